Source: an optimization exercise on an open RTL-to-GDS flow (aim: small area, a short achievable clock period and few clock cycles). Production flows keep margins and buffers that such runs may drop. RTL that was checked went through simulation tests only; none was proved equivalent to the original. Runs are listed by start time; runs that overlapped did not see each other's results, and the first one shown may already differ from the original design. Not every run is shown, and edits may drop behaviour that the tests do not exercise. For run 1, only the layout was checked, not whether the RTL still works. Power figures rest on the tool's default switching activity, not on a simulated workload.

## run.sh

```bash
#!/bin/bash
# synth_recipe.tcl (not shown) runs the flow's synth.tcl, then flattens the netlist and writes it again
# the make line also repeats each setting of config.mk as NAME=value (left out here)
make -C /OpenROAD-flow-scripts/flow DESIGN_CONFIG=/design/flow/config.mk WORK_HOME=/design/flow/orfs CLKGATE_MAP_FILE= SYNTH_SCRIPT=/design/flow/synth_recipe.tcl finish
```

## config.mk

```make
export PLATFORM = sky130hd
export DESIGN_NAME = JAM
export DESIGN_NICKNAME = JAM
export VERILOG_FILES = /design/flow/design.v
export SDC_FILE = /design/flow/constraint.sdc
export NUM_CORES = 4
export LEC_CHECK = 0
export ABC_CLOCK_PERIOD_IN_PS = 3500
export CAP_MARGIN = 20
export CORE_MARGIN = 2
export CORE_UTILIZATION = 40
export SLEW_MARGIN = 20
```

## constraint.sdc

```tcl
create_clock -name core_clock -period 12.0 [get_ports {clk}]
set_input_delay 2.4000 -clock core_clock [delete_from_list [all_inputs] [get_ports {clk}]]
set_output_delay 2.4000 -clock core_clock [all_outputs]
set_load 0.01 [all_outputs]
```

## design.v

```verilog
module JAM(
    input  clk,
    input  rst_n,
    input  in_valid,
    input  [6:0] in_cost,
    output logic out_valid,
    output logic [3:0] out_job,
    output logic [9:0] out_cost
);
localparam [3:0] S_IDLE   = 4'd0,    
                 S_WAIT   = 4'd1,    
                 S_RELAX  = 4'd2,    
                 S_SETTLE = 4'd3,    
                 S_END    = 4'd4,    
                 S_WALK   = 4'd5,    
                 S_EDGE   = 4'd6,    
                 S_CHECK  = 4'd7,    
                 S_BFS    = 4'd8,    
                 S_ROT    = 4'd9,    
                 S_OUT    = 4'd10;   
logic [3:0] state;
logic [5:0] cnt;         
logic [3:0] nrows;       
logic [2:0] ph;          
logic       root;        
logic [2:0] ok;          
logic [7:0][7:0][6:0] A;     
logic [7:0][6:0] pr;         
logic [7:0][6:0] U;          
logic [7:0][7:0] dst;       
logic [7:0][2:0] way;        
logic [7:0]      wroot;      
logic [7:0]      vis;        
logic [7:0]      vrow;       
logic [7:0][7:0] P;          
logic [7:0][7:0] T;          
logic [9:0]      cost;
logic [7:0] j1;              
logic [2:0] j1i;             
logic [7:0] xs;              
logic [8:0] K;               
logic [6:0] Dfin;
logic [7:0] j0;              
logic [7:0][7:0] E;          
logic [7:0]      bF, bV;     
logic [7:0][2:0] par;        
logic [2:0]      rw, ry;     
logic [2:0]      rcur;       
logic [7:0]      carry;
logic [7:0] cm;              
always_comb
    for (integer j = 0; j < 8; j = j + 1) begin
        cm[j] = 1'b0;
        for (integer x = 0; x < 8; x = x + 1) cm[j] = cm[j] | P[x][j];
    end
logic [7:0] xsel;
logic [7:0][6:0] arow;
always_comb begin
    xsel = root ? (8'd1 << ph) : xs;
    arow = '0;
    for (integer x = 0; x < 8; x = x + 1)
        if (xsel[x]) arow = arow | A[x];
end
logic [7:0][7:0] cand;
logic [7:0][9:0] csum;
logic [7:0] lt, eq;
always_comb
    for (integer j = 0; j < 8; j = j + 1) begin
        csum[j] = (root ? 10'd0 : {K[8], K}) + {3'd0, arow[j]} + {3'd0, pr[j]};
        cand[j] = (csum[j][9:8] != 2'b00) ? 8'hff : csum[j][7:0];
        lt[j] = root | (cand[j] < dst[j]);
        eq[j] = !root & (cand[j] == dst[j]);
    end
logic [2:0] smi;
logic [7:0] smd;
logic [3:0][7:0] sd0;
logic [3:0][2:0] si0;
logic [1:0][7:0] sd1;
logic [1:0][2:0] si1;
logic [7:0][7:0] dmask;
always_comb begin
    for (integer j = 0; j < 8; j = j + 1)
        dmask[j] = vis[j] ? 8'hff : dst[j];
    for (integer k = 0; k < 4; k = k + 1) begin
        if (dmask[2*k+1] < dmask[2*k]) begin sd0[k] = dmask[2*k+1]; si0[k] = 2*k+1; end
        else                           begin sd0[k] = dmask[2*k];   si0[k] = 2*k;   end
    end
    for (integer k = 0; k < 2; k = k + 1) begin
        if (sd0[2*k+1] < sd0[2*k]) begin sd1[k] = sd0[2*k+1]; si1[k] = si0[2*k+1]; end
        else                       begin sd1[k] = sd0[2*k];   si1[k] = si0[2*k];   end
    end
    if (sd1[1] < sd1[0]) begin smd = sd1[1]; smi = si1[1]; end
    else                 begin smd = sd1[0]; smi = si1[0]; end
end
logic [7:0] smh;
assign smh = 8'd1 << smi;
logic [7:0] xcol;            
always_comb
    for (integer x = 0; x < 8; x = x + 1) xcol[x] = P[x][smi];
logic [7:0] eqf;
logic [7:0][6:0] dlt;
always_comb
    for (integer j = 0; j < 8; j = j + 1) begin
        eqf[j] = (dst[j] == {1'b0, Dfin});
        dlt[j] = vis[j] ? (Dfin - dst[j][6:0]) : 7'd0;
    end
logic [2:0] j0i;
always_comb begin
    j0i = 3'd0;
    for (integer j = 0; j < 8; j = j + 1) if (j0[j]) j0i = j;
end
logic [2:0] wj;      
logic       wr;
assign wj = way[j0i];
assign wr = wroot[j0i];
logic [7:0] wrow;    
always_comb
    for (integer x = 0; x < 8; x = x + 1) wrow[x] = wr ? (x == ph) : P[x][wj];
logic [7:0][2:0] mj;
always_comb
    for (integer x = 0; x < 8; x = x + 1) begin
        mj[x] = 3'd0;
        for (integer j = 0; j < 8; j = j + 1) if (P[x][j]) mj[x] = j;
    end
logic [7:0][7:0] Ec;
always_comb
    for (integer x = 0; x < 8; x = x + 1)
        for (integer y = 0; y < 8; y = y + 1)
            Ec[x][y] = (x != y) && ((T[x] & P[y]) != 8'd0);
logic [7:0][7:0] X;
logic [8:0][7:0][7:0] R;
always_comb begin
    R[8] = E;
    for (integer k = 7; k >= 1; k = k - 1) begin
        for (integer a = 0; a < 8; a = a + 1)
            for (integer b = 0; b < 8; b = b + 1)
                if (a != k && b != k && a != b)
                    R[k][a][b] = R[k+1][a][b] | (R[k+1][a][k] & R[k+1][k][b]);
                else
                    R[k][a][b] = R[k+1][a][b];
    end
    R[0] = R[1];
    for (integer w = 0; w < 8; w = w + 1)
        for (integer y = 0; y < 8; y = y + 1)
            X[w][y] = (y > w && w < 7) ? R[w+1][y][w] : 1'b0;
end
logic [7:0][7:0] imp;    
logic [7:0] impw;
always_comb
    for (integer w = 0; w < 8; w = w + 1) begin
        for (integer y = 0; y < 8; y = y + 1)
            imp[w][y] = X[w][y] & E[w][y] & (mj[y] < mj[w]);
        impw[w] = imp[w] != 8'd0;
    end
logic [2:0] iw;
logic [2:0] iy;
logic [7:0] icols;
logic [2:0] ijc;
always_comb begin
    iw = 3'd0;
    for (integer w = 7; w >= 0; w = w - 1) if (impw[w]) iw = w;
    icols = 8'd0;
    for (integer y = 0; y < 8; y = y + 1) if (imp[iw][y]) icols = icols | P[y];
    ijc = 3'd0;
    for (integer j = 7; j >= 0; j = j - 1) if (icols[j]) ijc = j;
    iy = 3'd0;
    for (integer y = 0; y < 8; y = y + 1) if (P[y][ijc]) iy = y;
end
logic [7:0] bN;
logic [7:0][2:0] bpar;
always_comb
    for (integer z = 0; z < 8; z = z + 1) begin
        bN[z] = 1'b0;
        bpar[z] = par[z];
        if ((z > rw || z == rw) && !bV[z]) begin
            for (integer f = 7; f >= 0; f--)
                if (bF[f] && E[f][z]) begin bN[z] = 1'b1; bpar[z] = f; end
        end
    end
always_ff @(posedge clk or negedge rst_n) begin
    if (!rst_n) begin
        state <= S_IDLE;
        cnt   <= 6'd0;
        nrows <= 4'd0;
        ph    <= 3'd0;
        root  <= 1'b0;
        ok    <= 3'd0;
    end else begin
        if (in_valid) begin
            cnt <= cnt + 6'd1;
            if (cnt[2:0] == 3'd7) nrows <= nrows + 4'd1;
        end
        case (state)
            S_IDLE: begin
                nrows <= 4'd0;
                cnt   <= in_valid ? 6'd1 : 6'd0;
                ph    <= 3'd0;
                if (in_valid) state <= S_WAIT;
            end
            S_WAIT:
                if (nrows > {1'b0, ph}) begin
                    state <= S_RELAX;
                    root  <= 1'b1;
                end
            S_RELAX: begin
                root  <= 1'b0;
                state <= S_SETTLE;
            end
            S_SETTLE:
                state <= cm[smi] ? S_RELAX : S_END;
            S_END:
                state <= S_WALK;
            S_WALK:
                if (wr) begin
                    ph <= ph + 3'd1;
                    if (ph == 3'd7) state <= S_EDGE;
                    else if (nrows > {1'b0, ph} + 4'd1) begin
                        state <= S_RELAX;
                        root  <= 1'b1;
                    end else
                        state <= S_WAIT;
                end
            S_EDGE:
                state <= S_CHECK;
            S_CHECK:
                if (impw != 8'd0) state <= S_BFS;
                else begin
                    state <= S_OUT;
                    ok    <= 3'd0;
                end
            S_BFS:
                if (bN[rw]) state <= S_ROT;
            S_ROT:
                if (par[rcur] == ry) state <= S_EDGE;
            S_OUT: begin
                ok <= ok + 3'd1;
                if (ok == 3'd7) state <= S_IDLE;
            end
            default: state <= S_IDLE;
        endcase
    end
end
always_ff @(posedge clk)
    for (integer w = 0; w < 8; w = w + 1)
        for (integer j = 0; j < 8; j = j + 1)
            if (in_valid && cnt == 8*w + j)
                A[w][j] <= in_cost;
always_ff @(posedge clk) begin
    case (state)
        S_IDLE: begin
            pr   <= '0;
            P    <= '0;
            cost <= 10'd0;
        end
        S_RELAX: begin
            for (integer j = 0; j < 8; j = j + 1) begin
                if ((root || !vis[j]) && lt[j]) begin
                    dst[j]  <= cand[j];
                    way[j]   <= j1i;
                    wroot[j] <= root;
                end
                for (integer x = 0; x < 8; x = x + 1) begin
                    if (xsel[x])
                        T[x][j] <= (!root && vis[j]) ? eq[j] : (lt[j] | eq[j]);
                    else if (!root && vrow[x] && !vis[j] && lt[j])
                        T[x][j] <= 1'b0;
                end
            end
            if (root) begin
                vis  <= 8'd0;
                vrow <= xsel;
            end else
                vrow <= vrow | xsel;
        end
        S_SETTLE: begin
            vis <= vis | smh;
            j1  <= smh;
            j1i <= smi;
            xs  <= xcol;
            K   <= {2'b00, smd[6:0]} - {2'b00, U[smi]};
            Dfin <= smd[6:0];
            j0  <= smh;
        end
        S_END: begin
            cost <= cost + {3'd0, Dfin};
            for (integer j = 0; j < 8; j = j + 1) begin
                pr[j] <= pr[j] + dlt[j];
                U[j]  <= U[j] + dlt[j];
                for (integer x = 0; x < 8; x = x + 1)
                    T[x][j] <= T[x][j] & (eqf[j] | (vrow[x] == vis[j]));
            end
        end
        S_WALK: begin
            for (integer x = 0; x < 8; x = x + 1) P[x][j0i] <= wrow[x];
            U[j0i] <= wr ? Dfin : U[wj];
            j0 <= 8'd1 << wj;
        end
        S_EDGE:
            E <= Ec;
        S_CHECK: begin
            rw <= iw;
            ry <= iy;
            bF <= 8'd1 << iy;
            bV <= 8'd1 << iy;
        end
        S_BFS: begin
            bF  <= bN;
            bV  <= bV | bN;
            par <= bpar;
            rcur  <= rw;
            carry <= P[rw];
        end
        S_ROT: begin
            P[par[rcur]] <= carry;
            carry <= P[par[rcur]];
            rcur  <= par[rcur];
            if (par[rcur] == ry) P[rw] <= P[ry];
        end
        default: ;
    endcase
end
always_ff @(posedge clk or negedge rst_n) begin
    if (!rst_n) begin
        out_valid <= 1'b0;
        out_job   <= 4'd0;
        out_cost  <= 10'd0;
    end else if (state == S_OUT) begin
        out_valid <= 1'b1;
        out_job   <= {1'b0, mj[ok]} + 4'd1;
        out_cost  <= cost;
    end else begin
        out_valid <= 1'b0;
        out_job   <= 4'd0;
        out_cost  <= 10'd0;
    end
end
endmodule
```

==> run notes, run 1 <==
* Root Buffer: clkbuf_16
* Clk Latency, worst-skew pair at 0.80 ns
* Primary FF master, synth: edfxtp_1
* Skew final at 0.0698 ns
* Avg WL per Cell at 30.4 µm
* Detailed-route DRC error count at 0
* Post-route ant nets at 0
* Worst path max stage delay at 0.80 ns
* RSZ-0062 raised after global routing: no
* Drt via density at 6.54
* Starting DRC count in detailed routing at just over 9,000
* Layout cells sized above 1 at 8.05%
* First-pass GRT wire length at 380,000 µm
* Setup violators final at 0
* Post CTS Setup Buffer Count at 0
* Gpl congestion at roughly 1.1
* TritonCTS clock tree: built
* PortBufs at 24
* DR vias at 57,180
* Post-cts sizing count at 0
* Mapped cell area at 66,700 µm²
* Synth warnings at 1
* Die X at 412 µm
* Post-synth EDFFs at 956
* Synth-to-layout area growth at 9.85%
* Final period util at 82.9%
* WL final at 266,000 µm
* CTS H-tree depth at 3
* Worst rel slew slack at 19.9%
* Antenna violations before repair at 12
* Setup crit end kind: flop
* DP HPWL at 185,000 µm
* CP most frequent cell: o21a_1
* Crit Path Class: reg2reg
* Critical path required time at 12.51 ns
* Fin Setup TNS at 0 ns
* CP max-delay cell: edfxtp_1
* Synthesized flop and latch total at a little under 1,000
* Clock buffer count from CTS at 108
* Max-cap violations at 0
* Post-synthesis cell type count at 96
* CP startpoint kind: flop
* Nets at 6,987
* Slew Viols, Final at 0
* Tmin final at 9.95 ns
* Io pins at 25
* Grt ovf at 0
* Clock Path Buffers at 3
* Fill count at roughly 16,000
* Vias in the first global route at 54,383
* Syn Nets at ~7,000
* CORE AREA at roughly 170,000 µm²
* Asr flop ratio synth at under 10%
* Largest net degree at the start of global routing at 90
* DR pass1 iterations at 14
* Mean post-synth cell area at 10.1 µm²
* Global-route usage over all layers at 30.5%
* Part of the Yosys area used for sequential elements at 44.4%
* HP Class: reg2reg
* Worst-Margin Slew at 1.19 ns
* Clock transition at path regs at about 0.060 ns
* Status: finished clean
* Fmax at 101 MHz
* Final core utilization at 44.3%
* Row cnt at 149
* Die area at around 170,000 µm²
* Vert. Die Dim at 412 µm
* Final hold vios at 0
* Initial Util at about 40%
* CP Data Arrival Time at ~10 ns
* Clk sink count at 992
* Cts hold-fix bufs at 0
* Critical path peak fanout at 22
* Post-Synthesis Cells at 6,619
-- cell type report --
cell class / count / area (µm²) / area share (%)
multi-input cells: 4716 / 33900 / 46.3
flip-flops and latches: 992 / 29600 / 40.4
clock buffers: 130 / 2830 / 3.86
well taps: 2189 / 2740 / 3.74
repair buffers: 207 / 1630 / 2.22
inverters: 428 / 1610 / 2.19
clock inverters: 73 / 920 / 1.26
diodes: 5 / 12.5 / 0.0171
-- final timing paths --
path,end,slack (ns),from,cells after the start
max reg2reg,K[6],2.05,vis[6],40
max,K[6],2.05,vis[6],40
max in group asynchronous,root,9.70,rst_n,2
min in group asynchronous,cnt[4],1.71,rst_n,2
min,out_cost[9],0.54,cost[9],1
min reg2reg,out_cost[9],0.54,cost[9],1
-- critical path, delay by kind of cell (launching register included) --
| family | cells | cell delay (ns) |
|---|---|---|
| AO/OA/AOI/OAI | 18 | 2.93 |
| XOR/XNOR | 1 | 0.08 |
| adder cells (fa/ha/maj) | 5 | 1.33 |
| flip-flops | 1 | 0.80 |
| buffers and inverters | 4 | 1.42 |
| AND/OR/NAND/NOR | 12 | 3.11 |
-- stage by stage --
stage / hold WS (ns) / setup slack, ns / instances / instance area [µm²]
6_report: 0.535 / 2.05 / 8740 / 73200
3_3_place_gp: 0.513 / 2.37 / 8528 / 69400
2_1_floorplan: 0.485 / 3.14 / 6619 / 66700
3_5_place_dp: 0.526 / 2.31 / 8529 / 69400
5_1_grt: 0.551 / 1.17 / 8735 / 73200
4_1_cts: 0.540 / 2.28 / 8732 / 73100
-- Yosys cell counts, drive strengths merged (64+ instances only) --
| cell | instances | area (µm²) |
|---|---|---|
| edfxtp | 956 | 28700 |
| nor2 | 514 | 1930 |
| o21ai | 476 | 2390 |
| nand2 | 464 | 1740 |
| ha | 434 | 5430 |
| inv | 423 | 1590 |
| a22oi | 381 | 2860 |
| clkbuf | 361 | 1360 |
| a21oi | 359 | 1840 |
| xnor2 | 201 | 1760 |
| o22ai | 150 | 938 |
| a21o | 135 | 1010 |
| nand3 | 129 | 646 |
| a222oi | 127 | 1270 |
| nor2b | 127 | 795 |
| buf | 122 | 488 |
| fa | 90 | 1800 |
| nand4 | 90 | 563 |
| and3 | 86 | 538 |
| nand2b | 79 | 494 |
| and2 | 74 | 463 |
| mux2i | 70 | 701 |
| o21a | 64 | 480 |
-- cells by family (layout without fill, tap and decap cells) --
family | Yosys count | in the layout | synth area share, %
muxes | 137 | 137 | 2.94
other | 0 | 5 | 0
buffers and inverters | 911 | 838 | 5.18
AOI/OAI and AO/OA | 2069 | 2069 | 20.8
xor gates and xnor gates | 240 | 240 | 3.15
adders and majority gates | 524 | 524 | 10.8
and+or+nand+nor | 1746 | 1746 | 12.6
DFF | 992 | 992 | 44.4
-- state kept, by name, indices dropped and copies added, names as in the netlist, 10 cells and up --
name,cells
A,448
E,56
P,64
T,64
U,56
cost,10
dst,64
out_cost,10
par,24
pr,56
way,24
-- layout by cell type, fill, tap and decap left out, types with 179 or more instances in the layout --
cell type  synthesis  final
edfxtp_1         956    956
nand2_1          464    460
o21ai_0          448    440
xnor2_1          201    201
buf_4              4    179
a22oi_1          381    381
inv_1            422    421
ha_1             434    434
nor2_1           513    503
a21oi_1          351    351
-- layer usage --
layer | track usage [%] | up-vias | share of wire, %
li1 | - | 24537 | -
met1 | 39.1 | 27770 | 38
met2 | 46.9 | 3831 | 44
met3 | 7.24 | 1028 | 11
met4 | 17.9 | 14 | 7.2
met5 | 0.283 | - | 0.047
Power of run 1 is not shown: default switching activity piles up to over one toggle a cycle in this logic, so the estimate is an artifact.
==> inputs of run 2 (changes only) <==
==> design.v (replaced) <==
module JAM(
    input  clk,
    input  rst_n,
    input  in_valid,
    input  [6:0] in_cost,
    output logic out_valid,
    output logic [3:0] out_job,
    output logic [9:0] out_cost
);
function automatic le8;
    input [7:0] a, b;
    reg [7:0] l, e;
    reg [3:0] l1, e1;
    reg [1:0] l2, e2;
    integer k;
    begin
        l = ~a & b;
        e = ~(a ^ b);
        for (k = 0; k < 4; k = k + 1) begin
            l1[k] = l[2*k+1] | (e[2*k+1] & l[2*k]);
            e1[k] = e[2*k+1] & e[2*k];
        end
        for (k = 0; k < 2; k = k + 1) begin
            l2[k] = l1[2*k+1] | (e1[2*k+1] & l1[2*k]);
            e2[k] = e1[2*k+1] & e1[2*k];
        end
        le8 = l2[1] | (e2[1] & l2[0]) | (e2[1] & e2[0]);
    end
endfunction
function automatic [9:0] add10;
    input [9:0] a, b;
    input ci;
    reg [9:0] g, p, gg, pp, gn, pn;
    integer i, d;
    begin
        g = a & b;
        p = a ^ b;
        gg = g;
        pp = p;
        gg[0] = g[0] | (p[0] & ci);
        for (d = 1; d < 10; d = d * 2) begin
            gn = gg;
            pn = pp;
            for (i = d; i < 10; i = i + 1) begin
                gn[i] = gg[i] | (pp[i] & gg[i-d]);
                pn[i] = pp[i] & pp[i-d];
            end
            gg = gn;
            pp = pn;
        end
        add10 = p ^ {gg[8:0], ci};
    end
endfunction
function automatic [6:0] add7;
    input [6:0] a, b;
    input ci;
    reg [6:0] g, p, gg, pp, gn, pn;
    integer i, d;
    begin
        g = a & b;
        p = a ^ b;
        gg = g;
        pp = p;
        gg[0] = g[0] | (p[0] & ci);
        for (d = 1; d < 7; d = d * 2) begin
            gn = gg;
            pn = pp;
            for (i = d; i < 7; i = i + 1) begin
                gn[i] = gg[i] | (pp[i] & gg[i-d]);
                pn[i] = pp[i] & pp[i-d];
            end
            gg = gn;
            pp = pn;
        end
        add7 = p ^ {gg[5:0], ci};
    end
endfunction
function automatic lt3;
    input [2:0] a, b;
    begin
        lt3 = (~a[2] & b[2]) | (~(a[2] ^ b[2]) & ((~a[1] & b[1]) | (~(a[1] ^ b[1]) & ~a[0] & b[0])));
    end
endfunction
localparam [3:0] S_IDLE   = 4'd0,    
                 S_WAIT   = 4'd1,    
                 S_RELAX  = 4'd2,    
                 S_SETTLE = 4'd3,    
                 S_LAST   = 4'd4,    
                 S_EDGE   = 4'd5,    
                 S_CHECK  = 4'd6,    
                 S_PICK   = 4'd7,    
                 S_PICK2  = 4'd8,
                 S_BFS    = 4'd9,    
                 S_ROT    = 4'd10,   
                 S_OUT    = 4'd11;   
logic [3:0] state;
logic [5:0] cnt;         
logic [3:0] nrows;       
logic [2:0] ph;          
logic       root;        
logic [2:0] ok;          
logic [7:0][7:0][6:0] A;     
logic [7:0][6:0] pr;         
logic [7:0][6:0] U;          
logic [7:0][7:0] dst;        
logic [7:0][2:0] way;        
logic [1:0][7:0] nrt;        
logic [7:0]      vis;        
logic [7:0]      vrow;       
logic [7:0][7:0] P;          
logic [7:0][7:0] T;          
logic [9:0]      cost;
logic [2:0] j1i;             
logic [7:0] xs;              
logic [9:0] K;               
logic       walking;
logic [7:0] j0;              
logic [6:0] Dw;              
logic [2:0] wph;             
logic       wbank;
logic       endc;            
logic [7:0][7:0] R5;         
logic [5:0]      xhi;        
logic [2:0]      rw, ry;     
logic [7:0]      pcols;
logic [7:0]      bF, bV;     
logic [7:0][2:0] par;        
logic [2:0]      rcur;       
logic [7:0]      carry;
logic [7:0] cm;
always_comb
    for (integer j = 0; j < 8; j = j + 1) begin
        cm[j] = 1'b0;
        for (integer x = 0; x < 8; x = x + 1) cm[j] = cm[j] | P[x][j];
    end
logic [7:0] xsel;
logic [7:0][6:0] arow;
always_comb begin
    xsel = xs;
    arow = '0;
    for (integer x = 0; x < 8; x = x + 1)
        if (xsel[x]) arow = arow | A[x];
end
logic [7:0][9:0] cp;
logic [7:0] rv;              
logic [7:0][9:0] Kx, Bx;
logic [7:0] cx;
always_comb
    for (integer j = 0; j < 8; j = j + 1) begin
        cp[j] = add10({3'd0, pr[j]}, {2'b11, ~dst[j]}, 1'b0);
        rv[j] = root & endc & vis[j];
        Kx[j] = rv[j] ? {3'd0, Dw} : (root ? 10'd0 : K);
        Bx[j] = rv[j] ? cp[j] : {3'd0, pr[j]};
        cx[j] = rv[j];
    end
logic [7:0][7:0] cand;
logic [7:0] lt, eq;
logic [7:0][9:0] s1, c1, s2, c2, sdif;
always_comb
    for (integer j = 0; j < 8; j = j + 1) begin
        s1[j] = Kx[j] ^ {3'd0, arow[j]} ^ Bx[j];
        c1[j] = ((Kx[j] & {3'd0, arow[j]}) | (Kx[j] & Bx[j]) | ({3'd0, arow[j]} & Bx[j])) << 1;
        cand[j] = add10(s1[j], c1[j], cx[j]);
        s2[j] = K ^ {3'd0, arow[j]} ^ cp[j];
        c2[j] = ((K & {3'd0, arow[j]}) | (K & cp[j]) | ({3'd0, arow[j]} & cp[j])) << 1;
        sdif[j] = add10(s2[j], c2[j], 1'b1);
        lt[j] = root | sdif[j][9];
        eq[j] = !root & ((s2[j] ^ c2[j]) == 10'h3ff);
    end
logic [7:0][7:0] le;         
logic [7:0] win;
always_comb begin
    le = '0;
    for (integer j = 0; j < 8; j = j + 1)
        for (integer k = j + 1; k < 8; k = k + 1)
            le[j][k] = le8(dst[j], dst[k]);
    for (integer j = 0; j < 8; j = j + 1) begin
        win[j] = !vis[j];
        for (integer k = 0; k < 8; k = k + 1)
            if (k > j) win[j] = win[j] & (vis[k] | le[j][k]);
            else if (k < j) win[j] = win[j] & (vis[k] | !le[k][j]);
    end
end
logic [2:0] wini;
logic [7:0] smd;
logic [9:0] smk;
logic [7:0] xcol;
logic       wfree;
logic [7:0][9:0] dmu;
always_comb begin
    wini = 3'd0;
    smd = 8'd0;
    smk = 10'd0;
    xcol = 8'd0;
    wfree = 1'b1;
    for (integer j = 0; j < 8; j = j + 1) begin
        dmu[j] = add10({2'b00, dst[j]}, {3'b111, ~U[j]}, 1'b1);
        if (win[j]) begin
            wini = wini | j;
            smd = smd | dst[j];
            smk = smk | dmu[j];
            wfree = wfree & !cm[j];
            for (integer x = 0; x < 8; x = x + 1) xcol[x] = xcol[x] | P[x][j];
        end
    end
end
logic [7:0] visn;
assign visn = vis | win;
logic [7:0] eqf;
logic [7:0][6:0] dlt, prn, un;
always_comb
    for (integer j = 0; j < 8; j = j + 1) begin
        eqf[j] = (dst[j] == {1'b0, Dw});
        dlt[j] = (endc && vis[j]) ? add7(Dw, ~dst[j][6:0], 1'b1) : 7'd0;
        prn[j] = add7(pr[j], dlt[j], 1'b0);
        un[j]  = add7(U[j], dlt[j], 1'b0);
    end
logic [2:0] j0i;
logic [2:0] wj;
logic       wr;
logic [7:0] wrow;
logic [6:0] wu;
always_comb begin
    j0i = 3'd0;
    for (integer j = 0; j < 8; j = j + 1) if (j0[j]) j0i = j0i | j;
    wj = way[j0i];
    wr = !nrt[wbank][j0i];
    for (integer x = 0; x < 8; x = x + 1) wrow[x] = wr ? (x == wph) : P[x][wj];
    wu = wr ? Dw : un[wj];
end
logic [7:0][2:0] mj;         
always_comb
    for (integer x = 0; x < 8; x = x + 1) begin
        mj[x] = 3'd0;
        for (integer j = 0; j < 8; j = j + 1) if (P[x][j]) mj[x] = mj[x] | j;
    end
logic [7:0][7:0] Ec;         
always_comb
    for (integer x = 0; x < 8; x = x + 1)
        for (integer y = 0; y < 8; y = y + 1)
            Ec[x][y] = (x != y) && ((T[x] & P[y]) != 8'd0);
logic [3:0][7:0][7:0] Ra;    
logic [5:0] xhin;
always_comb begin
    Ra[3] = Ec;
    for (integer k = 7; k >= 5; k = k - 1)
        for (integer a = 0; a < 8; a = a + 1)
            for (integer b = 0; b < 8; b = b + 1)
                if (a != k && b != k && a != b)
                    Ra[k-5][a][b] = Ra[k-4][a][b] | (Ra[k-4][a][k] & Ra[k-4][k][b]);
                else
                    Ra[k-5][a][b] = Ra[k-4][a][b];
    xhin[0] = Ra[2][7][6];
    xhin[1] = Ra[1][6][5];
    xhin[2] = Ra[1][7][5];
    xhin[3] = Ra[0][5][4];
    xhin[4] = Ra[0][6][4];
    xhin[5] = Ra[0][7][4];
end
logic [7:0][7:0] X;          
logic [4:0][7:0][7:0] Rb;    
always_comb begin
    Rb[4] = '0;
    X = '0;
    X[6][7] = xhi[0];
    X[5][6] = xhi[1];
    X[5][7] = xhi[2];
    X[4][5] = xhi[3];
    X[4][6] = xhi[4];
    X[4][7] = xhi[5];
    for (integer k = 4; k >= 1; k = k - 1) begin
        for (integer a = 0; a < 8; a = a + 1)
            for (integer b = 0; b < 8; b = b + 1)
                if (a != k && b != k && a != b)
                    Rb[k-1][a][b] = (k == 4 ? R5[a][b] : Rb[k][a][b])
                                  | ((k == 4 ? R5[a][k] : Rb[k][a][k]) & (k == 4 ? R5[k][b] : Rb[k][k][b]));
                else
                    Rb[k-1][a][b] = (k == 4 ? R5[a][b] : Rb[k][a][b]);
        for (integer y = 0; y < 8; y = y + 1)
            if (y > k - 1) X[k-1][y] = Rb[k-1][y][k-1];
    end
end
logic [7:0][7:0] imp;        
logic [7:0] impw;
always_comb
    for (integer w = 0; w < 8; w = w + 1) begin
        for (integer y = 0; y < 8; y = y + 1)
            imp[w][y] = X[w][y] & Ec[w][y] & lt3(mj[y], mj[w]);
        impw[w] = imp[w] != 8'd0;
    end
logic [2:0] iw;
always_comb begin
    iw = 3'd0;
    for (integer w = 7; w >= 0; w = w - 1) if (impw[w]) iw = w;
end
logic [7:0] icols;
always_comb begin
    icols = 8'd0;
    for (integer y = 0; y < 8; y = y + 1) if (imp[rw][y]) icols = icols | P[y];
end
logic [2:0] iy;
logic [7:0] pc1;
always_comb begin
    pc1 = pcols & (~pcols + 8'd1);
    iy = 3'd0;
    for (integer y = 0; y < 8; y = y + 1) if ((P[y] & pc1) != 8'd0) iy = iy | y;
end
logic [7:0] bN;
logic [7:0][2:0] bpar;
always_comb
    for (integer z = 0; z < 8; z = z + 1) begin
        bN[z] = 1'b0;
        bpar[z] = par[z];
        if (z >= rw && !bV[z])
            for (integer f = 7; f >= 0; f = f - 1)
                if (bF[f] && Ec[f][z]) begin bN[z] = 1'b1; bpar[z] = f; end
    end
logic [2:0] rnext;
assign rnext = par[rcur];
logic rowrdy;                
assign rowrdy = nrows > {1'b0, ph} + 4'd1;
logic gor;                   
logic [2:0] gorow;           
always_comb begin
    gor = 1'b0;
    gorow = ph;
    if (state == S_WAIT && nrows > {1'b0, ph}) gor = 1'b1;
    if (state == S_SETTLE && !walking && wfree && ph != 3'd7 && rowrdy) begin
        gor = 1'b1;
        gorow = ph + 3'd1;
    end
end
always_ff @(posedge clk or negedge rst_n) begin
    if (!rst_n) begin
        state   <= S_IDLE;
        cnt     <= 6'd0;
        nrows   <= 4'd0;
        ph      <= 3'd0;
        root    <= 1'b0;
        ok      <= 3'd0;
        walking <= 1'b0;
        endc    <= 1'b0;
    end else begin
        if (in_valid) begin
            cnt <= cnt + 6'd1;
            if (cnt[2:0] == 3'd7) nrows <= nrows + 4'd1;
        end
        if (walking && wr) walking <= 1'b0;
        root <= 1'b0;
        endc <= 1'b0;
        case (state)
            S_IDLE: begin
                ph <= 3'd0;
                if (in_valid) state <= S_WAIT;
            end
            S_WAIT:
                if (nrows > {1'b0, ph}) begin
                    state <= S_RELAX;
                    root  <= 1'b1;
                end
            S_RELAX:
                state <= S_SETTLE;
            S_SETTLE:
                if (!walking) begin
                    if (!wfree) state <= S_RELAX;
                    else begin
                        walking <= 1'b1;
                        endc    <= 1'b1;
                        ph <= ph + 3'd1;
                        if (ph == 3'd7) state <= S_LAST;
                        else if (rowrdy) begin
                            state <= S_RELAX;
                            root  <= 1'b1;
                        end else
                            state <= S_WAIT;
                    end
                end
            S_LAST:
                if (!walking) state <= S_EDGE;
            S_EDGE:
                state <= S_CHECK;
            S_CHECK:
                if (impw != 8'd0) state <= S_PICK;
                else begin
                    state <= S_OUT;
                    ok    <= 3'd0;
                end
            S_PICK:
                state <= S_PICK2;
            S_PICK2:
                state <= S_BFS;
            S_BFS:
                if (bN[rw]) state <= S_ROT;
            S_ROT:
                if (rnext == ry) state <= S_EDGE;
            S_OUT: begin
                ok <= ok + 3'd1;
                if (ok == 3'd7) begin
                    state <= S_IDLE;
                    cnt   <= 6'd0;
                    nrows <= 4'd0;
                end
            end
            default: state <= S_IDLE;
        endcase
    end
end
always_ff @(posedge clk)
    for (integer w = 0; w < 8; w = w + 1)
        for (integer j = 0; j < 8; j = j + 1)
            if (in_valid && cnt == 8*w + j)
                A[w][j] <= in_cost;
always_ff @(posedge clk) begin
    j1i <= wini;
    xs  <= gor ? (8'd1 << gorow) : xcol;
    K   <= smk;
    R5  <= Ra[0];
    xhi <= xhin;
    pcols <= icols;
end
always_ff @(posedge clk) begin
    if (state == S_IDLE) begin
        pr   <= '0;
        P    <= '0;
        cost <= 10'd0;
    end
    if (state == S_RELAX) begin
        for (integer j = 0; j < 8; j = j + 1) begin
            if ((root || !vis[j]) && lt[j]) begin
                dst[j] <= cand[j];
                if (!root) way[j] <= j1i;
                nrt[ph[0]][j] <= !root;
            end
            for (integer x = 0; x < 8; x = x + 1) begin
                if (xsel[x])
                    T[x][j] <= (!root && vis[j]) ? eq[j] : (lt[j] | eq[j]);
                else if (!root && vrow[x] && !vis[j] && lt[j])
                    T[x][j] <= 1'b0;
            end
        end
        if (root) begin
            vis  <= 8'd0;
            vrow <= xsel;
        end else
            vrow <= vrow | xsel;
    end
    if (state == S_SETTLE && !walking) begin
        vis <= visn;
        if (wfree) begin
            j0    <= win;
            Dw    <= smd[6:0];
            wph   <= ph;
            wbank <= ph[0];
        end
    end
    if (endc) begin
        cost <= add10(cost, {3'd0, Dw}, 1'b0);
        pr   <= prn;
        U    <= un;
        for (integer j = 0; j < 8; j = j + 1)
            for (integer x = 0; x < 8; x = x + 1)
                if (!(state == S_RELAX && xsel[x]))
                    T[x][j] <= T[x][j] & (eqf[j] | (vrow[x] == vis[j]));
    end
    if (walking) begin
        for (integer x = 0; x < 8; x = x + 1) P[x][j0i] <= wrow[x];
        U[j0i] <= wu;
        j0 <= 8'd1 << wj;
    end
    if (state == S_CHECK) rw <= iw;
    if (state == S_PICK2) begin
        ry <= iy;
        bF <= 8'd1 << iy;
        bV <= 8'd1 << iy;
    end
    if (state == S_BFS) begin
        bF  <= bN;
        bV  <= bV | bN;
        par <= bpar;
        rcur  <= rw;
        carry <= P[rw];
    end
    if (state == S_ROT) begin
        P[rnext] <= carry;
        carry <= P[rnext];
        rcur  <= rnext;
        if (rnext == ry) P[rw] <= P[ry];
    end
end
always_ff @(posedge clk or negedge rst_n) begin
    if (!rst_n) begin
        out_valid <= 1'b0;
        out_job   <= 4'd0;
        out_cost  <= 10'd0;
    end else if (state == S_OUT) begin
        out_valid <= 1'b1;
        out_job   <= {1'b0, mj[ok]} + 4'd1;
        out_cost  <= cost;
    end else begin
        out_valid <= 1'b0;
        out_job   <= 4'd0;
        out_cost  <= 10'd0;
    end
end
endmodule
--- a/config.mk
+++ b/config.mk
@@ -6,5 +6,5 @@
 export NUM_CORES = 4
 export LEC_CHECK = 0
-export ABC_CLOCK_PERIOD_IN_PS = 3500
+export ABC_CLOCK_PERIOD_IN_PS = 2500
 export CAP_MARGIN = 20
 export CORE_MARGIN = 2
==> run notes, run 2 <==
* Tmin final at 6.18 ns
* Status: finished clean
* Post-synth EDFFs at 708
* RSZ-0062 raised after global routing: no
* Synth area leader: edfxtp_1
* Max-cap violations at 0
* CP most frequent cell: a21oi_1
* P_int at 5860 µW
* Crit Path Class: reg2reg
* Worst setup startpoint: dst[17]
* Net Sw Frac at between 20 and 25%
* DR vias at 67,358
* DP Worst Slack at 6.03 ns
* Synth area leaders: edfxtp_1 29%, ha_1 12%, dfxtp_1 6.6%
* Clk Latency, worst-skew pair at 0.83 ns
* First-pass GRT wire length at ~470,000 µm
* Most common cell after layout, fill and taps aside: ha_1
* CP startpoint kind: flop
* DP HPWL at 242,000 µm
* Vias in the first global route at roughly 64,000
* Avg WL per Cell at 32.7 µm
* Skew final at 0.119 ns
* Gpl congestion at 1.02
* DR pass1 iterations at 14
* Fin Setup TNS at 0 ns
* Worst rel slew slack at a little under a fifth
* CTS H-tree depth at 3
* Fin Hold WS at ~0.50 ns
* HP Class: reg2reg
* Reg2reg start: dst[17]
* Drt via density at around 6.6
* Io pins at 25
* Worst path max stage delay at 0.85 ns
* Commonest cells after routing, fill and taps aside: 716 x ha_1, 708 x edfxtp_1, 546 x inv_1
* Layout cells sized above 1 at roughly 7.7%
* Critical path required time at 12.35 ns
* Logic pwr share at 3.4%
* Worst-Margin Slew at 1.20 ns
* PortBufs at 24
* Synthesized flop and latch total at between 900 and 1,000
* Leak at 0.0323 µW
* Sequential share of power at 48.6%
* PD cells at around 95 nW/µm²
* Vert. Die Dim at 435 µm
* Primary FF master, synth: edfxtp_1
* Final cell count without fillers at between 10,000 and 15,000
* Synth top area share at 28.5%
* Root Buffer: clkbuf_16
* Mapped cell area at 74,500 µm²
* Clock share of power at 48.0%
* CORE AREA at 185,000 µm²
* Post-Synthesis Cells at 7,739
* Cts hold-fix bufs at 0
* Detailed-route DRC error count at 0
* Worst VDD drop at between 0.00015 and 0.0002 V
* Post-cts sizing count at 0
* Synth warnings at 1
* Die X at 435 µm
* Post-synthesis cell type count at 99
* Clock transition at path regs at 0.06 ns
* Nets at about 8,500
* Final period util at between 50% and 60%
* Post CTS Setup Buffer Count at 0
* Setup crit end kind: flop
* Setup violators final at 0
* Mean post-synth cell area at between 9 and 10 µm²
* Clock Path Buffers at 3
* Buf/Inv on CP at 1
* WL final at 333,000 µm
* TritonCTS clock tree: built
* Synth-to-layout area growth at 9.52%
* Grt ovf at 0
* Final worst slack at 5.82 ns
* Post-route ant nets at 0
* Dpl cells at ~10,000
* Final hold vios at 0
* Hold wc startpoint: cost[5]
* Final core utilization at 44.0%
* Largest net degree at the start of global routing at between 60 and 70
* Fmax at 162 MHz
* Global-route usage over all layers at 33.8%
* Net switching power at 1880 µW
* Worst path top cell family by delay: compound AO/OA/AOI/OAI gates
* Critical path peak fanout at 11
* Initial Util at 40.2%
* Starting DRC count in detailed routing at 9,947
* Largest register by flop count: A
* Asr flop ratio synth at 3.83%
* Max FFs per register at 448
* Clk sink count at 993
* CP Data Arrival Time at 6.53 ns
* Commonest cells post-synth: 716 x ha_1, 708 x edfxtp_1, 550 x inv_1, 533 x nand2_1, 525 x a22oi_1
* Row cnt at 158
* CP max-delay cell: xor2_2
* Part of the Yosys area used for sequential elements at 36.5%
* Clock buffer count from CTS at 116
* Worst-path cell chain: inv_1 -> ha_1 -> a21o_1 -> a21oi_1 -> o21ai_0 -> a21oi_1 -> o21bai_1 -> a21oi_1 -> xnor2_1 -> ha_1 -> ha_1 -> a21o_1 -> a21oi_1 -> o21ai_0 -> xor2_2 -> a21oi_1 -> nor2_1
* Die area at approximately 190,000 µm²
* Antenna violations before repair at 7
* Syn Nets at about 8,600
* Slew Viols, Final at 0
* Count leader, synth: ha_1
[run 2: metal layers]
| metal | share of wire, % | track usage, % |
|---|---|---|
| met1 | 39 | 44.3 |
| met2 | 42 | 50.8 |
| met3 | 11 | 8.58 |
| met4 | 6.8 | 19.1 |
| met5 | 0.012 | 0 |
[run 2: final cells by class]
cell class / count / area (µm²)
Antenna cell: 3 / 7.51
Clock buffer: 146 / 3130
Clock inverter: 74 / 838
Fill cell: 17792 / 104000
Inverter: 563 / 2120
Multi-Input combinational cell: 5686 / 43400
Sequential cell: 993 / 27200
Tap cell: 2480 / 3100
Timing Repair Buffer: 232 / 1790
[run 2: kinds of logic (layout without fill, tap and decap cells)]
kind of cell | count (synthesis) | in the layout | synth area share, %
buf+inv | 1060 | 1015 | 5.49
fa+ha+maj | 877 | 877 | 16.4
mux | 159 | 159 | 2.95
xor+xnor | 315 | 315 | 3.70
compound gates | 2455 | 2455 | 22.7
other cells | 0 | 3 | 0
flops | 993 | 993 | 36.5
simple gates | 1880 | 1880 | 12.4
[run 2: worst reg2reg max path: cells and delay by family, from the launching register on]
family	cells	cell delay, ns
buffers and inverters	1	0.59
flip-flops	1	0.59
AND/OR/NAND/NOR	1	0.69
adder cells (fa/ha/maj)	3	0.96
AO/OA/AOI/OAI	10	1.94
XOR/XNOR	2	1.04
[run 2: power groups by stage]
stage / clock (µW) / sequential, µW / combinational, µW
6_report: 3710 / 3760 / 261
3_3_place_gp: 0 / 3840 / 245
2_1_floorplan: 0 / 3820 / 139
4_1_cts: 3740 / 3760 / 257
3_5_place_dp: 0 / 3840 / 256
5_1_grt: 3880 / 3770 / 279
[run 2: path summary, 6_finish.rpt]
check | to | slack [ns] | depth (start not counted)
worst min-delay path | out_cost[5] | 0.50 | 1
max in group asynchronous | endc | 9.62 | 2
worst max register to register | dst[17] | 5.82 | 17
min in group asynchronous | nrows[2] | 1.76 | 2
worst max-delay path | dst[17] | 5.82 | 17
worst min register to register | out_cost[5] | 0.50 | 1
[run 2: per-stage QoR]
step                      instance area, µm²  total power [µW]
after floorplan                        74500              3960
after global placement                 77500              4080
after detailed placement               77600              4090
after CTS                              81500              7760
after global routing                   81600              7920
final                                  81600              7740
Testbench counts for the RTL of run 2, summed over its fixed seeds: cycles 29,491.
==> inputs of run 3 (changes only) <==
==> design.v (replaced) <==
module JAM(
    input  clk,
    input  rst_n,
    input  in_valid,
    input  [6:0] in_cost,
    output logic out_valid,
    output logic [3:0] out_job,
    output logic [9:0] out_cost
);
function automatic le8;
    input [7:0] a, b;
    reg [7:0] l, e;
    reg [3:0] l1, e1;
    reg [1:0] l2, e2;
    integer k;
    begin
        l = ~a & b;
        e = ~(a ^ b);
        for (k = 0; k < 4; k = k + 1) begin
            l1[k] = l[2*k+1] | (e[2*k+1] & l[2*k]);
            e1[k] = e[2*k+1] & e[2*k];
        end
        for (k = 0; k < 2; k = k + 1) begin
            l2[k] = l1[2*k+1] | (e1[2*k+1] & l1[2*k]);
            e2[k] = e1[2*k+1] & e1[2*k];
        end
        le8 = l2[1] | (e2[1] & l2[0]) | (e2[1] & e2[0]);
    end
endfunction
function automatic [9:0] add10;
    input [9:0] a, b;
    input ci;
    reg [9:0] g, p, gg, pp, gn, pn;
    integer i, d;
    begin
        g = a & b;
        p = a ^ b;
        gg = g;
        pp = p;
        gg[0] = g[0] | (p[0] & ci);
        for (d = 1; d < 10; d = d * 2) begin
            gn = gg;
            pn = pp;
            for (i = d; i < 10; i = i + 1) begin
                gn[i] = gg[i] | (pp[i] & gg[i-d]);
                pn[i] = pp[i] & pp[i-d];
            end
            gg = gn;
            pp = pn;
        end
        add10 = p ^ {gg[8:0], ci};
    end
endfunction
function automatic [6:0] add7;
    input [6:0] a, b;
    input ci;
    reg [6:0] g, p, gg, pp, gn, pn;
    integer i, d;
    begin
        g = a & b;
        p = a ^ b;
        gg = g;
        pp = p;
        gg[0] = g[0] | (p[0] & ci);
        for (d = 1; d < 7; d = d * 2) begin
            gn = gg;
            pn = pp;
            for (i = d; i < 7; i = i + 1) begin
                gn[i] = gg[i] | (pp[i] & gg[i-d]);
                pn[i] = pp[i] & pp[i-d];
            end
            gg = gn;
            pp = pn;
        end
        add7 = p ^ {gg[5:0], ci};
    end
endfunction
function automatic [6:0] add7x3;
    input [6:0] a, b, c;
    input ci;
    reg [6:0] s, cy;
    begin
        s = a ^ b ^ c;
        cy = (a & b) | (a & c) | (b & c);
        add7x3 = add7(s, {cy[5:0], 1'b0}, ci);
    end
endfunction
function automatic lt3;
    input [2:0] a, b;
    begin
        lt3 = (~a[2] & b[2]) | (~(a[2] ^ b[2]) & ((~a[1] & b[1]) | (~(a[1] ^ b[1]) & ~a[0] & b[0])));
    end
endfunction
function automatic [7:0] rot8;
    input [7:0] v;
    begin
        rot8 = {v[0], v[7:1]};
    end
endfunction
localparam [3:0] S_IDLE   = 4'd0,    
                 S_WAIT   = 4'd1,    
                 S_RELAX  = 4'd2,    
                 S_SETTLE = 4'd3,    
                 S_LAST   = 4'd4,    
                 S_EDGE   = 4'd5,    
                 S_CHECK  = 4'd6,    
                 S_PICK   = 4'd7,    
                 S_PICK2  = 4'd11,
                 S_BFS    = 4'd8,    
                 S_ROT    = 4'd9,    
                 S_OUT    = 4'd10;   
logic [3:0] state;
logic [5:0] cnt;         
logic [3:0] nrows;       
logic [2:0] ph;          
logic [7:0] phh;         
logic       root;        
logic [2:0] ok;          
logic [2:0] rho;         
logic [7:0][7:0][6:0] A;     
logic [7:0][7:0][6:0] nA;    
logic [7:0][6:0] pr;         
logic [7:0][6:0] U;          
logic [7:0][7:0] dst;        
logic [7:0][2:0] way;        
logic [1:0][7:0] nrt;        
logic [7:0]      vis;        
logic [7:0]      vrow;       
logic [7:0][7:0] P;          
logic [7:0][7:0] T;          
logic [9:0]      cost;
logic [7:0][6:0] arow;       
logic [7:0] xs;              
logic [2:0] j1p;             
logic [9:0] K;               
logic [7:0] ltr, eqr;        
logic [7:0][7:0] candr;
logic       rootr;
logic [7:0] xsr;
logic       rlx;             
logic [7:0] updr;            
logic [7:0] kmask;           
logic       walking;
logic [7:0] j0;              
logic [6:0] Dw;              
logic [2:0] wph;             
logic       wbank;
logic       endc;            
logic [7:0][7:0] R5;         
logic [5:0]      xhi;        
logic [2:0]      rw, ry;     
logic [7:0]      bF, bV;     
logic [7:0][2:0] par;        
logic [2:0]      rcur;       
logic [7:0]      carry;
logic [7:0] cm;
always_comb
    for (integer j = 0; j < 8; j = j + 1) begin
        cm[j] = 1'b0;
        for (integer x = 0; x < 8; x = x + 1) cm[j] = cm[j] | P[x][j];
    end
logic [7:0] rv;
logic [7:0][9:0] Kx;
logic [7:0][7:0] cand;
logic [7:0] lt, eq;
logic [7:0][9:0] s1, c1, s2, c2, sdif, sum1;
always_comb
    for (integer j = 0; j < 8; j = j + 1) begin
        rv[j] = root & kmask[j];
        Kx[j] = K & {10{!root | kmask[j]}};
        s1[j] = Kx[j] ^ {3'd0, arow[j]} ^ {3'd0, pr[j]};
        c1[j] = ((Kx[j] & {3'd0, arow[j]}) | (Kx[j] & {3'd0, pr[j]}) | ({3'd0, arow[j]} & {3'd0, pr[j]})) << 1;
        s2[j] = s1[j] ^ c1[j] ^ {2'b11, ~dst[j]};
        c2[j] = ((s1[j] & c1[j]) | (s1[j] & {2'b11, ~dst[j]}) | (c1[j] & {2'b11, ~dst[j]})) << 1;
        sdif[j] = add10(s2[j], c2[j], 1'b1);
        sum1[j] = add10(s1[j], c1[j], 1'b0);
        cand[j] = rv[j] ? sdif[j][7:0] : sum1[j][7:0];
        lt[j] = root | sdif[j][9];
        eq[j] = !root & ((s2[j] ^ c2[j]) == 10'h3ff);
    end
logic [7:0][7:0] le;         
logic [7:0] win;
logic [7:0] upd;             
logic [7:0][7:0] deff;       
always_comb begin
    for (integer j = 0; j < 8; j = j + 1) begin
        upd[j] = updr[j];
        deff[j] = upd[j] ? candr[j] : dst[j];
    end
    le = '0;
    for (integer j = 0; j < 8; j = j + 1)
        for (integer k = j + 1; k < 8; k = k + 1)
            le[j][k] = le8(deff[j], deff[k]);
    for (integer j = 0; j < 8; j = j + 1) begin
        win[j] = !vis[j];
        for (integer k = 0; k < 8; k = k + 1)
            if (k > j) win[j] = win[j] & (vis[k] | le[j][k]);
            else if (k < j) win[j] = win[j] & (vis[k] | !le[k][j]);
    end
end
logic [2:0] wini;
logic [7:0] smd;
logic [9:0] smk;
logic [7:0] xcol;
logic       wfree;
logic [7:0][9:0] dmu;
always_comb begin
    wini = 3'd0;
    smd = 8'd0;
    smk = 10'd0;
    xcol = 8'd0;
    wfree = 1'b1;
    for (integer j = 0; j < 8; j = j + 1) begin
        dmu[j] = add10({2'b00, deff[j]}, {3'b111, ~U[j]}, 1'b1);
        if (win[j]) begin
            wini = wini | j;
            smd = smd | deff[j];
            smk = smk | dmu[j];
            wfree = wfree & !cm[j];
            for (integer x = 0; x < 8; x = x + 1) xcol[x] = xcol[x] | P[x][j];
        end
    end
end
logic rowrdy;                
assign rowrdy = nrows > {1'b0, ph} + 4'd1 || (in_valid && cnt == {ph + 3'd1, 3'b111});
logic settle;                
assign settle = state == S_SETTLE && !walking;
logic gor;                   
logic [2:0] gorow;           
always_comb begin
    gor = 1'b0;
    gorow = ph;
    if (state == S_WAIT && (nrows > {1'b0, ph} || (in_valid && cnt == {ph, 3'b111}))) gor = 1'b1;
    if (settle && wfree && ph != 3'd7 && rowrdy) begin
        gor = 1'b1;
        gorow = ph + 3'd1;
    end
end
logic [7:0] xsel;             
always_comb begin
    xsel = xs;
    arow = '0;
    for (integer x = 0; x < 8; x = x + 1)
        if (xsel[x]) arow = arow | A[x];
end
logic [7:0] eqf;
logic [7:0][6:0] prn, un;
always_comb
    for (integer j = 0; j < 8; j = j + 1) begin
        eqf[j] = (dst[j] == {1'b0, Dw});
        prn[j] = (endc && vis[j]) ? add7x3(pr[j], Dw, ~dst[j][6:0], 1'b1) : pr[j];
        un[j]  = (endc && vis[j]) ? add7x3(U[j],  Dw, ~dst[j][6:0], 1'b1) : U[j];
    end
logic [7:0] wjh;             
logic       wr;              
logic [7:0] wrow;
logic [6:0] wu, wus, wds;
always_comb begin
    wr = 1'b1;
    for (integer c = 0; c < 8; c = c + 1) wr = wr & !(j0[c] & nrt[wbank][c]);
    for (integer q = 0; q < 8; q = q + 1) begin
        wjh[q] = 1'b0;
        for (integer c = 0; c < 8; c = c + 1)
            wjh[q] = wjh[q] | (j0[c] & (way[c] == ((q - c + 8) % 8)));
    end
    wus = 7'd0;
    wds = 7'd0;
    for (integer x = 0; x < 8; x = x + 1) wrow[x] = wr & (x == wph);
    for (integer q = 0; q < 8; q = q + 1)
        if (wjh[q]) begin
            wus = wus | un[q];
            wds = wds | dst[q][6:0];
            for (integer x = 0; x < 8; x = x + 1) wrow[x] = wrow[x] | (!wr & P[x][q]);
        end
    wu = wr ? Dw : wus;
end
logic [7:0][2:0] mlab;       
logic [7:0][2:0] mlabr;      
always_comb
    for (integer x = 0; x < 8; x = x + 1) begin
        mlab[x] = 3'd0;
        for (integer j = 0; j < 8; j = j + 1) if (P[x][j]) mlab[x] = mlab[x] | j;
        mlab[x] = mlab[x] + rho;
    end
logic [7:0][7:0] lessm;      
always_comb begin
    lessm = '0;
    for (integer a = 0; a < 8; a = a + 1)
        for (integer b = a + 1; b < 8; b = b + 1) begin
            lessm[a][b] = lt3(mlabr[a], mlabr[b]);
            lessm[b][a] = !lessm[a][b];
        end
end
logic [7:0][7:0] Ec;         
always_comb
    for (integer x = 0; x < 8; x = x + 1)
        for (integer y = 0; y < 8; y = y + 1)
            Ec[x][y] = (x != y) && ((T[x] & P[y]) != 8'd0);
logic [3:0][7:0][7:0] Ra;    
logic [5:0] xhin;
always_comb begin
    Ra[3] = Ec;
    for (integer k = 7; k >= 5; k = k - 1)
        for (integer a = 0; a < 8; a = a + 1)
            for (integer b = 0; b < 8; b = b + 1)
                if (a != k && b != k && a != b)
                    Ra[k-5][a][b] = Ra[k-4][a][b] | (Ra[k-4][a][k] & Ra[k-4][k][b]);
                else
                    Ra[k-5][a][b] = Ra[k-4][a][b];
    xhin[0] = Ra[2][7][6];
    xhin[1] = Ra[1][6][5];
    xhin[2] = Ra[1][7][5];
    xhin[3] = Ra[0][5][4];
    xhin[4] = Ra[0][6][4];
    xhin[5] = Ra[0][7][4];
end
logic [7:0][7:0] X;          
logic [4:0][7:0][7:0] Rb;    
always_comb begin
    Rb[4] = R5;
    X = '0;
    X[6][7] = xhi[0];
    X[5][6] = xhi[1];
    X[5][7] = xhi[2];
    X[4][5] = xhi[3];
    X[4][6] = xhi[4];
    X[4][7] = xhi[5];
    for (integer k = 4; k >= 1; k = k - 1) begin
        for (integer a = 0; a < 8; a = a + 1)
            for (integer b = 0; b < 8; b = b + 1)
                if (a != k && b != k && a != b)
                    Rb[k-1][a][b] = Rb[k][a][b] | (Rb[k][a][k] & Rb[k][k][b]);
                else
                    Rb[k-1][a][b] = Rb[k][a][b];
        for (integer y = 0; y < 8; y = y + 1)
            if (y > k - 1) X[k-1][y] = Rb[k-1][y][k-1];
    end
end
logic [7:0][7:0] imp;        
logic [7:0] impw;
always_comb
    for (integer w = 0; w < 8; w = w + 1) begin
        for (integer y = 0; y < 8; y = y + 1)
            imp[w][y] = X[w][y] & Ec[w][y] & lessm[y][w];
        impw[w] = imp[w] != 8'd0;
    end
logic [2:0] iw;
always_comb begin
    iw = 3'd0;
    for (integer w = 7; w >= 0; w = w - 1) if (impw[w]) iw = w;
end
logic [7:0] ivld, ivldr, ibest;
logic [2:0] iy;
always_comb begin
    ivld = ivldr;
    iy = 3'd0;
    for (integer y = 0; y < 8; y = y + 1) begin
        ibest[y] = ivld[y];
        for (integer z = 0; z < 8; z = z + 1)
            if (z != y) ibest[y] = ibest[y] & !(ivld[z] & lessm[z][y]);
        if (ibest[y]) iy = iy | y;
    end
end
logic [7:0] bN;
logic [7:0][2:0] bpar;
always_comb
    for (integer z = 0; z < 8; z = z + 1) begin
        bN[z] = 1'b0;
        bpar[z] = par[z];
        if (z >= rw && !bV[z])
            for (integer f = 7; f >= 0; f = f - 1)
                if (bF[f] && Ec[f][z]) begin bN[z] = 1'b1; bpar[z] = f; end
    end
logic [2:0] rnext;
assign rnext = par[rcur];
always_ff @(posedge clk or negedge rst_n) begin
    if (!rst_n) begin
        state   <= S_IDLE;
        cnt     <= 6'd0;
        nrows   <= 4'd0;
        ph      <= 3'd0;
        phh     <= 8'd1;
        root    <= 1'b0;
        ok      <= 3'd0;
        rho     <= 3'd0;
        walking <= 1'b0;
        endc    <= 1'b0;
    end else begin
        rho <= (state == S_IDLE && !in_valid) ? 3'd0 : rho + 3'd1;
        if (in_valid) begin
            cnt <= cnt + 6'd1;
            if (cnt[2:0] == 3'd7) nrows <= nrows + 4'd1;
        end
        if (walking && wr) walking <= 1'b0;
        root <= gor;
        endc <= 1'b0;
        case (state)
            S_IDLE: begin
                ph  <= 3'd0;
                phh <= 8'd1;
                if (in_valid) state <= S_WAIT;
            end
            S_WAIT:
                if (gor) state <= S_RELAX;
            S_RELAX:
                state <= S_SETTLE;
            S_SETTLE:
                if (settle) begin
                    if (!wfree) state <= S_RELAX;
                    else begin
                        walking <= 1'b1;
                        endc    <= 1'b1;
                        ph  <= ph + 3'd1;
                        phh <= {phh[6:0], phh[7]};
                        if (ph == 3'd7) state <= S_LAST;
                        else if (gor) state <= S_RELAX;
                        else state <= S_WAIT;
                    end
                end
            S_LAST:
                if (!walking || wr) state <= S_EDGE;
            S_EDGE:
                state <= S_CHECK;
            S_CHECK:
                if (impw != 8'd0) state <= S_PICK;
                else begin
                    state <= S_OUT;
                    ok    <= 3'd1;
                end
            S_PICK:
                state <= S_PICK2;
            S_PICK2:
                state <= S_BFS;
            S_BFS:
                if (bN[rw]) state <= S_ROT;
            S_ROT:
                if (rnext == ry) state <= S_EDGE;
            S_OUT: begin
                ok <= ok + 3'd1;
                if (ok == 3'd7) begin
                    state <= S_IDLE;
                    cnt   <= 6'd0;
                    nrows <= 4'd0;
                end
            end
            default: state <= S_IDLE;
        endcase
    end
end
logic [7:0][6:0] npr, nU;
logic [7:0][7:0] ndst;
logic [7:0][2:0] nway;
logic [1:0][7:0] nnrt;
logic [7:0] nvis;
logic [7:0][7:0] nP, nT;
logic [7:0] nj0, ncarry;
always_comb begin
    nA = A;
    for (integer w = 0; w < 8; w = w + 1)
        if (in_valid && cnt[5:3] == w) nA[w][0] = in_cost;
    npr = prn;
    nU = un;
    ndst = dst;
    nway = way;
    nnrt = nrt;
    nvis = vis;
    nP = P;
    nT = T;
    nj0 = j0;
    ncarry = carry;
    if (state == S_IDLE) begin
        npr = '0;
        nU = '0;
        nP = '0;
    end
    if (endc)
        for (integer x = 0; x < 8; x = x + 1)
            for (integer j = 0; j < 8; j = j + 1)
                nT[x][j] = T[x][j] & (eqf[j] | (vrow[x] == vis[j]));
    if (state == S_RELAX && root) nvis = 8'd0;
    if (state == S_SETTLE && rlx) begin
        ndst = deff;
        for (integer j = 0; j < 8; j = j + 1) begin
            if (upd[j]) begin
                nnrt[ph[0]][j] = !rootr;
                if (!rootr) nway[j] = j1p - j;
            end
            for (integer x = 0; x < 8; x = x + 1) begin
                if (xsr[x])
                    nT[x][j] = (!rootr && vis[j]) ? eqr[j] : (ltr[j] | eqr[j]);
                else if (!rootr && vrow[x] && !vis[j] && ltr[j])
                    nT[x][j] = 1'b0;
            end
        end
    end
    if (settle) begin
        nvis = vis | win;
        nj0 = win;
    end
    if (walking) begin
        for (integer q = 0; q < 8; q = q + 1)
            if (j0[q]) begin
                for (integer x = 0; x < 8; x = x + 1) nP[x][q] = wrow[x];
                nU[q] = wu;
            end
        nj0 = wjh;
    end
    if (state == S_BFS) ncarry = P[rw];
    if (state == S_ROT) begin
        nP[rnext] = carry;
        ncarry = P[rnext];
        if (rnext == ry) nP[rw] = P[ry];
    end
end
always_ff @(posedge clk) begin
    for (integer w = 0; w < 8; w = w + 1)
        for (integer j = 0; j < 8; j = j + 1)
            A[w][j] <= nA[w][(j + 1) % 8];
    for (integer j = 0; j < 8; j = j + 1) begin
        pr[j]   <= npr[(j + 1) % 8];
        U[j]    <= nU[(j + 1) % 8];
        dst[j]  <= ndst[(j + 1) % 8];
        way[j]  <= nway[(j + 1) % 8];
    end
    for (integer b = 0; b < 2; b = b + 1) nrt[b] <= rot8(nnrt[b]);
    vis <= rot8(nvis);
    kmask <= rot8((state == S_WAIT) ? 8'd0 : (vis | win));
    ltr   <= rot8(lt);
    eqr   <= rot8(eq);
    rlx   <= state == S_RELAX;
    updr  <= rot8({8{state == S_RELAX}} & (~vis | {8{root}}) & lt);
    for (integer j = 0; j < 8; j = j + 1) candr[j] <= cand[(j + 1) % 8];
    rootr <= root;
    xsr   <= xsel;
    for (integer x = 0; x < 8; x = x + 1) begin
        P[x] <= rot8(nP[x]);
        T[x] <= rot8(nT[x]);
    end
    j0    <= rot8(nj0);
    carry <= rot8(ncarry);
    xs  <= (state == S_WAIT) ? phh : (wfree ? {phh[6:0], phh[7]} : xcol);
    if (settle) j1p <= wini - 3'd2;
    K   <= (state == S_WAIT) ? 10'd0 : smk;
    R5  <= Ra[0];
    mlabr <= mlab;
    ivldr <= imp[rw];
    xhi <= xhin;
    if (state == S_IDLE) cost <= 10'd0;
    else if (endc) cost <= add10(cost, {3'd0, Dw}, 1'b0);
    if (state == S_RELAX)
        vrow <= root ? xsel : (vrow | xsel);
    if (settle) begin
        Dw    <= smd[6:0];
        wph   <= ph;
        wbank <= ph[0];
    end
    if (state == S_CHECK) rw <= iw;
    if (state == S_PICK2) begin
        ry <= iy;
        bF <= 8'd1 << iy;
        bV <= 8'd1 << iy;
    end
    if (state == S_BFS) begin
        bF   <= bN;
        bV   <= bV | bN;
        par  <= bpar;
        rcur <= rw;
    end
    if (state == S_ROT) rcur <= rnext;
end
always_ff @(posedge clk or negedge rst_n) begin
    if (!rst_n) begin
        out_valid <= 1'b0;
        out_job   <= 4'd0;
        out_cost  <= 10'd0;
    end else if (state == S_OUT || (state == S_CHECK && impw == 8'd0)) begin
        out_valid <= 1'b1;
        out_job   <= {1'b0, mlabr[state == S_OUT ? ok : 3'd0]} + 4'd1;
        out_cost  <= cost;
    end else begin
        out_valid <= 1'b0;
        out_job   <= 4'd0;
        out_cost  <= 10'd0;
    end
end
endmodule
--- a/config.mk
+++ b/config.mk
@@ -9,4 +9,4 @@
 export CAP_MARGIN = 20
 export CORE_MARGIN = 2
-export CORE_UTILIZATION = 40
+export CORE_UTILIZATION = 45
 export SLEW_MARGIN = 20
==> run notes, run 3 <==
* Status: finished clean
* CTS H-tree depth at 3
* Die area at between 150,000 and 200,000 µm²
* Commonest cells after routing, fill and taps aside: 1,007 x dfxtp_1, 819 x inv_1, 709 x nand2_1
* Synth warnings at 1
* Gpl congestion at 1.05
* Clock Path Buffers at 3
* Starting DRC count in detailed routing at 9,334
* Antenna violations before repair at 19
* Post-Synthesis Cells at around 8,000
* Synth top area share at 28.1%
* Vert. Die Dim at between 400 and 500 µm
* Most common cell after layout, fill and taps aside: dfxtp_1
* Max FFs per register at around 450
* RSZ-0062 raised after global routing: no
* Post CTS Setup Buffer Count at 0
* CP startpoint kind: flop
* Synth area leader: dfxtp_1
* Die X at ~400 µm
* Fin Hold WS at 0.321 ns
* Clk Latency, worst-skew pair at 0.84 ns
* Asr flop ratio synth at 4.32%
* HP Class: reg2reg
* Post-synth EDFFs at 70
* Mean post-synth cell area at 8.99 µm²
* Post-synthesis cell type count at 99
* Io pins at 25
* Worst rel slew slack at 18.5%
* Synthesized flop and latch total at 1,134
* DR vias at 66,348
* DP Worst Slack at 6.40 ns
* Tmin final at 5.99 ns
* Critical path required time at 12.68 ns
* Synth area leaders: dfxtp_1 28%, ha_1 11%, fa_1 7.1%
* Count leader, synth: dfxtp_1
* Syn Nets at approximately 9,000
* Initial Util at between 40% and 50%
* Nets at around 9,000
* Post-cts sizing count at 0
* Cts hold-fix bufs at 0
* DP HPWL at around 240,000 µm
* Vias in the first global route at between 60,000 and 70,000
* Largest net degree at the start of global routing at 82
* Setup violators final at 0
* Final period util at approximately half
* CORE AREA at 160,000 µm²
* Clock transition at path regs at 0.06 ns
* Crit Path Class: reg2reg
* Max-cap violations at 0
* Setup crit end kind: flop
* Final worst slack at roughly 6.0 ns
* PortBufs at 24
* Detailed-route DRC error count at 0
* Primary FF master, synth: dfxtp_1
* Post-route ant nets at 0
* Row cnt at 147
* Commonest cells post-synth: 1,015 x dfxtp_1, 824 x inv_1, 711 x nand2_1, 649 x ha_1, 545 x a22oi_1
* Skew final at between 0.1 and 0.15 ns
* DR pass1 iterations at 14
* Fmax at 167 MHz
* Clk sink count at between 1,000 and 1,500
* CP Data Arrival Time at 6.67 ns
* Critical path peak fanout at 30
* Largest register by flop count: A
* Slew Viols, Final at 0
* Global-route usage over all layers at between 30% and 40%
* Part of the Yosys area used for sequential elements at 32.7%
* WL final at 324,000 µm
* Final hold vios at 0
* Worst-Margin Slew at about 1.2 ns
* Fin Setup TNS at 0 ns
* First-pass GRT wire length at 458,000 µm
* Avg WL per Cell at 32.2 µm
* Grt ovf at 0
* Root Buffer: clkbuf_16
* Synth-to-layout area growth at 9.41%
* Layout cells sized above 1 at between 7 and 8%
* TritonCTS clock tree: built
* Mapped cell area at 72,200 µm²
* Drt via density at 6.58
* Clock buffer count from CTS at 121
-- run 3: cells by family (layout without fill, tap and decap cells) --
kind of cell,after synthesis,count (layout),share of synthesized area [%]
other cells,0,9,0
fa+ha+maj,906,906,18.4
buf+inv,1324,1272,6.93
mux,247,247,4.15
compound gates,2366,2366,22.4
flops,1134,1134,32.7
simple gates,1799,1799,12.3
xor+xnor,257,257,3.13
-- run 3: path summary, 6_finish.rpt --
| path | startpoint | to | slack, ns | cells past startpoint |
|---|---|---|---|---|
| setup / recovery | updr[4] | phh[4] | 6.01 | 13 |
| hold / removal | A[376] | A[369] | 0.32 | 0 |
| setup reg to reg | updr[4] | phh[4] | 6.01 | 13 |
| hold reg to reg | A[376] | A[369] | 0.32 | 0 |
| max in group asynchronous | rst_n | endc | 9.55 | 2 |
| min in group asynchronous | rst_n | out_job[2] | 1.76 | 2 |
-- run 3: worst max-delay path, cell delays in order (launching register included) --
cell       delay, ns
dfxtp_1         0.97
mux2i_1         0.89
inv_1           0.47
ha_1            0.44
nand2_1         0.06
a2111oi_0       0.50
o21ai_0         0.21
nand4_1         0.14
nor4_2          0.06
buf_4           0.31
a22o_1          0.33
nor3_4          0.73
and2_1          0.46
a22o_1          0.22
-- run 3: stage by stage --
| step | cells | util (%) | instance area [µm²] |
|---|---|---|---|
| 2_1_floorplan | 8033 | - | 72200 |
| 3_3_place_gp | 9839 | 46.7 | 74700 |
| 3_5_place_dp | 9839 | 46.7 | 74700 |
| 4_1_cts | 10065 | 49.4 | 79000 |
| 5_1_grt | 10067 | 49.4 | 79000 |
| 6_report | 10076 | 49.4 | 79000 |
-- run 3: final cells by class --
class | count | area, µm²
clock buffers | 170 | 3490
multi-input cells | 5575 | 43700
well taps | 2086 | 2610
fillers | 15045 | 81000
inverters | 827 | 3100
diodes | 9 | 22.5
repair buffers | 219 | 1710
clock inverters | 56 | 758
flip-flops and latches | 1134 | 23700
-- run 3: per-layer routing --
metal	up-vias	global-route usage (%)	part of all wire, %
met1	32156	50.3	40
met5	-	0.387	0.042
li1	28596	-	-
met4	10	22.3	7.2
met2	4388	56.1	41
met3	1198	12.1	12
Testbench counts for the RTL of run 3, summed over its fixed seeds: cycles 28,532.
Power of run 3 is not shown: the default activity estimate is doubtful for this run.
==> inputs of run 4 (changes only) <==
==> flow/run.sh (new file) <==
#!/bin/bash
# Standard layout, with timing repair aiming well below the clock period.
set -euo pipefail
bash standard.sh SETUP_SLACK_MARGIN=8 finish > flow_make.log 2>&1
==> standard.sh (new file) <==
#!/bin/bash
# synth_recipe.tcl (not shown) runs the flow's synth.tcl, then flattens the netlist and writes it again
# the make line also repeats each setting of config.mk as NAME=value (left out here)
make -C /OpenROAD-flow-scripts/flow DESIGN_CONFIG=/design/flow/config.mk WORK_HOME=/design/flow/orfs CLKGATE_MAP_FILE= SYNTH_SCRIPT=/design/flow/synth_recipe.tcl "${@:-finish}"
removed: run.sh
==> run notes, run 4 <==
* Global-route usage over all layers at 40.2%
* Avg WL per Cell at 32.9 µm
* CORE AREA at 160,000 µm²
* Clk sink count at 1,134
* Critical path peak fanout at 16
* Hold wc startpoint: A[65]
* Worst path top cell family by delay: compound AO/OA/AOI/OAI gates
* Synthesized flop and latch total at approximately 1,100
* Cts hold-fix bufs at 0
* Worst-Margin Slew at 1.26 ns
* Commonest cells after routing, fill and taps aside: 957 x dfxtp_1, 779 x inv_1, 706 x nand2_1
* Initial Util at a little under half
* Fmax at 241 MHz
* Setup crit end kind: flop
* Commonest cells post-synth: 1,015 x dfxtp_1, 824 x inv_1, 711 x nand2_1, 649 x ha_1, 545 x a22oi_1
* Clk Latency, worst-skew pair at 0.83 ns
* Part of the Yosys area used for sequential elements at 32.7%
* Nets at between 9,000 and 10,000
* PortBufs at 24
* Post-synth EDFFs at 70
* DR pass1 iterations at 19
* Post-Synthesis Cells at 8,033
* Routing usage on met2 at 58.4%
* Synth-to-layout area growth at 16.3%
* Synth area leaders: dfxtp_1 28%, ha_1 11%, fa_1 7.1%
* Largest register by flop count: A
* Reg2reg setup slack at 7.84 ns
* Clock transition at path regs at 0.06 ns
* HP Class: reg2reg
* CP startpoint kind: flop
* Mean post-synth cell area at 8.99 µm²
* Slew Viols, Final at 0
* Asr flop ratio synth at 4.32%
* Storage element area at roughly 24,000 µm²
* RSZ-0062 raised after global routing: yes
* Synth warnings at 1
* Register-to-Register Path Depth at 15
* Routing usage on met3 at 12.4%
* Fill count at 14,645
* Stages on worst setup path at 15
* Skew final at roughly 0.07 ns
* Post-route ant nets at 0
* Clock buffer count from CTS at 130
* Io pins at 25
* Area of the multi-input gates at roughly 45,000 µm²
* Vert. Die Dim at 405 µm
* Die area at 164,000 µm²
* Die X at 405 µm
* Crit Path Class: reg2reg
* DP HPWL at 246,000 µm
* Tmin final at a little over 4 ns
* First-pass GRT wire length at 473,000 µm
* Synth area leader: dfxtp_1
* Worst rel slew slack at around 15%
* TritonCTS clock tree: built
* Gpl congestion at 1.04
* Post-synthesis cell type count at 99
* Root Buffer: clkbuf_16
* Worst setup startpoint: updr[7]
* WL final at 341,000 µm
* Antenna violations before repair at 17
* Worst-path cell chain: mux2i_2 -> inv_2 -> ha_1 -> o21ai_0 -> o2bb2ai_1 -> a221oi_2 -> o2111ai_2 -> nor2_4 -> a22o_4 -> nor3_4 -> buf_12 -> buf_8 -> buf_4 -> o2bb2ai_1 -> a31o_1
* Gr busiest metal: met2
* Fin Setup TNS at 0 ns
* Starting DRC count in detailed routing at 9,667
* Count leader, synth: dfxtp_1
* Syn Nets at 8,949
* Synth top area share at 28.1%
* Status: finished clean
* Primary FF master, synth: dfxtp_1
* CTS H-tree depth at 4
* Vias in the first global route at 63,942
* Final period util at between 30% and 40%
* CP most frequent cell: o2bb2ai_1
* CP Data Arrival Time at 4.82 ns
* Most common cell after layout, fill and taps aside: dfxtp_1
* Met1 global-route usage at 51.3%
* CP max-delay cell: a221oi_2
* Layout cells sized above 1 at about 15%
* Clock Path Buffers at 3
* DR vias at 68,285
* Final cell count without fillers at 10,346
* Largest net degree at the start of global routing at 82
* Reg2reg start: updr[7]
* Max-cap violations at 0
* Reg-to-reg endpoint: state[1]
* Setup violators final at 0
* Dpl cells at 9,841
* Worst path max stage delay at 0.55 ns
* Crit path to: state[1]
* Grt ovf at 0
* Buf/Inv on CP at 4
* Row cnt at roughly 150
* Max FFs per register at around 450
* Final hold vios at 0
* Critical path required time at 12.67 ns
* Detailed-route DRC error count at 0
* Drt via density at 6.60
* Mapped cell area at 72,200 µm²
run 4: timing repair:
item / 4_1_cts / 5_1_grt
gates resized for setup: 440 / 176
gates cloned: 11 / 6
pin swaps: 71 / 113
buffers inserted: 157 / 87
setup endpoints to repair: 258 / 189
run 4: metrics by stage:
stage / setup WS [ns] / hold WS [ns] / utilization [%] / area [µm²]
4_1_cts: 7.93 / 0.327 / 51.5 / 82500
6_report: 7.84 / 0.337 / 52.5 / 84000
2_1_floorplan: 7.98 / 0.331 / - / 72300
5_1_grt: 7.81 / 0.337 / 52.5 / 84000
3_3_place_gp: 6.15 / 0.333 / 46.8 / 74800
3_5_place_dp: 6.15 / 0.336 / 46.8 / 74800
run 4: area by class of cell:
| cell class | instances | share of cell area [%] |
|---|---|---|
| flip-flops and latches | 1134 | 28.3 |
| clock inverters | 66 | 1.18 |
| clock buffers | 168 | 4.21 |
| repair buffers | 479 | 5.36 |
| multi-input cells | 5577 | 54.0 |
| inverters | 827 | 3.84 |
| well taps | 2086 | 3.11 |
| diodes | 9 | 0.0268 |
run 4: worst min-delay path by stage:
| stage | to | slack (ns) | cells past startpoint |
|---|---|---|---|
| after global placement | A[200] | 0.33 | 0 |
| final | A[58] | 0.34 | 0 |
| after detailed placement | A[270] | 0.34 | 0 |
| after CTS | A[58] | 0.33 | 0 |
| after floorplan | A[121] | 0.33 | 0 |
| after global routing | A[58] | 0.34 | 0 |
run 4: logic make-up (layout without fill, tap and decap cells):
kind of cell | count (synthesis) | after routing | synth area share [%]
xor gates and xnor gates | 257 | 257 | 3.13
adders and majority gates | 906 | 906 | 18.4
AOI/OAI and AO/OA | 2366 | 2367 | 22.4
and+or+nand+nor | 1799 | 1800 | 12.3
other | 0 | 9 | 0
buffers and inverters | 1324 | 1540 | 6.93
DFF | 1134 | 1134 | 32.7
muxes | 247 | 247 | 4.15
run 4: worst reg2reg max path: cells and delay by family (launching register included):
| kind | cells | cell delay [ns] |
|---|---|---|
| fa+ha+maj | 1 | 0.34 |
| buf+inv | 4 | 0.63 |
| compound gates | 7 | 1.80 |
| mux | 1 | 0.37 |
| flops | 1 | 0.49 |
| simple gates | 2 | 0.41 |
run 4: routing by layer:
layer | routed length, µm | part of all wire, % | up-vias
met5 | 234 | 0.069 | -
met4 | 28800 | 8.4 | 16
met3 | 42600 | 12 | 1425
met2 | 139000 | 41 | 4742
met1 | 130000 | 38 | 32904
li1 | - | - | 29198
Power of run 4 is not shown: the default activity estimate is doubtful for this run.
==> inputs of run 5 (changes only) <==
--- a/design.v
+++ b/design.v
@@ -86,4 +86,29 @@
     end
 endfunction
+function automatic ge9;
+    input [8:0] a, b;
+    reg [8:0] g, e;
+    reg [4:0] g1, e1;
+    reg [2:0] g2, e2;
+    reg g3, e3;
+    integer k;
+    begin
+        g = a & ~b;
+        e = ~(a ^ b);
+        for (k = 0; k < 4; k = k + 1) begin
+            g1[k] = g[2*k+2] | (e[2*k+2] & g[2*k+1]);
+            e1[k] = e[2*k+2] & e[2*k+1];
+        end
+        g1[4] = g[0];
+        e1[4] = e[0];
+        g2[0] = g1[3] | (e1[3] & g1[2]);
+        e2[0] = e1[3] & e1[2];
+        g2[1] = g1[1] | (e1[1] & g1[0]);
+        e2[1] = e1[1] & e1[0];
+        g3 = g2[0] | (e2[0] & g2[1]);
+        e3 = e2[0] & e2[1];
+        ge9 = g3 | (e3 & (g1[4] | e1[4]));
+    end
+endfunction
 function automatic lt3;
     input [2:0] a, b;
@@ -173,7 +198,7 @@
         s2[j] = s1[j] ^ c1[j] ^ {2'b11, ~dst[j]};
         c2[j] = ((s1[j] & c1[j]) | (s1[j] & {2'b11, ~dst[j]}) | (c1[j] & {2'b11, ~dst[j]})) << 1;
-        sdif[j] = add10(s2[j], c2[j], 1'b1);
+        sdif[j] = {s2[j][9] ^ c2[j][9] ^ ge9(s2[j][8:0], ~c2[j][8:0]), 9'd0};
         sum1[j] = add10(s1[j], c1[j], 1'b0);
-        cand[j] = rv[j] ? sdif[j][7:0] : sum1[j][7:0];
+        cand[j] = rv[j] ? add10(s2[j], c2[j], 1'b1) : sum1[j][7:0];
         lt[j] = root | sdif[j][9];
         eq[j] = !root & ((s2[j] ^ c2[j]) == 10'h3ff);
==> run notes, run 5 <==
* Status: finished clean
* Register-to-Register Path Depth at 16
* Cts hold-fix bufs at 0
* Final hold vios at 0
* Synth area leaders: dfxtp_1 29%, ha_1 11%, fa_1 7.2%
* Io pins at 25
* Largest register by flop count: A
* Commonest cells post-synth: 1,015 x dfxtp_1, 771 x inv_1, 680 x nand2_1, 649 x ha_1, 544 x a22oi_1
* Clock buffer count from CTS at 132
* Gpl congestion at 1.04
* Reg-to-reg endpoint: xs[7]
* Fill count at roughly 14,000
* Synth area leader: dfxtp_1
* Tmin final at 4.31 ns
* Area of the multi-input gates at roughly 45,000 µm²
* Storage element area at 23,800 µm²
* Avg WL per Cell at around 33 µm
* Critical path peak fanout at 6
* RSZ-0062 raised after global routing: yes
* Layout cells sized above 1 at 17.1%
* Final period util at 35.9%
* Crit Path Class: reg2reg
* Worst rel slew slack at 16.5%
* Detailed-route DRC error count at 0
* Vias in the first global route at 64,640
* DP HPWL at 239,000 µm
* Post-Synthesis Cells at 7,921
* DR vias at 67,850
* Row cnt at about 150
* Clk sink count at 1,134
* PortBufs at 24
* Hold wc startpoint: A[293]
* Vert. Die Dim at 402 µm
* Commonest cells after routing, fill and taps aside: 963 x dfxtp_1, 710 x inv_1, 676 x nand2_1
* Synth top area share at approximately 29%
* Clock transition at path regs at approximately 0.060 ns
* Reg2reg start: updr[3]
* Setup crit end kind: flop
* Worst-Margin Slew at 1.24 ns
* Reg2reg setup slack at 7.69 ns
* HP Class: reg2reg
* Starting DRC count in detailed routing at 9,873
* CP startpoint kind: flop
* Primary FF master, synth: dfxtp_1
* Post-route ant nets at 0
* CTS H-tree depth at 4
* Asr flop ratio synth at 4.32%
* Placed cell area at between 70,000 and 80,000 µm²
* Critical path required time at roughly 13 ns
* Hold Path Depth at 0
* Part of the Yosys area used for sequential elements at 33.2%
* Clk Latency, worst-skew pair at 0.82 ns
* Mean post-synth cell area at between 8 and 9 µm²
* Antenna violations before repair at 18
* CORE AREA at 157,000 µm²
* Syn Nets at 8,837
* WL final at about 340,000 µm
* Die X at 402 µm
* Nets at roughly 9,000
* Post-Layout Inst Area at roughly 84,000 µm²
* Global-route usage over all layers at 40.6%
* Root Buffer: clkbuf_16
* Post-synth EDFFs at 70
* Most common cell after layout, fill and taps aside: dfxtp_1
* Initial Util at between 40% and 50%
* Grt ovf at 0
* DR pass1 iterations at 12
* Drt via density at 6.59
* Die area at 161,000 µm²
* Fin Setup TNS at 0 ns
* Slew Viols, Final at 0
* TritonCTS clock tree: built
* Max FFs per register at approximately 450
* Endpoint, Worst Hold: A[286]
* Count leader, synth: dfxtp_1
* Synth warnings at 1
* Mapped cell area at around 71,000 µm²
* Final core utilization at 53.9%
* CP Data Arrival Time at 4.98 ns
* Setup violators final at 0
* Clock Path Buffers at 3
* Synthesized flop and latch total at 1,134
* Skew final at 0.0659 ns
* Max-cap violations at 0
* First-pass GRT wire length at 475,000 µm
* Fmax at around 230 MHz
* Post-synthesis cell type count at 96
* Largest net degree at the start of global routing at 82
* Synth-to-layout area growth at 18.5%
==> run 5: what timing repair did <==
| action | 4_1_cts | 5_1_grt |
|---|---|---|
| endpoints found under the setup margin | 296 | 172 |
| buffers inserted | 183 | 87 |
| endpoints found under the hold margin | 0 | 0 |
| gates resized for setup | 507 | 281 |
| gates cloned | 21 | 3 |
| pin swaps | 88 | 167 |
==> run 5: area by class of cell <==
type	instances	share of cell area [%]
Multi-Input combinational cell	5531	53.4
Sequential cell	1134	28.2
Timing Repair Buffer	540	6.32
Clock buffer	186	4.47
Inverter	776	3.56
Tap cell	2058	3.05
Clock inverter	55	0.977
Antenna cell	11	0.0326
==> run 5: cell families (layout without fill, tap and decap cells) <==
family / after synthesis / in the layout / share of synthesized area (%)
AO/OA/AOI/OAI: 2338 / 2338 / 21.9
XOR/XNOR: 251 / 251 / 3.09
buffers and inverters: 1258 / 1557 / 6.66
AND/OR/NAND/NOR: 1783 / 1785 / 12.1
other: 0 / 11 / 0
flip-flops: 1134 / 1134 / 33.2
adder cells (fa/ha/maj): 906 / 906 / 18.6
multiplexers: 251 / 251 / 4.32
==> run 5: critical path, cell delays in order (launching register included) <==
cell and delay, ns:
dfxtp_4 0.44, buf_6 0.13, mux2i_4 0.32, clkinvlp_4 0.33, ha_4 0.35, o211ai_1 0.09, a2111o_1 0.46, a21oi_4 0.26
a2111oi_4 0.08, and2_4 0.18, buf_12 0.13, a22o_4 0.26, buf_6 0.12, or4b_4 0.51, nand4_1 0.12, o211ai_1 0.11
o21ai_2 0.24
==> run 5: routing by layer <==
metal  GRT usage, %  part of all wire [%]  vias to the layer above
met3           11.9                    12                     1374
met1           50.6                    37                    32979
met4           29.6                   9.0                       12
li1               -                     -                    28882
met2           59.6                    42                     4603
met5          0.357                 0.047                        -
==> run 5: worst max path at each step <==
stage,startpoint,endpoint,cells after the start,slack (ns)
2_1_floorplan,Dw[0],U[6],14,7.97
3_3_place_gp,updr[3],xs[7],12,5.87
3_5_place_dp,updr[3],xs[7],14,5.86
4_1_cts,xs[5],ltr[1],19,7.85
5_1_grt,Dw[0],U[13],16,7.68
6_report,updr[3],xs[7],16,7.69
==> run 5: stage by stage <==
| stage | hold WS, ns | instances | setup WS [ns] |
|---|---|---|---|
| floorplan | 0.331 | 7921 | 7.97 |
| global placement | 0.334 | 9744 | 5.87 |
| detailed placement | 0.337 | 9745 | 5.86 |
| CTS | 0.315 | 10190 | 7.85 |
| global route | 0.329 | 10280 | 7.68 |
| finish | 0.312 | 10291 | 7.69 |
Testbench counts for the RTL of run 5, summed over its fixed seeds: cycles 28,532.
Power of run 5 is not shown: the default activity estimate is doubtful for this run.
==> inputs of run 6 (changes only) <==
--- a/design.v
+++ b/design.v
@@ -86,29 +86,4 @@
     end
 endfunction
-function automatic ge9;
-    input [8:0] a, b;
-    reg [8:0] g, e;
-    reg [4:0] g1, e1;
-    reg [2:0] g2, e2;
-    reg g3, e3;
-    integer k;
-    begin
-        g = a & ~b;
-        e = ~(a ^ b);
-        for (k = 0; k < 4; k = k + 1) begin
-            g1[k] = g[2*k+2] | (e[2*k+2] & g[2*k+1]);
-            e1[k] = e[2*k+2] & e[2*k+1];
-        end
-        g1[4] = g[0];
-        e1[4] = e[0];
-        g2[0] = g1[3] | (e1[3] & g1[2]);
-        e2[0] = e1[3] & e1[2];
-        g2[1] = g1[1] | (e1[1] & g1[0]);
-        e2[1] = e1[1] & e1[0];
-        g3 = g2[0] | (e2[0] & g2[1]);
-        e3 = e2[0] & e2[1];
-        ge9 = g3 | (e3 & (g1[4] | e1[4]));
-    end
-endfunction
 function automatic lt3;
     input [2:0] a, b;
@@ -198,7 +173,7 @@
         s2[j] = s1[j] ^ c1[j] ^ {2'b11, ~dst[j]};
         c2[j] = ((s1[j] & c1[j]) | (s1[j] & {2'b11, ~dst[j]}) | (c1[j] & {2'b11, ~dst[j]})) << 1;
-        sdif[j] = {s2[j][9] ^ c2[j][9] ^ ge9(s2[j][8:0], ~c2[j][8:0]), 9'd0};
+        sdif[j] = add10(s2[j], c2[j], 1'b1);
         sum1[j] = add10(s1[j], c1[j], 1'b0);
-        cand[j] = rv[j] ? add10(s2[j], c2[j], 1'b1) : sum1[j][7:0];
+        cand[j] = rv[j] ? sdif[j][7:0] : sum1[j][7:0];
         lt[j] = root | sdif[j][9];
         eq[j] = !root & ((s2[j] ^ c2[j]) == 10'h3ff);
--- a/config.mk
+++ b/config.mk
@@ -10,3 +10,6 @@
 export CORE_MARGIN = 2
 export CORE_UTILIZATION = 45
+export CTS_BUF_LIST = sky130_fd_sc_hd__clkbuf_8
+export CTS_CLUSTER_DIAMETER = 100
+export CTS_CLUSTER_SIZE = 14
 export SLEW_MARGIN = 20
==> run notes, run 6 <==
* Mean post-synth cell area at 8.99 µm²
* Worst-Margin Slew at 1.35 ns
* Most common cell after layout, fill and taps aside: dfxtp_1
* Root Buffer: clkbuf_8
* Clk Latency, worst-skew pair at 0.94 ns
* Max-cap violations at 0
* Post-synth EDFFs at 70
* DR pass1 iterations at 23
* Avg WL per Cell at 33.0 µm
* Reg2reg start: dst[58]
* Final hold vios at 0
* Clock buffer count from CTS at 95
* Slew Viols, Final at 0
* Synth area leaders: dfxtp_1 28%, ha_1 11%, fa_1 7.1%
* Clock Path Buffers at 3
* Post-route ant nets at 0
* Reg2reg setup slack at 7.85 ns
* Vert. Die Dim at 405 µm
* Die X at around 400 µm
* RSZ-0062 raised after global routing: yes
* Asr flop ratio synth at under 10%
* HP Class: reg2reg
* Hold wc startpoint: A[182]
* DP HPWL at approximately 250,000 µm
* Global-route usage over all layers at about two fifths
* Critical path required time at 12.60 ns
* CTS H-tree depth at 3
* Initial Util at 45.2%
* Layout cells sized above 1 at 14.5%
* Largest net degree at the start of global routing at 82
* Final period util at between 30% and 40%
* Grt ovf at 0
* Row cnt at 147
* Synthesized flop and latch total at around 1,100
* First-pass GRT wire length at 470,000 µm
* Max FFs per register at about 450
* Mapped cell area at ~72,000 µm²
* Starting DRC count in detailed routing at 10,251
* PortBufs at 24
* Gpl congestion at 1.04
* TritonCTS clock tree: built
* Synth warnings at 1
* Setup violators final at 0
* Vias in the first global route at 63,362
* Synth area leader: dfxtp_1
* Critical path peak fanout at 12
* Syn Nets at around 8,900
* Synth-to-layout area growth at 12.7%
* Setup crit end kind: flop
* Fin Setup TNS at 0 ns
* Primary FF master, synth: dfxtp_1
* Post-synthesis cell type count at just under 100
* Crit Path Class: reg2reg
* Final worst slack at 7.85 ns
* Part of the Yosys area used for sequential elements at 32.7%
* Count leader, synth: dfxtp_1
* Fill count at around 15,000
* Fmax at 241 MHz
* Nets at 9,036
* Status: finished clean
* CORE AREA at approximately 160,000 µm²
* Largest register by flop count: A
* Worst setup startpoint: dst[58]
* Die area at 164,000 µm²
* Io pins at 25
* Post-Synthesis Cells at between 8,000 and 9,000
* Cts hold-fix bufs at 0
* Drt via density at roughly 6.6
* Antenna violations before repair at 11
* CP startpoint kind: flop
* Clk sink count at between 1,000 and 1,500
* Skew final at 0.110 ns
* Commonest cells after routing, fill and taps aside: 956 x dfxtp_1, 802 x inv_1, 703 x nand2_1
* WL final at approximately 340,000 µm
* Clock transition at path regs at 0.10 ns
* Synth top area share at 28.1%
* Worst rel slew slack at 9.87%
* DR vias at ~68,000
* CP Data Arrival Time at 4.75 ns
* DP Worst Slack at 6.15 ns
* Commonest cells post-synth: 1,015 x dfxtp_1, 824 x inv_1, 711 x nand2_1, 649 x ha_1, 545 x a22oi_1
* Detailed-route DRC error count at 0
* Tmin final at 4.15 ns
[run 6: changes by cell type after synthesis, moves of 46 or more]
cell	previous run	this run
a21oi_1	517	418
nand3_1	82	128
o21ai_0	380	435
nor2_1	399	308
o2bb2ai_1	11	68
a31oi_1	78	20
inv_1	771	824
[run 6: critical path: stages, from the launching register on]
cell and delay, ns:
dfxtp_2 0.51, inv_1 0.13, o21ai_1 0.14, buf_4 0.30, ha_1 0.29, o21a_1 0.19
o2bb2ai_1 0.50, a221oi_4 0.21, o2111ai_2 0.23, nor2_4 0.14, buf_12 0.19, a222oi_1 0.76
nand4_1 0.22
[run 6: worst paths after layout]
kind,endpoint,cells after the start
max in group asynchronous,endc,2
min reg2reg,A[175],0
min in group asynchronous,out_job[3],2
min,A[175],0
max reg2reg,Dw[0],12
max,Dw[0],12
[run 6: kinds of logic (layout without fill, tap and decap cells)]
group | count (synthesis) | after routing | synth area share (%)
AOI/OAI and AO/OA | 2366 | 2366 | 22.4
DFF | 1134 | 1134 | 32.7
other | 0 | 9 | 0
buffers and inverters | 1324 | 1449 | 6.93
xor gates and xnor gates | 257 | 257 | 3.13
adders and majority gates | 906 | 906 | 18.4
muxes | 247 | 247 | 4.15
and+or+nand+nor | 1799 | 1801 | 12.3
[run 6: timing repair]
item                                    4_1_cts  5_1_grt
pin swaps                                    49      121
endpoints found under the setup margin      259      215
setup buffers                               136      115
gates resized for setup                     439      232
cloned                                        8        8
[run 6: cell type report]
type | instances | area, µm² | share of cell area [%]
multi-input combinational | 5577 | 45600 | 56.0
clock inverter | 42 | 315 | 0.387
clock buffer | 95 | 1310 | 1.61
tap | 2086 | 2610 | 3.21
antenna | 9 | 22.5 | 0.0277
timing repair buffer | 485 | 4560 | 5.60
inverter | 827 | 3230 | 3.97
sequential | 1134 | 23800 | 29.2
[run 6: layer usage]
layer / wire [µm] / GRT usage, %
met4: 28200 / 26.2
met3: 42200 / 11.8
met5: 232 / 0.387
met1: 130000 / 51.3
met2: 138000 / 57.7
[run 6: stage by stage]
stage | util [%] | hold WS [ns] | cells | instance area [µm²]
floorplan | - | 0.331 | 8033 | 72300
global placement | 46.8 | 0.333 | 9841 | 74800
detailed placement | 46.8 | 0.336 | 9841 | 74800
CTS | 49.6 | 0.334 | 10122 | 79300
global route | 50.9 | 0.349 | 10250 | 81400
finish | 50.9 | 0.316 | 10255 | 81400
Testbench counts for the RTL of run 6, summed over its fixed seeds: cycles 28,532.
Power of run 6 is not shown: the default activity estimate is doubtful for this run.
==> inputs of run 7 (changes only) <==
--- a/config.mk
+++ b/config.mk
@@ -11,5 +11,5 @@
 export CORE_UTILIZATION = 45
 export CTS_BUF_LIST = sky130_fd_sc_hd__clkbuf_8
-export CTS_CLUSTER_DIAMETER = 100
-export CTS_CLUSTER_SIZE = 14
+export CTS_CLUSTER_DIAMETER = 80
+export CTS_CLUSTER_SIZE = 12
 export SLEW_MARGIN = 20
==> run notes, run 7 <==
* Gpl congestion at 1.04
* Clock buffer count from CTS at 113
* WL final at 339,000 µm
* Largest register by flop count: A
* Io pins at 25
* Synth area leaders: dfxtp_1 28%, ha_1 11%, fa_1 7.1%
* DP HPWL at approximately 250,000 µm
* Detailed-route DRC error count at 0
* Commonest cells after routing, fill and taps aside: 957 x dfxtp_1, 801 x inv_1, 706 x nand2_1
* Post-Synthesis Cells at 8,033
* CORE AREA at 160,000 µm²
* Slew Viols, Final at 0
* Part of the Yosys area used for sequential elements at 32.7%
* Max FFs per register at 448
* Vias in the first global route at 63,654
* Primary FF master, synth: dfxtp_1
* Synth area leader: dfxtp_1
* Grt ovf at 0
* Fmax at 243 MHz
* Die X at 405 µm
* Starting DRC count in detailed routing at slightly below 10,000
* CP startpoint kind: flop
* Final period util at 34.3%
* Vert. Die Dim at between 400 and 500 µm
* Fin Setup TNS at 0 ns
* Die area at 164,000 µm²
* Worst rel slew slack at 13.9%
* Largest net degree at the start of global routing at 82
* Setup violators final at 0
* Synthesized flop and latch total at ~1,100
* Mapped cell area at 72,200 µm²
* Post-route ant nets at 0
* Asr flop ratio synth at 4.32%
* Row cnt at around 150
* Nets at between 9,000 and 10,000
* Max-cap violations at 0
* Most common cell after layout, fill and taps aside: dfxtp_1
* Synth warnings at 1
* Clock Path Buffers at 3
* Layout cells sized above 1 at 14.4%
* Drt via density at 6.63
* Antenna violations before repair at 15
* Setup crit end kind: flop
* Final hold vios at 0
* Status: finished clean
* Commonest cells post-synth: 1,015 x dfxtp_1, 824 x inv_1, 711 x nand2_1, 649 x ha_1, 545 x a22oi_1
* DR pass1 iterations at 11
* Avg WL per Cell at roughly 33 µm
* Worst-Margin Slew at roughly 1.3 ns
* Hold Path Depth at 0
* Initial Util at 45.2%
* Post-synth EDFFs at 70
* TritonCTS clock tree: built
* Skew final at 0.115 ns
* DR vias at 67,933
* Register-to-Register Path Depth at 15
* Post-synthesis cell type count at 99
* Crit Path Class: reg2reg
* Clk Latency, worst-skew pair at 0.97 ns
* Root Buffer: clkbuf_8
* Mean post-synth cell area at 8.99 µm²
* Clock transition at path regs at 0.10 ns
* Synth-to-layout area growth at 12.6%
* Count leader, synth: dfxtp_1
* Cts hold-fix bufs at 0
* Critical path required time at 12.80 ns
* Clk sink count at 1,134
* HP Class: reg2reg
* CTS H-tree depth at 3
* Global-route usage over all layers at 40.0%
* First-pass GRT wire length at 472,000 µm
* RSZ-0062 raised after global routing: yes
* Synth top area share at 28.1%
* PortBufs at 24
* Critical path peak fanout at 16
* Tmin final at 4.12 ns
* Syn Nets at 8,949
* CP Data Arrival Time at around 4.9 ns
==> run 7: final cells by class <==
cell class              count  area [µm²]
fillers                 15007       78700
multi-input cells        5576       45400
flip-flops and latches   1134       23800
diodes                      6        15.0
inverters                 827        3220
well taps                2086        2610
repair buffers            459        4280
clock inverters            50         458
clock buffers             116        1600
==> run 7: cells by family after synthesis <==
kind of cell	share of synthesized area, %
adders and majority gates	18.4
and+or+nand+nor	12.3
xor gates and xnor gates	3.13
DFF	32.7
buffers and inverters	6.93
muxes	4.15
AOI/OAI and AO/OA	22.4
==> run 7: path summary, 6_finish.rpt <==
| kind | start | end | slack [ns] |
|---|---|---|---|
| max | updr[7] | state[1] | 7.88 |
| min | A[77] | A[70] | 0.32 |
| max reg2reg | updr[7] | state[1] | 7.88 |
| min reg2reg | A[77] | A[70] | 0.32 |
| max in group asynchronous | rst_n | endc | 9.68 |
| min in group asynchronous | rst_n | out_cost[1] | 1.67 |
==> run 7: critical path: stages (launching register included) <==
cell,delay [ns]
dfxtp_4,0.50
mux2i_2,0.38
inv_2,0.27
ha_1,0.37
o211ai_1,0.11
a211oi_2,0.33
nor4_2,0.12
a2111o_1,0.40
nor4_4,0.34
bufbuf_16,0.35
a22o_4,0.16
nor3_4,0.05
buf_4,0.16
buf_4,0.14
o2bb2ai_1,0.12
a31o_1,0.22
==> run 7: what timing repair did <==
action                                  4_1_cts  5_1_grt
buffers inserted                            156       69
gates resized for setup                     440      201
pin swaps                                    53      128
endpoints found under the setup margin      255      191
gates cloned                                  7        7
==> run 7: through the flow <==
stage          area, µm²  hold slack [ns]  cells  setup WS [ns]  util, %
6_report           81300            0.319  10254           7.88     50.8
5_1_grt            81300            0.332  10250           7.82     50.8
4_1_cts            79800            0.327  10170           7.92     49.9
3_5_place_dp       74800            0.336   9841           6.15     46.8
3_3_place_gp       74800            0.333   9841           6.15     46.8
2_1_floorplan      72300            0.331   8033           7.98        -
==> run 7: metal layers <==
metal / GRT usage (%) / share of wire (%)
met1: 51.3 / 39
met2: 58.3 / 41
met3: 12.0 / 12
met4: 26.1 / 8.3
met5: 0.565 / 0.068
Power of run 7 is not shown: the default activity estimate is doubtful for this run.

==> static timing again, ports no longer ideal <==
How much do the figures lean on ideal ports? The routed layouts below were timed once more, with nothing changed but the port constraints. Step 1 sets driving cells, clkbuf_16 on the clock port and buf_2 on the other inputs (assumed; they add their load-dependent delay and slew). Step 2 times the ports against the registers' clock, not the clock port: input delays grow and output delays shrink by t, the midpoint of the rising clock arrivals with the driver on. Slacks: no drivers / after step 1 / after step 2; pairs: no drivers / after step 1.
run	t, ns	slack for setup (ns)	latest minus earliest clock arrival (ns)	worst data-port slew with drivers (ns)	cell pins on the clock port's net
run 1	0.843	2.050 / 2.050 / 2.050	0.085 / 0.086	0.03	1
run 2	0.864	5.815 / 5.815 / 5.815	0.125 / 0.125	0.03	1
run 3	0.867	6.010 / 6.010 / 6.010	0.104 / 0.104	0.09	1
run 4	0.882	7.843 / 7.843 / 7.223	0.070 / 0.070	0.07	1
run 5	0.879	7.689 / 7.689 / 7.177	0.072 / 0.071	0.13	1
run 6	0.976	7.850 / 7.850 / 7.139	0.110 / 0.109	0.07	1
run 7	0.993	7.881 / 7.881 / 7.028	0.115 / 0.116	0.08	1
After both steps setup and hold are still met in every run listed. For run 7, which loses most, drivers alone change the setup slack by 0.000 ns; drivers and shift together by -0.853 ns.
